This is an optimization exercise on Yosys and OpenROAD, whose aim is small area, not a production implementation. Where RTL was checked, it was by simulation tests only, not by an equivalence proof against the original. Runs are listed by start time; runs that overlapped did not see each other's results, and the first one shown may already differ from the original design. The series may have gaps, and a smaller design here may also do less where the tests do not look. For runs 1 and 2, only the layout was checked, not whether the RTL still works. No activity file was given, so power comes from the tool's default toggle rates.

===== flow/run.sh =====
#!/bin/bash
# synth_recipe.tcl (not shown) runs the flow's synth.tcl, then flattens the netlist and writes it again
# the make line also repeats each setting of config.mk as NAME=value (left out here)
make -C /OpenROAD-flow-scripts/flow DESIGN_CONFIG=/design/flow/config.mk WORK_HOME=/design/flow/orfs CLKGATE_MAP_FILE= SYNTH_SCRIPT=/design/flow/synth_recipe.tcl finish

===== flow/config.mk =====
export PLATFORM = sky130hd
export DESIGN_NAME = riscv_cpu
export DESIGN_NICKNAME = riscv_cpu
export VERILOG_FILES = /design/flow/design.v
export SDC_FILE = /design/flow/constraint.sdc
export NUM_CORES = 4
export LEC_CHECK = 0
export CAP_MARGIN = 20
export CORE_MARGIN = 2
export CORE_UTILIZATION = 40
export SLEW_MARGIN = 20

===== flow/constraint.sdc =====
create_clock -name core_clock -period 8.0 [get_ports {clk}]
set_input_delay 1.6000 -clock core_clock [delete_from_list [all_inputs] [get_ports {clk}]]
set_output_delay 1.6000 -clock core_clock [all_outputs]
set_load 0.01 [all_outputs]

===== flow/design.v =====
module alu (
    input  logic [31:0] operand_a_i,  
    input  logic [31:0] operand_b_i,  
    input  logic [3:0]  alu_op_i,     
    output logic [31:0] result_o,     
    output logic        zero_o        
);
    localparam ALU_OP_ADD  = 4'b0000;
    localparam ALU_OP_SUB  = 4'b0001;
    localparam ALU_OP_SLL  = 4'b0010;  
    localparam ALU_OP_SLT  = 4'b0011;  
    localparam ALU_OP_SLTU = 4'b0100;  
    localparam ALU_OP_XOR  = 4'b0101;
    localparam ALU_OP_SRL  = 4'b0110;  
    localparam ALU_OP_SRA  = 4'b0111;  
    localparam ALU_OP_OR   = 4'b1000;
    localparam ALU_OP_AND  = 4'b1001;
    logic [31:0] result_comb;  
    always @(*) begin
        case (alu_op_i)
            ALU_OP_ADD:  result_comb = operand_a_i + operand_b_i;
            ALU_OP_SUB:  result_comb = operand_a_i - operand_b_i;
            ALU_OP_SLL:  result_comb = operand_a_i << operand_b_i[4:0];  
            ALU_OP_SLT:  result_comb = ($signed(operand_a_i) < $signed(operand_b_i)) ? 32'd1 : 32'd0;
            ALU_OP_SLTU: result_comb = (operand_a_i < operand_b_i) ? 32'd1 : 32'd0;
            ALU_OP_XOR:  result_comb = operand_a_i ^ operand_b_i;
            ALU_OP_SRL:  result_comb = operand_a_i >> operand_b_i[4:0];  
            ALU_OP_SRA:  result_comb = $signed(operand_a_i) >>> operand_b_i[4:0];  
            ALU_OP_OR:   result_comb = operand_a_i | operand_b_i;
            ALU_OP_AND:  result_comb = operand_a_i & operand_b_i;
            default:     result_comb = 32'b0;  
        endcase
    end
    assign result_o = result_comb;
    assign zero_o = (result_comb == 32'b0);  
endmodule
module control_unit (
    input  logic [6:0] opcode_i,     
    input  logic [2:0] funct3_i,     
    input  logic       funct7_b5_i,  
    output logic       alu_src_a_sel_o,  
    output logic [1:0] alu_src_b_sel_o,  
    output logic [3:0] alu_op_o,         
    output logic       mem_read_o,       
    output logic       mem_write_o,      
    output logic       reg_we_o,         
    output logic [1:0] wb_mux_sel_o,     
    output logic       branch_o,         
    output logic       jump_o            
);
    localparam OPCODE_R_TYPE  = 7'b0110011;  
    localparam OPCODE_I_TYPE  = 7'b0010011;  
    localparam OPCODE_LOAD    = 7'b0000011;  
    localparam OPCODE_STORE   = 7'b0100011;  
    localparam OPCODE_BRANCH  = 7'b1100011;  
    localparam OPCODE_LUI     = 7'b0110111;  
    localparam OPCODE_AUIPC   = 7'b0010111;  
    localparam OPCODE_JAL     = 7'b1101111;  
    localparam OPCODE_JALR    = 7'b1100111;  
    localparam ALU_OP_ADD  = 4'b0000;
    localparam ALU_OP_SUB  = 4'b0001;
    localparam ALU_OP_SLL  = 4'b0010;
    localparam ALU_OP_SLT  = 4'b0011;
    localparam ALU_OP_SLTU = 4'b0100;
    localparam ALU_OP_XOR  = 4'b0101;
    localparam ALU_OP_SRL  = 4'b0110;
    localparam ALU_OP_SRA  = 4'b0111;
    localparam ALU_OP_OR   = 4'b1000;
    localparam ALU_OP_AND  = 4'b1001;
    localparam ALU_OP_PASS_B = 4'b1010;  
    localparam DEFAULT_ALU_SRC_A = 1'b1;  
    localparam DEFAULT_ALU_SRC_B = 2'b00;  
    localparam DEFAULT_ALU_OP  = 4'b0000;  
    localparam DEFAULT_MEM_READ = 1'b0;
    localparam DEFAULT_MEM_WRITE= 1'b0;
    localparam DEFAULT_REG_WE  = 1'b0;
    localparam DEFAULT_WB_MUX  = 2'b00;  
    localparam DEFAULT_BRANCH = 1'b0;
    localparam DEFAULT_JUMP   = 1'b0;
    always_comb begin
        alu_src_a_sel_o = DEFAULT_ALU_SRC_A;
        alu_src_b_sel_o = DEFAULT_ALU_SRC_B;
        alu_op_o        = DEFAULT_ALU_OP;
        mem_read_o      = DEFAULT_MEM_READ;
        mem_write_o     = DEFAULT_MEM_WRITE;
        reg_we_o        = DEFAULT_REG_WE;
        wb_mux_sel_o    = DEFAULT_WB_MUX;
        branch_o        = DEFAULT_BRANCH;
        jump_o          = DEFAULT_JUMP;
        case (opcode_i)
            OPCODE_R_TYPE: begin
                alu_src_a_sel_o = 1'b1;  
                alu_src_b_sel_o = 2'b00;  
                reg_we_o        = 1'b1;
                wb_mux_sel_o    = 2'b00;  
                case (funct3_i)
                    3'b000: alu_op_o = funct7_b5_i ? ALU_OP_SUB : ALU_OP_ADD;  
                    3'b001: alu_op_o = ALU_OP_SLL;
                    3'b010: alu_op_o = ALU_OP_SLT;
                    3'b011: alu_op_o = ALU_OP_SLTU;
                    3'b100: alu_op_o = ALU_OP_XOR;
                    3'b101: alu_op_o = funct7_b5_i ? ALU_OP_SRA : ALU_OP_SRL;  
                    3'b110: alu_op_o = ALU_OP_OR;
                    3'b111: alu_op_o = ALU_OP_AND;
                    default: alu_op_o = DEFAULT_ALU_OP;  
                endcase
            end
            OPCODE_I_TYPE: begin
                alu_src_a_sel_o = 1'b1;  
                alu_src_b_sel_o = 2'b01;  
                reg_we_o        = 1'b1;
                wb_mux_sel_o    = 2'b00;  
                case (funct3_i)
                    3'b000: alu_op_o = ALU_OP_ADD;   
                    3'b010: alu_op_o = ALU_OP_SLT;   
                    3'b011: alu_op_o = ALU_OP_SLTU;  
                    3'b100: alu_op_o = ALU_OP_XOR;   
                    3'b110: alu_op_o = ALU_OP_OR;    
                    3'b111: alu_op_o = ALU_OP_AND;   
                    3'b001: alu_op_o = ALU_OP_SLL;   
                    3'b101: alu_op_o = funct7_b5_i ? ALU_OP_SRA : ALU_OP_SRL;  
                    default: alu_op_o = DEFAULT_ALU_OP;  
                endcase
            end
            OPCODE_LOAD: begin
                alu_src_a_sel_o = 1'b1;  
                alu_src_b_sel_o = 2'b01;  
                alu_op_o        = 4'b0000;  
                mem_read_o      = 1'b1;
                reg_we_o        = 1'b1;
                wb_mux_sel_o    = 2'b01;  
            end
            OPCODE_STORE: begin
                alu_src_a_sel_o = 1'b1;  
                alu_src_b_sel_o = 2'b01;  
                alu_op_o        = 4'b0000;  
                mem_write_o     = 1'b1;
            end
            OPCODE_BRANCH: begin
                alu_src_a_sel_o = 1'b1;  
                alu_src_b_sel_o = 2'b00;  
                alu_op_o        = ALU_OP_SUB;
                branch_o        = 1'b1;  
            end
            OPCODE_LUI: begin
                alu_src_a_sel_o = 1'b0;  
                alu_src_b_sel_o = 2'b01;  
                alu_op_o        = ALU_OP_PASS_B;  
                reg_we_o        = 1'b1;
                wb_mux_sel_o    = 2'b00;  
            end
            OPCODE_AUIPC: begin
                alu_src_a_sel_o = 1'b0;  
                alu_src_b_sel_o = 2'b01;  
                alu_op_o        = ALU_OP_ADD;  
                reg_we_o        = 1'b1;
                wb_mux_sel_o    = 2'b00;  
            end
            OPCODE_JAL: begin
                reg_we_o        = 1'b1;
                wb_mux_sel_o    = 2'b10;  
                alu_op_o        = DEFAULT_ALU_OP;  
                jump_o          = 1'b1;  
            end
            OPCODE_JALR: begin
                alu_src_a_sel_o = 1'b1;  
                alu_src_b_sel_o = 2'b01;  
                alu_op_o        = ALU_OP_ADD;  
                reg_we_o        = 1'b1;
                wb_mux_sel_o    = 2'b10;  
                jump_o          = 1'b1;  
            end
            default: begin
            end
        endcase
    end
endmodule
module if_stage (
    input  logic        clk,           
    input  logic        rst,           
    input  logic        jump_i,        
    input  logic        branch_i,      
    input  logic        branch_condition_met_i,  
    input  logic [31:0] jal_target_addr_i,     
    input  logic [31:0] jalr_target_addr_i,    
    input  logic [31:0] branch_target_addr_i,  
    input  logic        is_jalr_i,     
    output logic [31:0] pc_o,          
    output logic [31:0] pc_plus4_o     
);
    logic [31:0] pc_reg;       
    logic [31:0] next_pc;      
    logic [31:0] pc_plus_4;    
    assign pc_plus_4 = pc_reg + 4;
    always_comb begin
        if (jump_i) begin
            next_pc = is_jalr_i ? jalr_target_addr_i : jal_target_addr_i;  
        end else if (branch_condition_met_i) begin  
            next_pc = branch_target_addr_i;  
        end else begin
            next_pc = pc_plus_4;  
        end
    end
    always_ff @(posedge clk or posedge rst) begin
        if (rst) begin
            pc_reg <= 32'b0;  
        end else begin
            pc_reg <= next_pc;  
        end
    end
    assign pc_o = pc_reg;        
    assign pc_plus4_o = pc_plus_4;  
endmodule
module id_stage (
    input  logic        clk,           
    input  logic        rst,           
    input  logic [31:0] pc_i,          
    input  logic [31:0] instr_i,       
    input  logic [31:0] pc_plus4_i,    
    input  logic        wb_reg_we_i,   
    input  logic [4:0]  wb_rd_addr_i,  
    input  logic [31:0] wb_rd_data_i,  
    output logic [31:0] rs1_data_o,    
    output logic [31:0] rs2_data_o,    
    output logic [31:0] imm_o,         
    output logic [4:0]  rd_addr_o,     
    output logic [6:0]  opcode_o,      
    output logic [2:0]  funct3_o,      
    output logic [6:0]  funct7_o,      
    output logic [31:0] pc_o,          
    output logic [31:0] pc_plus4_o     
);
    logic [4:0] rs1_addr;
    logic [4:0] rs2_addr;
    assign opcode_o = instr_i[6:0];
    assign rd_addr_o = instr_i[11:7];
    assign funct3_o = instr_i[14:12];
    assign rs1_addr = instr_i[19:15];
    assign rs2_addr = instr_i[24:20];
    assign funct7_o = instr_i[31:25];
    logic [31:0] rf [31:0];  
    assign rs1_data_o = (rs1_addr == 5'b0) ? 32'b0 : rf[rs1_addr];
    assign rs2_data_o = (rs2_addr == 5'b0) ? 32'b0 : rf[rs2_addr];
    always_ff @(posedge clk) begin
        if (wb_reg_we_i && (wb_rd_addr_i != 5'b0)) begin  
            rf[wb_rd_addr_i] <= wb_rd_data_i;
        end
    end
    logic [31:0] imm_i_type;
    logic [31:0] imm_s_type;
    logic [31:0] imm_b_type;
    logic [31:0] imm_u_type;
    logic [31:0] imm_j_type;
    assign imm_i_type = {{20{instr_i[31]}}, instr_i[31:20]};  
    assign imm_s_type = {{20{instr_i[31]}}, instr_i[31:25], instr_i[11:7]};  
    assign imm_b_type = {{20{instr_i[31]}}, instr_i[7], instr_i[30:25], instr_i[11:8], 1'b0};  
    assign imm_u_type = {instr_i[31:12], 12'b0};  
    assign imm_j_type = {{12{instr_i[31]}}, instr_i[19:12], instr_i[20], instr_i[30:21], 1'b0};  
    always_comb begin
        case (opcode_o)
            7'b0110011: imm_o = 32'b0;  
            7'b0010011: imm_o = imm_i_type;  
            7'b0000011: imm_o = imm_i_type;  
            7'b1100111: imm_o = imm_i_type;  
            7'b0100011: imm_o = imm_s_type;  
            7'b1100011: imm_o = imm_b_type;  
            7'b0110111: imm_o = imm_u_type;  
            7'b0010111: imm_o = imm_u_type;  
            7'b1101111: imm_o = imm_j_type;  
            default: imm_o = 32'b0;  
        endcase
    end
    assign pc_o = pc_i;                
    assign pc_plus4_o = pc_plus4_i;
endmodule
module ex_stage (
    input  logic        clk,           
    input  logic        rst,           
    input  logic [31:0] pc_i,          
    input  logic [31:0] rs1_data_i,    
    input  logic [31:0] rs2_data_i,    
    input  logic [31:0] imm_i,         
    input  logic [4:0]  rd_addr_i,     
    input  logic [31:0] pc_plus4_i,    
    input  logic        alu_src_a_sel_i,  
    input  logic [1:0]  alu_src_b_sel_i,  
    input  logic [3:0]  alu_op_i,      
    input  logic [2:0]  funct3_i,      
    input  logic        branch_i,      
    output logic [31:0] alu_result_o,  
    output logic        alu_zero_o,    
    output logic [31:0] rs2_data_o,    
    output logic [4:0]  rd_addr_o,     
    output logic [31:0] pc_plus4_o,    
    output logic [31:0] branch_target_addr_o,  
    output logic [31:0] jalr_target_addr_o,    
    output logic        branch_condition_met_o  
);
    logic [31:0] alu_operand_a;
    logic [31:0] alu_operand_b;
    logic [31:0] alu_result;
    logic        alu_zero;
    logic        alu_sign;  
    assign alu_operand_a = alu_src_a_sel_i ? rs1_data_i : pc_i;
    assign alu_operand_b = (alu_src_b_sel_i == 2'b01) ? imm_i : rs2_data_i;  
    alu alu_inst (
        .operand_a_i(alu_operand_a),
        .operand_b_i(alu_operand_b),
        .alu_op_i   (alu_op_i),
        .result_o   (alu_result),
        .zero_o     (alu_zero)
    );
    assign branch_target_addr_o = pc_i + imm_i;
    assign jalr_target_addr_o   = rs1_data_i + imm_i;  
    assign alu_sign = alu_result[31];  
    always_comb begin
        branch_condition_met_o = 1'b0;  
        if (branch_i) begin
            case (funct3_i)
                3'b000: branch_condition_met_o = alu_zero;          
                3'b001: branch_condition_met_o = ~alu_zero;         
                3'b100: branch_condition_met_o = alu_sign;          
                3'b101: branch_condition_met_o = ~alu_sign | alu_zero;  
                3'b110: branch_condition_met_o = ~(rs1_data_i >= rs2_data_i);  
                3'b111: branch_condition_met_o = (rs1_data_i >= rs2_data_i);   
                default: branch_condition_met_o = 1'b0;
            endcase
        end
    end
    assign alu_result_o = alu_result;
    assign alu_zero_o   = alu_zero;
    assign rs2_data_o   = rs2_data_i;  
    assign rd_addr_o    = rd_addr_i;   
    assign pc_plus4_o   = pc_plus4_i;  
endmodule
module mem_stage (
    input  logic        clk,           
    input  logic        rst,           
    input  logic [31:0] alu_result_i,  
    input  logic [31:0] rs2_data_i,    
    input  logic [4:0]  rd_addr_i,     
    input  logic [31:0] pc_plus4_i,    
    input  logic        mem_read_i,    
    input  logic        mem_write_i,   
    input  logic [1:0]  mem_op_size_i, 
    output logic [31:0] data_addr_o,   
    output logic [31:0] data_wdata_o,  
    output logic [3:0]  data_we_o,     
    input  logic [31:0] data_rdata_i,  
    output logic [31:0] mem_rdata_o,   
    output logic [31:0] alu_result_o,  
    output logic [4:0]  rd_addr_o,     
    output logic [31:0] pc_plus4_o     
);
    assign data_addr_o = alu_result_i;  
    assign data_wdata_o = rs2_data_i;   
    assign data_we_o = mem_write_i ? 4'b1111 : 4'b0000;  
    assign mem_rdata_o = data_rdata_i;  
    assign alu_result_o = alu_result_i;
    assign rd_addr_o = rd_addr_i;
    assign pc_plus4_o = pc_plus4_i;
endmodule
module wb_stage (
    input  logic        clk,           
    input  logic        rst,           
    input  logic [31:0] mem_rdata_i,   
    input  logic [31:0] alu_result_i,  
    input  logic [4:0]  rd_addr_i,     
    input  logic [31:0] pc_plus4_i,    
    input  logic        reg_we_i,      
    input  logic [1:0]  wb_mux_sel_i,  
    output logic        wb_reg_we_o,   
    output logic [4:0]  wb_rd_addr_o,  
    output logic [31:0] wb_rd_data_o   
);
    logic [31:0] write_data;
    always_comb begin
        case (wb_mux_sel_i)
            2'b00:  write_data = alu_result_i;  
            2'b01:  write_data = mem_rdata_i;   
            2'b10:  write_data = pc_plus4_i;    
            default: write_data = alu_result_i;  
        endcase
    end
    assign wb_reg_we_o  = reg_we_i;      
    assign wb_rd_addr_o = rd_addr_i;     
    assign wb_rd_data_o = write_data;    
endmodule
module riscv_cpu (
    input clk,           
    input rst,           
    output logic [31:0] instr_addr_o,  
    input  logic [31:0] instr_data_i,  
    output logic [31:0] data_addr_o,   
    output logic [31:0] data_wdata_o,  
    output logic [3:0]  data_we_o,     
    input  logic [31:0] data_rdata_i   
);
    logic [31:0] if_pc;
    logic [31:0] if_pc_plus4;
    logic [31:0] id_rs1_data;
    logic [31:0] id_rs2_data;
    logic [31:0] id_imm;
    logic [4:0]  id_rd_addr;
    logic [6:0]  id_opcode;
    logic [2:0]  id_funct3;
    logic [6:0]  id_funct7;
    logic [31:0] id_pc;           
    logic [31:0] id_pc_plus4;     
    logic        ctrl_alu_src_a_sel;
    logic [1:0]  ctrl_alu_src_b_sel;
    logic [3:0]  ctrl_alu_op;
    logic        ctrl_mem_read;
    logic        ctrl_mem_write;
    logic        ctrl_reg_we;
    logic [1:0]  ctrl_wb_mux_sel;
    logic        ctrl_branch;  
    logic        ctrl_jump;    
    logic [31:0] ex_alu_result;
    logic        ex_alu_zero;
    logic [31:0] ex_rs2_data;
    logic [4:0]  ex_rd_addr;
    logic [31:0] ex_pc_plus4;
    logic [31:0] ex_branch_target_addr;  
    logic [31:0] ex_jalr_target_addr;    
    logic        ex_branch_condition_met;  
    logic        id_ex_alu_src_a_sel_reg;
    logic [1:0]  id_ex_alu_src_b_sel_reg;
    logic [3:0]  id_ex_alu_op_reg;
    logic        id_ex_mem_read_reg;
    logic        id_ex_mem_write_reg;
    logic        id_ex_reg_we_reg;
    logic [1:0]  id_ex_wb_mux_sel_reg;
    logic        id_ex_branch_reg;  
    logic [31:0] id_ex_pc_reg;
    logic [31:0] id_ex_pc_plus4_reg;
    logic [31:0] id_ex_rs1_data_reg;
    logic [31:0] id_ex_rs2_data_reg;
    logic [31:0] id_ex_imm_reg;
    logic [4:0]  id_ex_rd_addr_reg;
    logic [2:0]  id_ex_funct3_reg;  
    logic        ex_mem_mem_read_reg;
    logic        ex_mem_mem_write_reg;
    logic        ex_mem_reg_we_reg;
    logic [1:0]  ex_mem_wb_mux_sel_reg;
    logic [31:0] ex_mem_alu_result_reg;
    logic [31:0] ex_mem_rs2_data_reg;  
    logic [4:0]  ex_mem_rd_addr_reg;
    logic [31:0] ex_mem_pc_plus4_reg;  
    logic [31:0] mem_rdata;
    logic [31:0] mem_alu_result;
    logic [4:0]  mem_rd_addr;
    logic [31:0] mem_pc_plus4;
    logic        mem_wb_reg_we_reg;
    logic [1:0]  mem_wb_wb_mux_sel_reg;
    logic [31:0] mem_wb_mem_rdata_reg;
    logic [31:0] mem_wb_alu_result_reg;
    logic [4:0]  mem_wb_rd_addr_reg;
    logic [31:0] mem_wb_pc_plus4_reg;
    logic        wb_reg_we;
    logic [4:0]  wb_rd_addr;
    logic [31:0] wb_rd_data;
    logic [31:0] jal_target_addr;  
    logic        is_jalr;          
    if_stage if_stage_inst (
        .clk                    (clk),
        .rst                    (rst),
        .jump_i                 (ctrl_jump),                  
        .branch_i               (ctrl_branch),                
        .branch_condition_met_i (ex_branch_condition_met),  
        .jal_target_addr_i      (jal_target_addr),          
        .jalr_target_addr_i     (ex_jalr_target_addr),      
        .branch_target_addr_i   (ex_branch_target_addr),    
        .is_jalr_i              (is_jalr),                  
        .pc_o                   (if_pc),
        .pc_plus4_o             (if_pc_plus4)
    );
    id_stage id_stage_inst (
        .clk            (clk),
        .rst            (rst),
        .pc_i           (if_pc),         
        .instr_i        (instr_data_i),  
        .pc_plus4_i     (if_pc_plus4),   
        .wb_reg_we_i    (wb_reg_we),     
        .wb_rd_addr_i   (wb_rd_addr),    
        .wb_rd_data_i   (wb_rd_data),    
        .rs1_data_o     (id_rs1_data),
        .rs2_data_o     (id_rs2_data),
        .imm_o          (id_imm),
        .rd_addr_o      (id_rd_addr),
        .opcode_o       (id_opcode),
        .funct3_o       (id_funct3),
        .funct7_o       (id_funct7),
        .pc_o           (id_pc),         
        .pc_plus4_o     (id_pc_plus4)
    );
    control_unit control_unit_inst (
        .opcode_i       (id_opcode),
        .funct3_i       (id_funct3),      
        .funct7_b5_i    (id_funct7[5]),   
        .alu_src_a_sel_o(ctrl_alu_src_a_sel),
        .alu_src_b_sel_o(ctrl_alu_src_b_sel),
        .alu_op_o       (ctrl_alu_op),
        .mem_read_o     (ctrl_mem_read),
        .mem_write_o    (ctrl_mem_write),
        .reg_we_o       (ctrl_reg_we),
        .wb_mux_sel_o   (ctrl_wb_mux_sel),
        .branch_o       (ctrl_branch),  
        .jump_o         (ctrl_jump)     
    );
    assign jal_target_addr = id_pc + id_imm;  
    assign is_jalr = (id_opcode == 7'b1100111);  
    always_ff @(posedge clk or posedge rst) begin
        if (rst) begin
            id_ex_pc_reg            <= 32'b0;
            id_ex_pc_plus4_reg      <= 32'b0;
            id_ex_rs1_data_reg      <= 32'b0;
            id_ex_rs2_data_reg      <= 32'b0;
            id_ex_imm_reg           <= 32'b0;
            id_ex_rd_addr_reg       <= 5'b0;
            id_ex_funct3_reg        <= 3'b0;
            id_ex_alu_src_a_sel_reg <= 1'b1;  
            id_ex_alu_src_b_sel_reg <= 2'b00;  
            id_ex_alu_op_reg        <= 4'b0000;  
            id_ex_mem_read_reg      <= 1'b0;
            id_ex_mem_write_reg     <= 1'b0;
            id_ex_reg_we_reg        <= 1'b0;  
            id_ex_wb_mux_sel_reg    <= 2'b00;  
            id_ex_branch_reg        <= 1'b0;  
        end else begin  
            id_ex_pc_reg            <= id_pc;
            id_ex_pc_plus4_reg      <= id_pc_plus4;
            id_ex_rs1_data_reg      <= id_rs1_data;
            id_ex_rs2_data_reg      <= id_rs2_data;
            id_ex_imm_reg           <= id_imm;
            id_ex_rd_addr_reg       <= id_rd_addr;
            id_ex_funct3_reg        <= id_funct3;
            id_ex_alu_src_a_sel_reg <= ctrl_alu_src_a_sel;
            id_ex_alu_src_b_sel_reg <= ctrl_alu_src_b_sel;
            id_ex_alu_op_reg        <= ctrl_alu_op;
            id_ex_mem_read_reg      <= ctrl_mem_read;
            id_ex_mem_write_reg     <= ctrl_mem_write;
            id_ex_reg_we_reg        <= ctrl_reg_we;
            id_ex_wb_mux_sel_reg    <= ctrl_wb_mux_sel;
            id_ex_branch_reg        <= ctrl_branch;  
        end
    end
    ex_stage ex_stage_inst (
        .clk            (clk),
        .rst            (rst),
        .pc_i           (id_ex_pc_reg),         
        .rs1_data_i     (id_ex_rs1_data_reg),   
        .rs2_data_i     (id_ex_rs2_data_reg),   
        .imm_i          (id_ex_imm_reg),        
        .rd_addr_i      (id_ex_rd_addr_reg),    
        .pc_plus4_i     (id_ex_pc_plus4_reg),   
        .alu_src_a_sel_i(id_ex_alu_src_a_sel_reg),  
        .alu_src_b_sel_i(id_ex_alu_src_b_sel_reg),  
        .alu_op_i       (id_ex_alu_op_reg),        
        .funct3_i       (id_ex_funct3_reg),        
        .branch_i       (id_ex_branch_reg),        
        .alu_result_o   (ex_alu_result),
        .alu_zero_o     (ex_alu_zero),
        .rs2_data_o     (ex_rs2_data),          
        .rd_addr_o      (ex_rd_addr),           
        .pc_plus4_o     (ex_pc_plus4),          
        .branch_target_addr_o (ex_branch_target_addr),
        .jalr_target_addr_o   (ex_jalr_target_addr),
        .branch_condition_met_o(ex_branch_condition_met)
    );
    always_ff @(posedge clk or posedge rst) begin
        if (rst) begin
            ex_mem_alu_result_reg <= 32'b0;
            ex_mem_rs2_data_reg   <= 32'b0;
            ex_mem_rd_addr_reg    <= 5'b0;
            ex_mem_pc_plus4_reg   <= 32'b0;
            ex_mem_mem_read_reg   <= 1'b0;
            ex_mem_mem_write_reg  <= 1'b0;
            ex_mem_reg_we_reg     <= 1'b0;
            ex_mem_wb_mux_sel_reg <= 2'b00;
        end else begin  
            ex_mem_alu_result_reg <= ex_alu_result;
            ex_mem_rs2_data_reg   <= ex_rs2_data;  
            ex_mem_rd_addr_reg    <= ex_rd_addr;   
            ex_mem_pc_plus4_reg   <= ex_pc_plus4;  
            ex_mem_mem_read_reg   <= id_ex_mem_read_reg;
            ex_mem_mem_write_reg  <= id_ex_mem_write_reg;
            ex_mem_reg_we_reg     <= id_ex_reg_we_reg;
            ex_mem_wb_mux_sel_reg <= id_ex_wb_mux_sel_reg;
        end
    end
    mem_stage mem_stage_inst (
        .clk            (clk),
        .rst            (rst),
        .alu_result_i   (ex_mem_alu_result_reg),  
        .rs2_data_i     (ex_mem_rs2_data_reg),    
        .rd_addr_i      (ex_mem_rd_addr_reg),     
        .pc_plus4_i     (ex_mem_pc_plus4_reg),    
        .mem_read_i     (ex_mem_mem_read_reg),    
        .mem_write_i    (ex_mem_mem_write_reg),   
        .data_addr_o    (data_addr_o),
        .data_wdata_o   (data_wdata_o),
        .data_we_o      (data_we_o),
        .data_rdata_i   (data_rdata_i),
        .mem_rdata_o    (mem_rdata),              
        .alu_result_o   (mem_alu_result),         
        .rd_addr_o      (mem_rd_addr),            
        .pc_plus4_o     (mem_pc_plus4)            
    );
    always_ff @(posedge clk or posedge rst) begin
        if (rst) begin
            mem_wb_mem_rdata_reg    <= 32'b0;
            mem_wb_alu_result_reg <= 32'b0;
            mem_wb_rd_addr_reg    <= 5'b0;
            mem_wb_pc_plus4_reg   <= 32'b0;
            mem_wb_reg_we_reg     <= 1'b0;
            mem_wb_wb_mux_sel_reg <= 2'b00;
        end else begin  
            mem_wb_mem_rdata_reg    <= mem_rdata;       
            mem_wb_alu_result_reg <= mem_alu_result;   
            mem_wb_rd_addr_reg    <= mem_rd_addr;      
            mem_wb_pc_plus4_reg   <= mem_pc_plus4;     
            mem_wb_reg_we_reg     <= ex_mem_reg_we_reg;
            mem_wb_wb_mux_sel_reg <= ex_mem_wb_mux_sel_reg;
        end
    end
    wb_stage wb_stage_inst (
        .clk            (clk),
        .rst            (rst),
        .mem_rdata_i    (mem_wb_mem_rdata_reg),     
        .alu_result_i   (mem_wb_alu_result_reg),  
        .rd_addr_i      (mem_wb_rd_addr_reg),     
        .pc_plus4_i     (mem_wb_pc_plus4_reg),    
        .reg_we_i       (mem_wb_reg_we_reg),      
        .wb_mux_sel_i   (mem_wb_wb_mux_sel_reg),  
        .wb_reg_we_o    (wb_reg_we),
        .wb_rd_addr_o   (wb_rd_addr),
        .wb_rd_data_o   (wb_rd_data)
    );
    assign instr_addr_o = if_pc;
endmodule

==> results of run 1 <==
[metrics by stage]
stage               cells  total power [mW]  hold slack [ps]  util, %  setup WS [ps]
detailed placement   7693             15.85            334.7    43.21          900.5
CTS                  7968             22.82            333.4    45.79           1104
finish               7975             22.86            336.3    45.82          662.7
floorplan            5144             13.02            331.2        -          763.3
global placement     7692             15.83            332.1    43.19          835.8
global route         7970             23.61            345.2    45.81          541.5
[final timing paths]
kind / from / to / slack (ps) / depth (start not counted)
worst max register to register: id_ex_alu_src_b_sel_reg[0] / if_stage_inst.pc_reg[30] / 660 / 24
max in group asynchronous: rst / ex_mem_alu_result_reg[30] / 5340 / 3
min in group asynchronous: rst / if_stage_inst.pc_reg[8] / 1250 / 2
worst min register to register: ex_mem_pc_plus4_reg[15] / mem_wb_pc_plus4_reg[15] / 340 / 0
worst min-delay path: ex_mem_pc_plus4_reg[15] / mem_wb_pc_plus4_reg[15] / 340 / 0
worst max-delay path: id_ex_alu_src_b_sel_reg[0] / if_stage_inst.pc_reg[30] / 660 / 24
[routing by layer]
layer | share of wire (%) | global-route usage (%) | up-vias
li1 | - | - | 20936
met1 | 38 | 39.03 | 26845
met2 | 46 | 45.84 | 3016
met3 | 9.5 | 6.378 | 633
met4 | 6.7 | 16.66 | 6
met5 | 0.012 | 0 | -
[cells by family after synthesis]
family                     count (synthesis)  synth area share [%]
AOI/OAI and AO/OA                        987                 8.962
xor gates and xnor gates                 113                 1.318
adders and majority gates                233                 3.931
buffers and inverters                    503                 2.650
DFF                                     1442                 54.87
muxes                                    859                 22.28
other                                      1              0.004993
and+or+nand+nor                          975                 5.990
[area by class of cell]
type | instances | area share [%]
sequential | 1442 | 48.05
clock inverter | 77 | 0.7775
timing repair buffer | 383 | 3.940
tap | 2495 | 3.640
multi-input combinational | 3199 | 37.94
clock buffer | 198 | 4.862
inverter | 176 | 0.7746
antenna | 5 | 0.01459
[cell usage in the layout, fill, tap and decap left out, types with 85 or more instances in the layout]
cell type                         count
sky130_fd_sc_hd__nand2_1            239
sky130_fd_sc_hd__mux4_2             646
sky130_fd_sc_hd__o21ai_0            134
sky130_fd_sc_hd__edfxtp_1          1024
sky130_fd_sc_hd__a21o_1              85
sky130_fd_sc_hd__buf_4              215
sky130_fd_sc_hd__a21oi_1            194
sky130_fd_sc_hd__ha_1               227
sky130_fd_sc_hd__mux2i_1            193
sky130_fd_sc_hd__inv_1              169
sky130_fd_sc_hd__dfrtp_1            416
sky130_fd_sc_hd__clkbuf_16          155
sky130_fd_sc_hd__nor2_1             329
sky130_fd_sc_hd__clkdlybuf4s50_1    155
[critical path, cell delays in order (launching register included)]
cell and delay (ps):
sky130_fd_sc_hd__dfrtp_2 910, sky130_fd_sc_hd__nand2_1 130, sky130_fd_sc_hd__o21a_1 280, sky130_fd_sc_hd__ha_1 540, sky130_fd_sc_hd__inv_1 190, sky130_fd_sc_hd__nor3_1 460
sky130_fd_sc_hd__a21bo_2 300, sky130_fd_sc_hd__a21oi_1 800, sky130_fd_sc_hd__a311oi_1 220, sky130_fd_sc_hd__buf_4 210, sky130_fd_sc_hd__a21oi_1 690, sky130_fd_sc_hd__a31oi_1 200
sky130_fd_sc_hd__a21oi_1 170, sky130_fd_sc_hd__o2bb2ai_1 80, sky130_fd_sc_hd__buf_4 160, sky130_fd_sc_hd__nor4_1 270, sky130_fd_sc_hd__buf_4 180, sky130_fd_sc_hd__and4_1 320
sky130_fd_sc_hd__a21oi_1 90, sky130_fd_sc_hd__nand3b_1 230, sky130_fd_sc_hd__buf_12 200, sky130_fd_sc_hd__buf_4 160, sky130_fd_sc_hd__buf_4 130, sky130_fd_sc_hd__nor3_1 140
sky130_fd_sc_hd__nor3_1 60
[power by group through the flow]
stage | Sequential [mW] | Combinational [mW] | Clock, mW
after CTS | 10.2 | 5.55 | 7.08
after floorplan | 9.90 | 3.12 | 0
after global placement | 10.3 | 5.49 | 0
after detailed placement | 10.3 | 5.52 | 0
after global routing | 10.2 | 6.01 | 7.37
final | 10.2 | 5.68 | 6.97
==> summary.md, run 1 <==
The number of antenna violations at the first check in global routing is 15, and the power per standard cell area is 266.5 nW/um^2. The synthesis-to-finish area growth is 14.19%. Summed over all cells, the static leakage comes to 31.04 nW.

In this run the deepest clock path goes through 3 buffers. The core region area came out at 187200 sq um. After synthesis, the cell types taking the most area are sky130_fd_sc_hd__edfxtp_1 (41%), sky130_fd_sc_hd__mux4_2 (19%), sky130_fd_sc_hd__dfrtp_1 (14%). The area of the multi-input gates was 32540 sq um; the number of flip-flops in the largest register was 1024. The number of nets in the layout is 5653, and the die width is 437.3 um. Mean instance size in the synthesized netlist: 14.69 sq um.

The logs give 85770 sq um for the area of all placed cells without fillers and 0 for the post-cts repair resize count. The run gives 0 as the number of buffers added for setup after CTS. The die footprint is 191300 sq um.

The remaining global-route overflow came out at 0. In the synthesized netlist the dominant register cell turns out to be sky130_fd_sc_hd__edfxtp_1. The tools report the cell-internal power as 15.25 mW.

The layout cell share with drive strength beyond 1 was 22.34%. Yosys printed 7 warnings. Per report_power, the clock group accounts for 30.5% of the total. Of the post-synthesis cell area, the dominant cell type holds 40.94%. Sequential elements use 54.87% of the synthesized area. The flow ran to the end and the layout has no timing, DRC or antenna violations. The via count of the first global-routing pass was 51005; the number of enable-type register cells in the synthesized netlist was 1024.

Entering global routing, the biggest net connects 158 pins. The highest net fanout along the worst path works out to 28. The later pin in the worst-skew pair is clocked with a latency of 810 ps. The post-detailed-route count of antenna-violating nets is 0.

Across all layers, the routed design uses 51436 vias. The initialized floorplan defines 159 standard-cell rows. Headroom to the max-slew limit came out at 24.42%.

For this design the total switching power over the nets is 7.607 mW. Synthesis produced 5113 cells. The worst setup path is captured at a flip-flop.

After synthesis, the netlist uses 92 different library cells. The layout has 16196 filler cells. Of the total power, registers draw 44.7%. The root buffer cell chosen for the clock tree is sky130_fd_sc_hd__clkbuf_16. Across every metal layer, demand over resource in global routing totals 29.68%. The fraction of registers with async set/reset came out at 28.99%. The number of pins exceeding their max-slew limit in the final report was 0; the net switching share of the total power was 33.28%. After detailed routing, the average wire length per cell comes to 35.85 um. The synthesized design contains 1442 register bits. Clock transition time at the flip-flop clock pins of the worst setup and hold paths: 70 ps. Summed over all instances, the cell type with the most area after synthesis is sky130_fd_sc_hd__edfxtp_1. The type of the worst setup path was reg -> reg. VDD sags by at most 193.7 uV.

The worst setup path is launched from a flip-flop. The total clock buffers created by CTS is 152, and the final setup violation count is 0. The post-route fraction of the period consumed by the critical path is 91.72%, and the highest achievable clock rate is 136.3 MHz. The leading cell type by number of instances after synthesis is sky130_fd_sc_hd__edfxtp_1. id_stage_inst.rf holds more flip-flops than any other register. The final weighted congestion of routability-driven global placement was 1.050; the CTS sink count was 1442. The final hold violation count came out at 0.

Sorting the synthesized cells by how often they occur yields sky130_fd_sc_hd__edfxtp_1 (1024), sky130_fd_sc_hd__mux4_2 (646), sky130_fd_sc_hd__dfrtp_1 (417). After synthesis the cells add up to 75110 sq um. Number of hold-repair buffers added at the cts stage: 0.

The initial core utilization was 40.12%. The path class of the tightest hold or removal check is reg -> reg. For the final routed database, the setup TNS stands at 0 ps.

Counting I/O delays and the setup requirement, the final critical path takes 7337 ps. The iteration-0 DRC count of the detailed router came out at 6667. For the area taken by flip-flops and latches, the log shows 41210 sq um. The port buffer count came out at 165.

The share of total power dissipated in combinational logic is 24.9%. At the worst endpoint, the required time is 8670 ps. Detailed placement ended at an HPWL of 193900 um. The transition time at the pin with the least slew margin is 1123 ps, and the detailed-routing iteration count for the pre-antenna-repair pass is 8. The number of H-tree levels was 4. The first global-routing pass estimated 399000 um of wire. Across the run, the number of max-cap violations was 0. After detailed routing, the number of remaining DRC violations is 0. The clock arrives with 42.83 ps of skew. TritonCTS built the clock tree. The final layout contains routed wiring with a total length of 285900 um. Setup repair after global routing left no endpoint under its margin. From bottom edge to top edge, the die measures 437.3 um. After detailed placement, the total cell area comes to 80880 sq um.

For the arrival time of the worst setup path, the log shows 8010 ps. For the number of I/O pins, the log shows 166. In the routed layout, each cell is associated on average with a via count of 6.450.
==> run 2, diff against run 1 <==
==> flow/design.v (replaced) <==
module riscv_cpu (
    input clk,
    input rst,
    output logic [31:0] instr_addr_o,
    input  logic [31:0] instr_data_i,
    output logic [31:0] data_addr_o,
    output logic [31:0] data_wdata_o,
    output logic [3:0]  data_we_o,
    input  logic [31:0] data_rdata_i
);
    wire [31:0] ins = instr_data_i;
    wire [6:0]  op  = ins[6:0];
    wire [4:0]  rd  = ins[11:7];
    wire [2:0]  f3  = ins[14:12];
    wire [4:0]  ra  = ins[19:15];
    wire [4:0]  rb  = ins[24:20];
    wire is_r    = (op == 7'b0110011);
    wire is_i    = (op == 7'b0010011);
    wire is_ld   = (op == 7'b0000011);
    wire is_st   = (op == 7'b0100011);
    wire is_br   = (op == 7'b1100011);
    wire is_lui  = (op == 7'b0110111);
    wire is_aui  = (op == 7'b0010111);
    wire is_jal  = (op == 7'b1101111);
    wire is_jalr = (op == 7'b1100111);
    logic [31:0] imm;
    always_comb begin
        imm = 32'b0;
        if (is_i | is_ld | is_jalr) imm = {{20{ins[31]}}, ins[31:20]};
        if (is_st)                  imm = {{20{ins[31]}}, ins[31:25], ins[11:7]};
        if (is_br)                  imm = {{20{ins[31]}}, ins[7], ins[30:25], ins[11:8], 1'b0};
        if (is_lui | is_aui)        imm = {ins[31:12], 12'b0};
        if (is_jal)                 imm = {{12{ins[31]}}, ins[19:12], ins[20], ins[30:21], 1'b0};
    end
    logic [31:0] rf [1:31];
    logic        w_we;
    logic [4:0]  w_rd;
    logic [31:0] w_data;
    genvar gi;
    generate
        for (gi = 1; gi < 32; gi = gi + 1) begin : g_rf
            always_ff @(posedge clk)
                if (w_we && w_rd == gi) rf[gi] <= w_data;
        end
    endgenerate
    logic [31:0] rs1, rs2;
    always_comb begin
        rs1 = 32'b0;
        rs2 = 32'b0;
        for (int i = 1; i < 32; i++) begin
            rs1 = rs1 | ({32{ra == i}} & rf[i]);
            rs2 = rs2 | ({32{rb == i}} & rf[i]);
        end
    end
    logic [31:0] pc;
    wire [31:0] opb   = op[5] ? rs2 : imm;           
    wire        sub   = (f3 != 3'b000) | op[6] | (op[5] & ins[30]);
    wire [32:0] sum2  = {1'b0, rs1} + {1'b0, opb ^ {32{sub}}} + {32'b0, sub};
    wire [31:0] diff  = sum2[31:0];
    wire        ltu   = ~sum2[32];
    wire        lts   = (rs1[31] != opb[31]) ? rs1[31] : diff[31];
    wire        eq    = (rs1 == rs2);
    wire [31:0] jt    = rs1 + imm;           
    wire [31:0] pcimm = pc + imm;            
    wire [31:0] pc4   = pc + 32'd4;
    wire        shl   = ~f3[2];
    logic [31:0] shin, shout, shrev;
    always_comb begin
        for (int i = 0; i < 32; i++) shin[i] = shl ? rs1[31 - i] : rs1[i];
    end
    wire        fill  = ins[30] & rs1[31] & ~shl;
    assign shout = $signed({fill, shin}) >>> opb[4:0];
    always_comb begin
        for (int i = 0; i < 32; i++) shrev[i] = shout[31 - i];
    end
    logic [31:0] alu;
    always_comb begin
        case (f3)
            3'b000: alu = diff;
            3'b001: alu = shrev;
            3'b010: alu = {31'b0, lts};
            3'b011: alu = {31'b0, ltu};
            3'b100: alu = rs1 ^ opb;
            3'b101: alu = shout;
            3'b110: alu = rs1 | opb;
            default: alu = rs1 & opb;
        endcase
    end
    logic [31:0] res;
    always_comb begin
        if (is_st)                  res = rs2;
        else if (is_br | is_aui)    res = pcimm;
        else if (is_jal | is_jalr)  res = pc4;
        else if (is_lui)            res = 32'b0;
        else                        res = alu;
    end
    logic taken;
    always_comb begin
        case (f3)
            3'b000: taken = eq;
            3'b001: taken = ~eq;
            3'b100: taken = diff[31];
            3'b101: taken = ~diff[31];
            3'b110: taken = ltu;
            3'b111: taken = ~ltu;
            default: taken = 1'b0;
        endcase
        taken = taken & is_br;
    end
    wire wr = (is_r | is_i | is_ld | is_lui | is_aui | is_jal | is_jalr) & (rd != 5'd0);
    logic [31:0] e_jt, e_res, m_addr, m_res;
    logic        e_taken, e_we, e_ld, e_st, m_we, m_ld, m_st;
    logic [4:0]  e_rd, m_rd;
    always_ff @(posedge clk or posedge rst) begin
        if (rst) begin
            pc      <= 32'b0;
            e_jt    <= 32'b0;
            e_taken <= 1'b0;
            e_we    <= 1'b0;
            e_st    <= 1'b0;
            m_we    <= 1'b0;
            m_st    <= 1'b0;
            w_we    <= 1'b0;
        end else begin
            pc      <= is_jal ? pcimm : is_jalr ? e_jt : e_taken ? e_res : pc4;
            e_jt    <= jt;
            e_taken <= taken;
            e_we    <= wr;
            e_st    <= is_st;
            m_we    <= e_we;
            m_st    <= e_st;
            w_we    <= m_we;
        end
    end
    always_ff @(posedge clk) begin
        e_res  <= res;
        e_rd   <= rd;
        e_ld   <= is_ld;
        m_addr <= e_jt;
        m_res  <= e_res;
        m_rd   <= e_rd;
        m_ld   <= e_ld;
        w_data <= m_ld ? data_rdata_i : m_res;
        w_rd   <= m_rd;
    end
    assign instr_addr_o = pc;
    assign data_addr_o  = m_addr;
    assign data_wdata_o = m_res;
    assign data_we_o    = {4{m_st}};
endmodule
==> run 2 against run 1 <==
Compared with the run above: die area fell by 16%; combinational power fell by 21%; final area is 11% lower; final cell count increased by 3.5%; sequential power shrank 23%; critical path depth rose by 3; hold slack got worse by 9.1 ps; largest cell class unchanged; largest power group unchanged.
==> summary.md, run 2 <==
Via count of the first global-routing pass: 56929 (+12%). The share of the synthesized netlist area taken by xor and xnor gates came out at 2.305% (+0.99 points). The logs give 63080 sq um (-16%) for the cell area after synthesis and 226.2 uV (+17%) for the worst IR drop on VDD. The initial core utilization was 40.34% (+0.21 points); the post-route minimum period was 7366 ps (+29.02 ps).

The total buffers and inverters traversed by the critical path is 8 (+1). Area of all placed cells without fillers: 76650 sq um (-11%). The final hold violation count was 0 (unchanged); the port buffer count was 165 (unchanged). After synthesis, the cell types taking the most area are sky130_fd_sc_hd__edfxtp_1 (47%), sky130_fd_sc_hd__and3_1 (5.8%), sky130_fd_sc_hd__a22oi_1 (4.8%). Type of the worst setup path: in -> reg. In this design, the largest share of critical-path delay is due to simple AND/OR/NAND/NOR gates. The number of H-tree levels was 4 (unchanged). The placed wire-length estimate came out at 280100 um (+44%). The mean instance size in the synthesized netlist was 11.43 sq um (-22%); the DRC violations left was 0 (unchanged). The run gives 71780 sq um (-11%) as the placed instance area. Final setup violation count: 0 (unchanged). From synthesis to final layout, the design area changed by 21.51%.

The logs give 156400 sq um (-16%) for the core region area and 30.01 nW (-3.3%) for the static leakage. For the number of hold-repair buffers added at the cts stage, the log shows 0 (unchanged). The total number of placement rows was 145 (-8.8%). The tools report the number of antenna violations at the first check in global routing as 40 (+25). The area taken by flip-flops and latches was 34450 sq um (-16%). For the remaining max-slew budget at the tightest pin, the log shows 16.41% (-8.0 points).

The top cell types in the final layout, fill and taps aside, are sky130_fd_sc_hd__edfxtp_1 (992), sky130_fd_sc_hd__and3_1 (584), sky130_fd_sc_hd__buf_4 (575). The average routed wire per standard cell is 49.45 um (+38%). The arrival time of the worst setup path is 8080 ps (+70 ps), and the pin count of the biggest net entering global routing is 71 (-55%). The tools report the area of the multi-input gates as 27250 sq um (-16%). The most repeated library cell on the critical path is sky130_fd_sc_hd__buf_4. The fraction of registers with async set/reset was 5.800% (-23 points); the remaining global-route overflow was 0 (unchanged). The post-route fraction of the period consumed by the critical path was 92.08% (+0.36 points).

The die outline height was 401.1 um (-8.3%). The tools report the CTS sink count as 1207 (-16%). The tools report the buffer depth of the longest clock path as 3 (unchanged). The number of instances in the synthesized netlist came out at 5519 (+7.9%). The tools report the least setup slack across all paths after layout as 633.7 ps (-29.03 ps). The run gives 135.8 MHz (-0.39%) as the highest achievable clock rate.

By area, the combinational part of the netlist is dominated by compound AO/OA/AOI/OAI gates. The flow ran to the end and the layout has no timing, DRC or antenna violations. The source-to-sink clock delay at the later pin of the worst-skew pair is 820 ps (about the same), and the number of flip-flops in the largest register is 992 (-3.1%). The clock skew after layout was 37.78 ps (-5.056 ps). STA classifies the critical path startpoint as an input pin. The number of pins exceeding their max-slew limit in the final report is 0 (unchanged).

The number of warnings reported in the yosys synthesis log was 2 (-5); the mux cell area share after synthesis was 3.281% (-19 points). The tools report the total track usage as 49.21% (+20 points). The library cell used most frequently in the layout, excluding fill and tap cells, is sky130_fd_sc_hd__edfxtp_1. For this run, the leading register cell type out of synthesis is sky130_fd_sc_hd__edfxtp_1. The kind of path behind the tightest hold check is reg -> reg.

The transition time at the pin with the least slew margin is 1251 ps (+127.5 ps). Setup repair after global routing left no endpoint under its margin. The number of distinct library cells after synthesis is 94 (+2.2%). The detailed-route vias per instance was 7.476 (+16%); the total clock buffers created by CTS was 136 (-11%). The worst path required time is 8710 ps (+40 ps).

The arithmetic-cell share of the synthesized area counting full adders, half adders and majority gates is 3.229% (-0.70 points), and the complex-gate fraction of the synthesized area is 17.23% (+8.3 points). The die footprint came out at 160900 sq um (-16%). The slowest stage of the critical path is the sky130_fd_sc_hd__nor2_4 cell. The layout cell share with drive strength beyond 1 was 18.15% (-4.2 points); the number of enable-type register cells in the synthesized netlist was 992 (-3.1%).

The final weighted congestion of routability-driven global placement is 1.074 (+2.3%). The number of storage elements in the synthesis netlist came out at 1207 (-16%). The sequential-to-total area share from yosys stat was 54.60% (-0.26 points); the total via count in the routed design was 61687 (+20%). TritonCTS built the clock tree. The number of nets in the layout is 6273 (+11%). The top-area cell type share of the netlist area came out at 47.22% (+6.3 points). The commonest cells after synthesis are sky130_fd_sc_hd__edfxtp_1 (992), sky130_fd_sc_hd__and3_1 (585), sky130_fd_sc_hd__a22oi_1 (403).

Clock tree synthesis selected as its root buffer the cell sky130_fd_sc_hd__clkbuf_16. The worst slack after detailed placement came out at 169.3 ps (-731.3 ps). The post-cts repair resize count came out at 0 (unchanged). The tools report the wire length reported by the detailed router as 408000 um (+43%).

sky130_fd_sc_hd__edfxtp_1 takes more of the synthesized area than any other cell. The highest net fanout along the worst path works out to 15 (-46%). STA classifies the critical path endpoint as a flip-flop. For the detailed-routing iteration count for the pre-antenna-repair pass, the log shows 7 (-1). The number of max-capacitance violations reported was 0 (unchanged); the post-detailed-route count of antenna-violating nets was 0 (unchanged). The run gives 11907 (+79%) as the iteration-0 DRC count of the detailed router. The register with the most flip-flops in the final layout is rf. The tools report the number of fillers in the final layout as 14062 (-13%). The power per standard cell area came out at 249.5 nW/um^2 (-6.4%).

The tools report the wire length of the first global-routing pass as 533000 um (+34%). The number of I/O pins is 166 (unchanged), and the clock transition time at the flip-flop clock pins of the worst setup and hold paths is 60 ps (about the same). The peak per-stage delay on the critical path works out to 850 ps (-60 ps). The leading cell type by number of instances after synthesis is sky130_fd_sc_hd__edfxtp_1. The share of synthesized cell area in and, or, nand and nor gates was 16.06% (+10 points); the die width was 401.1 um (-8.3%).

The number of buffers added for setup after CTS was 0 (unchanged).
-- run 2: cell types whose count changed after synthesis, moves of 94 or more --
cell / delta
sky130_fd_sc_hd__a22oi_1: +343
sky130_fd_sc_hd__mux2i_1: -94
sky130_fd_sc_hd__nand3_1: +177
sky130_fd_sc_hd__dfxtp_1: +145
sky130_fd_sc_hd__dfrtp_1: -347
sky130_fd_sc_hd__clkbuf_1: +106
sky130_fd_sc_hd__and3_1: +570
sky130_fd_sc_hd__a2111oi_0: +147
sky130_fd_sc_hd__mux4_2: -627
-- run 2: final timing paths --
check / start / end / slack [ps] / cells past startpoint
min in group asynchronous: rst / pc[21] / 1340 / 3
worst max register to register: rf[1][22] / e_res[0] / 2150 / 21
worst max-delay path: instr_data_i[20] / e_res[23] / 630 / 27
worst min register to register: e_rd[3] / m_rd[3] / 330 / 0
worst min-delay path: e_rd[3] / m_rd[3] / 330 / 0
max in group asynchronous: rst / e_jt[5] / 6120 / 3
-- run 2: area by class of cell --
class | instances | share of cell area, %
well taps | 2058 | 3.359
inverters | 111 | 0.5485
flip-flops and latches | 1207 | 44.95
clock buffers | 168 | 4.731
multi-input cells | 3789 | 35.55
diodes | 34 | 0.1110
clock inverters | 83 | 1.466
repair buffers | 801 | 9.286
-- run 2: cell families (layout without fill, tap and decap cells) --
family	Yosys count	count (layout)
compound gates	1465	1465
buf+inv	523	1163
flops	1207	1207
fa+ha+maj	161	161
simple gates	1821	1821
other cells	0	34
mux	176	176
xor+xnor	166	166
-- run 2: power breakdown --
group          internal [mW]  leakage [nW]  switching (mW)
Clock                   3.84          2.29            2.93
Sequential              7.33          11.1           0.546
Combinational           1.56          16.7            2.92
-- run 2: stage by stage --
stage	power (mW)	util (%)	std cells	hold WS (ps)	TNS [ps]
after floorplan	9.600	-	5519	309.6	0
after global placement	12.23	45.84	7961	310.6	-81.40
after detailed placement	12.23	45.90	7965	312.1	0
after CTS	18.88	48.94	8216	327.4	0
after global routing	19.42	48.97	8222	328.6	0
final	19.12	49.01	8251	327.2	0
-- run 2: per-layer routing --
metal,GRT usage (%),routed length (um),vias up
met4,43.54,44340,28
met5,0,206,-
li1,-,-,23080
met3,17.82,55570,2061
met1,57.01,137400,30280
met2,71.62,170400,6238
==> run 3, diff against run 2 <==
--- a/flow/design.v
+++ b/flow/design.v
@@ -36,22 +36,33 @@
     logic        w_we;
     logic [4:0]  w_rd;
     logic [31:0] w_data;
-    genvar gi;
+    wire [31:1] wsel, rsel1, rsel2;
+    rf_dec5 u_wdec  (.a(w_rd), .en(w_we), .s(wsel));
+    rf_dec5 u_rdec1 (.a(ra),   .en(1'b1), .s(rsel1));
+    rf_dec5 u_rdec2 (.a(rb),   .en(1'b1), .s(rsel2));
+    genvar gi, gb;
     generate
         for (gi = 1; gi < 32; gi = gi + 1) begin : g_rf
-            always_ff @(posedge clk)
-                if (w_we && w_rd == gi) rf[gi] <= w_data;
+            wire we  = wsel[gi];
+            wire wen = ~wsel[gi];
+            for (gb = 0; gb < 32; gb = gb + 1) begin : g_bit
+                wire nxt;
+                rf_hold u_h (.d(w_data[gb]), .we(we), .q(rf[gi][gb]), .wen(wen), .y(nxt));
+                always_ff @(posedge clk) rf[gi][gb] <= nxt;
+            end
         end
     endgenerate
     logic [31:0] rs1, rs2;
-    always_comb begin
-        rs1 = 32'b0;
-        rs2 = 32'b0;
-        for (int i = 1; i < 32; i++) begin
-            rs1 = rs1 | ({32{ra == i}} & rf[i]);
-            rs2 = rs2 | ({32{rb == i}} & rf[i]);
+    generate
+        for (gb = 0; gb < 32; gb = gb + 1) begin : g_rd
+            wire [31:1] col;
+            for (gi = 1; gi < 32; gi = gi + 1) begin : g_col
+                assign col[gi] = rf[gi][gb];
+            end
+            rf_rdbit u_r1 (.s(rsel1), .d(col), .y(rs1[gb]));
+            rf_rdbit u_r2 (.s(rsel2), .d(col), .y(rs2[gb]));
         end
-    end
+    endgenerate
     logic [31:0] pc;
     wire [31:0] opb   = op[5] ? rs2 : imm;           
     wire        sub   = (f3 != 3'b000) | op[6] | (op[5] & ins[30]);
@@ -148,3 +159,28 @@
     assign data_wdata_o = m_res;
     assign data_we_o    = {4{m_st}};
 endmodule
+module rf_hold (input d, input we, input q, input wen, output y);
+    assign y = (d & we) | (q & wen);
+endmodule
+module rf_dec5 (input [4:0] a, input en, output [31:1] s);
+    genvar k;
+    generate
+        for (k = 1; k < 32; k = k + 1) begin : g
+            assign s[k] = en & (a == k);
+        end
+    endgenerate
+endmodule
+module rf_ao3 (input a1, input b1, input a2, input b2, input a3, input b3, output y);
+    assign y = ~((a1 & b1) | (a2 & b2) | (a3 & b3));
+endmodule
+module rf_rdbit (input [31:1] s, input [31:1] d, output y);
+    wire [9:0] t;
+    genvar k;
+    generate
+        for (k = 0; k < 10; k = k + 1) begin : g
+            rf_ao3 u (.a1(s[3*k+1]), .b1(d[3*k+1]), .a2(s[3*k+2]), .b2(d[3*k+2]),
+                      .a3(s[3*k+3]), .b3(d[3*k+3]), .y(t[k]));
+        end
+    endgenerate
+    assign y = ~(&t) | (s[31] & d[31]);
+endmodule
--- a/flow/config.mk
+++ b/flow/config.mk
@@ -9,3 +9,4 @@
 export CORE_MARGIN = 2
 export CORE_UTILIZATION = 40
 export SLEW_MARGIN = 20
+export SYNTH_HIERARCHICAL = 1
==> run 3 against run 2 <==
Compared with the run above: still clean on timing, DRC and antenna; maximum frequency is 0.96% lower; clock skew is 4.5 ps higher; final area is 11% lower; non-clock buffer count is 140 lower; die area is 12% lower; hold slack worse by 3.6 ps; sequential share of layout area is 8.9 points lower; critical endpoint is now e_res[30]; largest power group unchanged.
==> summary.md, run 3 <==
The run finished with no timing, DRC or antenna violations. The run gives 56653 (-8.2%) as the total via count in the routed design. The number of storage elements in the synthesis netlist came out at 1207 (unchanged). The tools report the root cell of the clock tree as sky130_fd_sc_hd__clkbuf_16. The cell area after synthesis is 55510 sq um (-12%). The die outline height was 376.5 um (-6.1%). The post-cts repair resize count is 0 (unchanged), and the mean instance size in the synthesized netlist is 10.71 sq um (-6.3%). The via count of the first global-routing pass was 52807 (-7.2%). The tools report the nature of the critical path endpoint as a flip-flop. The area of all placed cells without fillers came out at 67980 sq um (-11%). For the number of max-capacitance violations reported, the log shows 0 (unchanged).

Compared with the post-synthesis result, the final layout area differs by 22.46%. The number of pins exceeding their max-slew limit in the final report came out at 0 (unchanged). STA classifies the critical path startpoint as an input pin. The share of synthesized cell area in and, or, nand and nor gates is 7.515% (-8.5 points), and the iteration-0 DRC count of the detailed router is 11758 (-1.3%). The library cells used most frequently in the layout, excluding fill and tap cells, are sky130_fd_sc_hd__dfxtp_1 (1133), sky130_fd_sc_hd__a22o_1 (999), sky130_fd_sc_hd__a222oi_1 (643). The number of hold-repair buffers added at the cts stage came out at 0 (unchanged). The fraction of registers with async set/reset works out to 5.800% (unchanged). The worst path required time came out at 8620 ps (-90 ps). The number of H-tree levels came out at 4 (unchanged).

The number of instances in the synthesized netlist is 5184 (-6.1%), and the final hold slack is 323.5 ps (-3.632 ps). The number of I/O pins is 166 (unchanged). Post-detailed-route count of antenna-violating nets: 0 (unchanged). The largest family of logic cells by synthesized area is compound AO/OA/AOI/OAI gates.

The complex-gate fraction of the synthesized area came out at 36.43% (+19 points). The wire length reported by the detailed router is 290900 um (-29%). The source-to-sink clock delay at the later pin of the worst-skew pair is 800 ps (-20 ps). The logs give 9 (+7) for the number of warnings reported in the yosys synthesis log and 407400 um (-24%) for the wire length of the first global-routing pass. The tools report the CTS sink count as 1207 (unchanged).

For the buffer depth of the longest clock path, the log shows 3 (unchanged). Static leakage: 27.42 nW (-8.6%). The top-area cell type share of the netlist area is 41.01% (-6.2 points), and the sum of negative setup slack is 0 ps (unchanged). After synthesis, the cell types taking the most area are sky130_fd_sc_hd__dfxtp_1 (41%), sky130_fd_sc_hd__a22o_1 (16%), sky130_fd_sc_hd__a222oi_1 (12%). The most area-hungry cell type in the Yosys netlist was sky130_fd_sc_hd__dfxtp_1.

The total clock buffers created by CTS is 132 (-2.9%), and the mux cell area share after synthesis is 3.512% (+0.23 points). The tools report the DRC violations left as 0 (unchanged). The number of flip-flops in the largest register was 992 (unchanged); the remaining global-route overflow was 0 (unchanged). For the number of buffers added for setup after CTS, the log shows 0 (unchanged).

The run gives 40.32% (about the same) as the initial core utilization. The clock transition time at the flip-flop clock pins of the worst setup and hold paths came out at 70 ps (about the same). Setup repair after global routing left no endpoint under its margin. The number of enable-type register cells in the synthesized netlist was 0 (-100%).

The pin count of the biggest net entering global routing came out at 52 (-27%). The logs give 8060 ps (-20 ps) for the arrival time of the worst setup path and 49.38% (+0.37 points) for the utilization after layout. For the total number of placement rows, the log shows 136 (-6.2%). Type of the worst setup path: in -> reg. The hold path depth was 0 (unchanged). The cell count after placement was 7531 (-5.4%); the area taken by flip-flops and latches was 24520 sq um (-29%). Power per standard cell area: 217.1 nW/um^2 (-13%). The tools report the final hold violation count as 0 (unchanged). TritonCTS built the clock tree. The tools report the number of standard cells in the layout, taps in and fillers out as 7777 (-5.7%). The port buffer count was 165 (unchanged); the post-route minimum period was 7438 ps (+71.39 ps). The average routed wire per standard cell was 37.41 um (-24%). The number of nets in the layout came out at 6099 (-2.8%). The worst IR drop on VDD was 193.3 uV (-15%); the detailed-routing iteration count for the pre-antenna-repair pass was 13 (+6).

Clock skew after layout: 42.23 ps (+4.459 ps). The min-delay analysis places its worst path in the category reg -> reg. Leading cell type by number of instances after synthesis: sky130_fd_sc_hd__dfxtp_1. The detailed-route vias per instance was 7.285 (-2.6%). For the placed wire-length estimate, the log shows 199000 um (-29%). The die width came out at 376.5 um (-6.1%).

The tools report the worst slack after detailed placement as -107.6 ps (-276.9 ps). The least setup slack across all paths after layout is 562.3 ps (-71.39 ps). The tools report the die footprint as 141800 sq um (-12%).

The run gives 99 (+5.3%) as the number of distinct library cells after synthesis. The top flip-flop cell by instance count after synthesis was sky130_fd_sc_hd__dfxtp_1. The tools report the placed instance area as 63570 sq um (-11%). Remaining max-slew budget at the tightest pin: 21.41% (+5.0 points).

The highest net fanout along the worst path was 24 (+9); the arithmetic-cell share of the synthesized area counting full adders, half adders and majority gates was 3.670% (+0.44 points). The register ranked first by flip-flop count is rf. The layout cell share with drive strength beyond 1 is 15.39% (-2.8 points). Area of the multi-input gates: 30540 sq um (+12%).

Total track usage: 39.52% (-9.7 points). The tools report the number of antenna violations at the first check in global routing as 18 (-55%). The run gives 134.5 MHz (-0.96%) as the highest achievable clock rate. The number of fillers in the final layout was 12455 (-11%).

By count the netlist is led by sky130_fd_sc_hd__dfxtp_1 (1137), sky130_fd_sc_hd__a22o_1 (999), sky130_fd_sc_hd__a222oi_1 (643). The sequential-to-total area share from yosys stat is 44.16% (-10 points). Share of the synthesized netlist area taken by xor and xnor gates: 2.761% (+0.46 points). The most frequent standard cell in the layout excluding fill and tap cells is sky130_fd_sc_hd__dfxtp_1. The transition time at the pin with the least slew margin was 1171 ps (-79.89 ps); the final setup violation count was 0 (unchanged). The depth of the most critical reg-to-reg path came out at 18 (-14%). For the final weighted congestion of routability-driven global placement, the log shows 1.086 (+1.1%).

The overall power of the completed layout came out at 14.76 mW (-23%). Core region area: 137700 sq um (-12%). The post-route fraction of the period consumed by the critical path is 92.97% (+0.89 points).
==> run 3: layout make-up <==
| class | count | share of cell area, % |
|---|---|---|
| multi-input cells | 3729 | 44.93 |
| flip-flops and latches | 1207 | 36.07 |
| repair buffers | 661 | 8.473 |
| clock buffers | 190 | 5.612 |
| well taps | 1794 | 3.302 |
| clock inverters | 44 | 0.7970 |
| inverters | 141 | 0.7804 |
| diodes | 11 | 0.04049 |
==> run 3: worst paths after layout <==
path	start	to	slack [ps]
worst max register to register	rf[19][1]	e_res[30]	2600
worst min-delay path	m_rd[0]	w_rd[0]	320
worst max-delay path	instr_data_i[23]	e_res[30]	560
max in group asynchronous	rst	pc[2]	5710
min in group asynchronous	rst	e_jt[31]	1170
worst min register to register	m_rd[0]	w_rd[0]	320
==> run 3: Yosys stat by module, one instance, submodules excluded <==
module / copies in the design / cells / cell area [sq um]
rf_ao3: 640 / 1 / 10.01
rf_dec5: 3 / 46 / 230.2
rf_hold: 992 / 1 / 8.758
rf_rdbit: 64 / 4 / 27.53
riscv_cpu: 1 / 3158 / 37960
==> run 3: power breakdown <==
part           switching, mW  internal (mW)  total, mW
logic                   1.19          0.737       1.92
registers              0.330           6.30       6.63
clock network           2.69           3.51       6.20
total                   4.21           10.6       14.8
==> run 3: cells by family (layout without fill, tap and decap cells) <==
family | count (synthesis) | count (layout)
AOI/OAI and AO/OA | 2355 | 2355
xor gates and xnor gates | 175 | 175
adders and majority gates | 161 | 161
buffers and inverters | 263 | 1036
DFF | 1207 | 1207
muxes | 181 | 181
other | 1 | 27
and+or+nand+nor | 841 | 841
==> run 3: critical path: stages <==
cell                              delay, ps
sky130_fd_sc_hd__clkdlybuf4s50_1        720
sky130_fd_sc_hd__nand4_1                410
sky130_fd_sc_hd__nor2_4                 880
sky130_fd_sc_hd__a222oi_1               230
sky130_fd_sc_hd__nand4_1                230
sky130_fd_sc_hd__a2111o_1               390
sky130_fd_sc_hd__a32oi_4                 90
sky130_fd_sc_hd__nand2_1                 90
sky130_fd_sc_hd__o21ai_0                170
sky130_fd_sc_hd__fa_1                   420
sky130_fd_sc_hd__a211o_1                320
sky130_fd_sc_hd__a211oi_2               300
sky130_fd_sc_hd__o211ai_2               190
sky130_fd_sc_hd__a41oi_2                270
sky130_fd_sc_hd__o21a_1                 180
sky130_fd_sc_hd__o221a_2                220
sky130_fd_sc_hd__o311ai_2               130
sky130_fd_sc_hd__a221oi_2               320
sky130_fd_sc_hd__buf_4                  170
sky130_fd_sc_hd__xnor2_1                120
sky130_fd_sc_hd__a221oi_1               120
sky130_fd_sc_hd__a2111oi_0              470
==> run 3: routing by layer <==
layer / track usage (%) / vias to the layer above / wire length [um]
met4: 23.01 / 18 / 21700
li1: - / 23439 / -
met1: 52.41 / 27727 / 113100
met5: 0.4460 / - / 125
met2: 57.82 / 4557 / 119500
met3: 10.13 / 912 / 36500
==> run 4, diff against run 3 <==
--- a/flow/design.v
+++ b/flow/design.v
@@ -122,10 +122,19 @@
     logic [31:0] e_jt, e_res, m_addr, m_res;
     logic        e_taken, e_we, e_ld, e_st, m_we, m_ld, m_st;
     logic [4:0]  e_rd, m_rd;
+    logic e_first;
+    wire  sel_jal  = is_jal;
+    wire  sel_jalr = is_jalr & ~e_first;
+    wire  sel_br   = ~is_jal & ~is_jalr & e_taken;
+    wire  sel_inc  = ~is_jal & ~is_jalr & ~e_taken;
+    wire [31:0] next_pc = ({32{sel_jal}}  & pcimm) |
+                          ({32{sel_jalr}} & e_jt)  |
+                          ({32{sel_br}}   & e_res) |
+                          ({32{sel_inc}}  & pc4);
     always_ff @(posedge clk or posedge rst) begin
         if (rst) begin
             pc      <= 32'b0;
-            e_jt    <= 32'b0;
+            e_first <= 1'b1;
             e_taken <= 1'b0;
             e_we    <= 1'b0;
             e_st    <= 1'b0;
@@ -133,8 +142,8 @@
             m_st    <= 1'b0;
             w_we    <= 1'b0;
         end else begin
-            pc      <= is_jal ? pcimm : is_jalr ? e_jt : e_taken ? e_res : pc4;
-            e_jt    <= jt;
+            pc      <= next_pc;
+            e_first <= 1'b0;
             e_taken <= taken;
             e_we    <= wr;
             e_st    <= is_st;
@@ -144,6 +153,7 @@
         end
     end
     always_ff @(posedge clk) begin
+        e_jt   <= jt;
         e_res  <= res;
         e_rd   <= rd;
         e_ld   <= is_ld;
==> flow/flow/run.sh (new file) <==
#!/bin/bash
# Layout flow: the standard ORFS flow (standard.sh, unchanged synthesis),
# with these layout settings passed to make:
#  - port buffers use buf_1 instead of the default choice
#  - CTS without dummy loads (clustering as in config.mk)
#  - power recovery after global routing (downsizes non-critical gates)
set -uo pipefail
bash standard.sh \
  "BUFFER_PORTS_ARGS=-buffer_cell sky130_fd_sc_hd__buf_1" \
  "CTS_ARGS=-sink_clustering_enable -repair_clock_nets -sink_clustering_size 20 -sink_clustering_max_diameter 100 -dont_use_dummy_load" \
  "RECOVER_POWER=100" \
  finish > flow_make.log 2>&1
status=$?
cp -f orfs/logs/sky130hd/riscv_cpu/base/*.log . 2>/dev/null || true
exit $status
==> flow/standard.sh (new file) <==
#!/bin/bash
# synth_recipe.tcl (not shown) runs the flow's synth.tcl, then flattens the netlist and writes it again
# the make line also repeats each setting of config.mk as NAME=value (left out here)
make -C /OpenROAD-flow-scripts/flow DESIGN_CONFIG=/design/flow/config.mk WORK_HOME=/design/flow/orfs CLKGATE_MAP_FILE= SYNTH_SCRIPT=/design/flow/synth_recipe.tcl "${@:-finish}"
--- a/flow/config.mk
+++ b/flow/config.mk
@@ -5,8 +5,10 @@
 export SDC_FILE = /design/flow/constraint.sdc
 export NUM_CORES = 4
 export LEC_CHECK = 0
-export CAP_MARGIN = 20
+export CAP_MARGIN = 10
 export CORE_MARGIN = 2
 export CORE_UTILIZATION = 40
-export SLEW_MARGIN = 20
+export CTS_CLUSTER_DIAMETER = 100
+export CTS_CLUSTER_SIZE = 20
+export SLEW_MARGIN = 10
 export SYNTH_HIERARCHICAL = 1
removed: flow/run.sh
==> run 4 against run 3 <==
Compared with the run above: combinational power shrank 9%; now fails the layout checks on max-capacitance violations, max-slew violations; final area shrank 6.8%; worst setup slack lost 380 ps; non-clock buffer count shrank 80.
==> summary.md, run 4 <==
The arrival time of the worst setup path is 8420 ps (+360 ps). The min-delay analysis places its worst path in the category reg -> reg. The peak per-stage delay on the critical path is 820 ps (-60 ps), and the cell area after synthesis is 55540 sq um (about the same). The top-area cell type share of the netlist area is 42.14% (+1.1 points).

Mean instance size in the synthesized netlist: 10.54 sq um (-1.5%). Static leakage: 24.72 nW (-9.9%). The clock transition time at the flip-flop clock pins of the worst setup and hold paths is 80 ps (about the same).

For the number of instances in the synthesized netlist, the log shows 5268 (+1.6%). The run gives 136 (unchanged) as the total number of placement rows. Yosys instantiated no cell more often than sky130_fd_sc_hd__dfxtp_1. Final hold violation count: 0 (unchanged). The sequential power share was 54.6% (+9.7 points); the remaining max-slew budget at the tightest pin was -151.2% (-170 points). The global routing met2 resource utilization came out at 57.47% (-0.36 points). The root cell of the clock tree was sky130_fd_sc_hd__clkbuf_16. The run gives 0 (unchanged) as the post-cts repair resize count. The die width works out to 376.6 um (about the same). The tools report the final weighted congestion of routability-driven global placement as 1.058 (-2.5%).

Standard cell with the maximum stage delay on the critical path: sky130_fd_sc_hd__clkbuf_1. For the initial core utilization, the log shows 40.34% (about the same). The tools report the worst IR drop on VDD as 189.7 uV (-1.9%). The highest achievable clock rate is 127.9 MHz (-4.9%), and the number of distinct library cells after synthesis is 86 (-13%). The tools report the element type at the critical path start as an input pin. The cell-internal power was 8.459 mW (-20%); the wire length of the first global-routing pass was 412100 um (+1.1%). The number of antenna violations at the first check in global routing was 18 (unchanged); the number of nets in the layout was 6034 (-1.1%).

The most frequent standard cell in the layout excluding fill and tap cells is sky130_fd_sc_hd__dfxtp_1. The total clock buffers created by CTS was 73 (-45%); the sum of negative setup slack was 0 ps (unchanged). The number of warnings reported in the yosys synthesis log is 9 (unchanged), and the post-route fraction of the period consumed by the critical path is 97.71% (+4.7 points). The logs give 297500 um (+2.2%) for the wire length reported by the detailed router and 1208 (+0.083%) for the CTS sink count. The run gives 0 (unchanged) as the post-detailed-route count of antenna-violating nets. sky130_fd_sc_hd__dfxtp_1 takes more of the synthesized area than any other cell. Sorting the synthesized cells by how often they occur yields sky130_fd_sc_hd__dfxtp_1 (1169), sky130_fd_sc_hd__a22o_1 (1007), sky130_fd_sc_hd__a222oi_1 (641). The number of hold-repair buffers added at the cts stage is 0 (unchanged), and the number of pins exceeding their max-slew limit in the final report is 1839 (+1839). For the via count of the first global-routing pass, the log shows 52661 (-0.28%). More flip-flops sit in one register than any other, and that register is rf. Sorting the synthesized cells by area gives the leading types as sky130_fd_sc_hd__dfxtp_1 (42%), sky130_fd_sc_hd__a22o_1 (16%), sky130_fd_sc_hd__a222oi_1 (12%).

The tools report the final setup violation count as 0 (unchanged). The run finished, with violations left. Core region area: 137700 sq um (unchanged).

Total track usage: 40.04% (+0.52 points). The number of enable-type register cells in the synthesized netlist was 0 (unchanged); the layout cell share with drive strength beyond 1 was 10.59% (-4.8 points). For this run, the leading register cell type out of synthesis is sky130_fd_sc_hd__dfxtp_1. The detailed-route vias per instance works out to 7.513 (+3.1%). A clean result was blocked by max-capacitance violations, max-slew violations. The run gives 57136 (+0.85%) as the total via count in the routed design. The number of fillers in the final layout was 12971 (+4.1%); the net switching share of the total power was 29.72% (+1.2 points).

The logs give 30.9% (-11 points) for the clock share of power and 11.87% (+1.7 points) for the met3 demand-to-capacity share in global routing. The number of storage elements in the synthesis netlist is 1208 (+0.083%). The port buffer count works out to 165 (unchanged). The utilization after layout is 46.02% (-3.4 points).

Number of flip-flops in the largest register: 992 (unchanged). The buffer depth of the longest clock path is 3 (unchanged), and the average routed wire per standard cell is 39.12 um (+4.6%). Fraction of registers with async set/reset: 3.228% (-2.6 points). The tools report the source-to-sink clock delay at the later pin of the worst-skew pair as 730 ps (-70 ps). Walking the worst path, the cells encountered are clkbuf_1 > nand4b_1 > nor2_4 > buf_4 > a222oi_1 > nand4_1 > buf_4 > a2111o_1 > mux2i_1 > o311a_1 > a211oi_1 > a21oi_1 > a21oi_1 > a21oi_1 > a2111oi_0 > buf_4 > o22ai_1 > o21ai_0 > clkbuf_4. Placed wire-length estimate: 207400 um (+4.2%). The worst path required time came out at 8610 ps (about the same). The tools report the sequential-to-total area share from yosys stat as 43.90% (-0.26 points).

For the die footprint, the log shows 141800 sq um (about the same). The number of H-tree levels is 3 (-1), and the clock skew after layout is 89.91 ps (+47.68 ps). The number of max-capacitance violations reported was 60 (+60). The switching component of the power came out at 3.578 mW (-15%). In the layout the commonest cells are sky130_fd_sc_hd__dfxtp_1 (1169), sky130_fd_sc_hd__a22o_1 (1007), sky130_fd_sc_hd__a222oi_1 (641). Die outline height: 376.6 um (about the same). The tools report the number of buffers added for setup after CTS as 0 (unchanged). The number of I/O pins is 166 (unchanged), and the transition time at the pin with the least slew margin is 3754 ps (+2583 ps). The logs give 12631 (+7.4%) for the iteration-0 DRC count of the detailed router and 47 (-9.6%) for the pin count of the biggest net entering global routing.

DRC violations left: 0 (unchanged). The detailed-routing iteration count for the pre-antenna-repair pass was 13 (unchanged); the remaining global-route overflow was 0 (unchanged). TritonCTS built the clock tree. The type of the worst setup path is in -> reg. The worst setup path is captured at a flip-flop. The tools report the cell count after placement as 7526 (-0.066%).

For the met1 track demand over resource in global routing, the log shows 51.90% (-0.51 points). The synthesis-to-finish area growth came out at 14.08%. The layer flagged by global routing as most heavily used is met2. The combinational cell fraction of total power was 14.5% (+1.5 points); the power per standard cell area was 190.0 nW/um^2 (-13%). The post-route minimum period works out to 7817 ps (+379.2 ps). The highest net fanout along the worst path is 17 (-29%).

Setup repair after global routing left no endpoint under its margin. The number of standard cells in the layout, taps in and fillers out came out at 7605 (-2.2%).
[run 4: per-module statistics from Yosys, one instance, submodules excluded]
module / flops+latches / cells inside / copies in the design
rf_ao3: 0 / 1 / 640
rf_rdbit: 0 / 4 / 64
rf_hold: 0 / 1 / 992
riscv_cpu: 1208 / 3242 / 1
rf_dec5: 0 / 46 / 3
[run 4: cells by family after synthesis]
family / after synthesis / share of synthesized area (%)
AO/OA/AOI/OAI: 2420 / 37.22
XOR/XNOR: 174 / 2.744
adder cells (fa/ha/maj): 161 / 3.668
buffers and inverters: 265 / 1.886
flip-flops: 1208 / 43.90
multiplexers: 138 / 2.719
other: 2 / 0.01352
AND/OR/NAND/NOR: 900 / 7.854
[run 4: metrics by stage]
stage                     setup slack (ps)  hold slack, ps  instance area, sq um  total power, mW
after global placement               75.31           310.6                 61860            8.364
final                                183.1           317.3                 63360            12.04
after CTS                            851.2           319.8                 63690            11.98
after detailed placement             180.1           314.7                 61860            8.368
after global routing                 259.8           331.0                 63350            12.31
after floorplan                      806.9           309.6                 55590            7.520
[run 4: layer usage]
layer | share of wire (%) | vias to the layer above
met5 | 0.031 | -
met4 | 8.2 | 16
met3 | 14 | 895
met2 | 41 | 4816
met1 | 37 | 27963
li1 | - | 23446
[run 4: power by group through the flow]
stage | Clock [mW] | Sequential [mW] | Combinational (mW)
floorplan | 0 | 6.71 | 0.806
global placement | 0 | 6.69 | 1.68
detailed placement | 0 | 6.69 | 1.68
CTS | 3.74 | 6.55 | 1.69
global route | 3.91 | 6.59 | 1.81
finish | 3.72 | 6.57 | 1.75
[run 4: critical path, delay by kind of cell]
family | cells | cell delay, ps
buffers and inverters | 5 | 1960
muxes | 1 | 300
and+or+nand+nor | 3 | 1450
AOI/OAI and AO/OA | 10 | 3080
[run 4: final cells by class]
class / count / area [sq um] / share of cell area (%)
antenna: 6 / 15.01 / 0.02370
clock buffer: 73 / 1827 / 2.883
inverter: 133 / 499.2 / 0.7880
multi-input combinational: 3810 / 30760 / 48.56
sequential: 1208 / 24380 / 38.48
tap: 1794 / 2245 / 3.543
timing repair buffer: 581 / 3627 / 5.725
[run 4: worst paths after layout]
| check | cells after the start | to | slack (ps) | start |
|---|---|---|---|---|
| max | 19 | e_res[3] | 180 | instr_data_i[19] |
| min | 0 | m_addr[7] | 320 | e_jt[7] |
| max reg2reg | 5 | rf[1][19] | 1740 | w_rd[3] |
| min reg2reg | 0 | m_addr[7] | 320 | e_jt[7] |
| max in group asynchronous | 3 | pc[2] | 4170 | rst |
| min in group asynchronous | 3 | pc[16] | 2040 | rst |
==> run 5, diff against run 4 <==
==> flow/flow/run.sh (replaced) <==
#!/bin/bash
# Layout flow: the standard ORFS flow (standard.sh, unchanged synthesis),
# with these layout settings passed to make:
#  - port buffers use buf_1 instead of the default choice
#  - CTS without dummy loads (clustering as in config.mk)
set -uo pipefail
bash standard.sh \
  "BUFFER_PORTS_ARGS=-buffer_cell sky130_fd_sc_hd__buf_1" \
  "CTS_ARGS=-sink_clustering_enable -repair_clock_nets -sink_clustering_size 20 -sink_clustering_max_diameter 100 -dont_use_dummy_load" \
  finish > flow_make.log 2>&1
status=$?
cp -f orfs/logs/sky130hd/riscv_cpu/base/*.log . 2>/dev/null || true
exit $status
==> run 5 against run 4 <==
Compared with the run above: maximum frequency rose by 0.83%; routed wire length barely moved; core utilization rose by 0.26 points; synthesized area did not move; now clean on timing, DRC and antenna; hold slack got worse by 2.0 ps; clock skew barely moved; critical path depth did not move.
==> summary.md, run 5 <==
The total track usage came out at 40.04% (unchanged). The cell-internal power is 8.464 mW (about the same). Overall power of the completed layout: 12.05 mW (+0.13%). The worst IR drop on VDD is 192.5 uV (+1.5%), and the wire length of the first global-routing pass is 412100 um (unchanged). The register ranked first by flip-flop count is rf.

The run gives 297300 um (about the same) as the wire length reported by the detailed router. The pin count of the biggest net entering global routing was 47 (unchanged). Sorting the synthesized cells by area gives the leading types as sky130_fd_sc_hd__dfxtp_1 (42%), sky130_fd_sc_hd__a22o_1 (16%), sky130_fd_sc_hd__a222oi_1 (12%).

For the source-to-sink clock delay at the later pin of the worst-skew pair, the log shows 700 ps (-30 ps). Leaving out fill and tap cells, the most frequent cell in the layout is sky130_fd_sc_hd__dfxtp_1. The run finished with no timing, DRC or antenna violations. Final weighted congestion of routability-driven global placement: 1.058 (unchanged).

The run gives 0 (unchanged) as the final hold violation count. The placed wire-length estimate was 207400 um (unchanged); the number of antenna violations at the first check in global routing was 19 (+1). The highest achievable clock rate is 129.0 MHz (+0.83%). The switching component of the power came out at 3.588 mW (+0.29%).

For the clock share of power, the log shows 30.9% (about the same). The total number of placement rows is 136 (unchanged), and the number of storage elements in the synthesis netlist is 1208 (unchanged). The number of nets in the layout is 6034 (unchanged), and the power per standard cell area is 189.2 nW/um^2 (-0.42%). The remaining global-route overflow is 0 (unchanged), and the post-detailed-route count of antenna-violating nets is 0 (unchanged). The peak per-stage delay on the critical path works out to 800 ps (-20 ps). The mean instance size in the synthesized netlist came out at 10.54 sq um (unchanged). Setup repair after global routing left no endpoint under its margin. The element type at the critical path start was an input pin. The library cells used most frequently in the layout, excluding fill and tap cells, are sky130_fd_sc_hd__dfxtp_1 (1168), sky130_fd_sc_hd__a22o_1 (1007), sky130_fd_sc_hd__a222oi_1 (641). The initial core utilization is 40.34% (unchanged), and the layout cell share with drive strength beyond 1 is 12.14% (+1.6 points).

The number of pins exceeding their max-slew limit in the final report is 0 (-100%). The final setup violation count is 0 (unchanged), and the arrival time of the worst setup path is 8370 ps (-50 ps). In the synthesized netlist, the cells that appear most often are sky130_fd_sc_hd__dfxtp_1 (1169), sky130_fd_sc_hd__a22o_1 (1007), sky130_fd_sc_hd__a222oi_1 (641). The die width is 376.6 um (unchanged), and the core region area is 137700 sq um (unchanged).

The die outline height is 376.6 um (unchanged), and the detailed-route vias per instance is 7.518 (about the same). The clock transition time at the flip-flop clock pins of the worst setup and hold paths came out at 80 ps (about the same). Number of I/O pins: 166 (unchanged).

The top-area cell type share of the netlist area works out to 42.14% (unchanged). Top layer used by detailed routing: met5. The iteration-0 DRC count of the detailed router was 12766 (+1.1%).

The total via count in the routed design came out at 57190 (+0.095%). The buffer depth of the longest clock path came out at 3 (unchanged). The sum of negative setup slack came out at 0 ps (unchanged). The setup path with the least slack is of type in -> reg. Top flip-flop cell by instance count after synthesis: sky130_fd_sc_hd__dfxtp_1. The logs give 3 (unchanged) for the number of H-tree levels and 12.04% (+160 points) for the remaining max-slew budget at the tightest pin. The highest net fanout along the worst path came out at 17 (unchanged). The combinational cell fraction of total power is 14.6% (about the same), and the synthesis-to-finish area growth is 14.72%. Die footprint: 141800 sq um (unchanged).

For the static leakage, the log shows 24.96 nW (+0.96%). The number of instances in the synthesized netlist was 5268 (unchanged). The run gives 0 (unchanged) as the number of buffers added for setup after CTS.

The tools report the detailed-routing iteration count for the pre-antenna-repair pass as 14 (+1). The worst path required time came out at 8620 ps (about the same). The port buffer count is 165 (unchanged). The number of warnings reported in the yosys synthesis log is 9 (unchanged). For the number of fillers in the final layout, the log shows 12889 (-0.63%). For the post-cts repair resize count, the log shows 0 (unchanged). Total clock buffers created by CTS: 73 (unchanged). The number of hold-repair buffers added at the cts stage was 0 (unchanged); the average routed wire per standard cell was 39.08 um (about the same). The post-route fraction of the period consumed by the critical path was 96.91% (-0.80 points). The standard cell with the maximum stage delay on the critical path is sky130_fd_sc_hd__buf_1.

The run gives 86 (unchanged) as the number of distinct library cells after synthesis. Traced cell by cell, the critical path runs through buf_1 > nand4b_1 > nor2_4 > buf_4 > a222oi_1 > nand4_1 > buf_4 > a2111o_1 > mux2i_1 > o311a_1 > a211oi_1 > a21oi_1 > a21oi_1 > a21oi_1 > a2111oi_0 > buf_4 > o22ai_1 > o21ai_0 > buf_4. The sequential-to-total area share from yosys stat is 43.90% (unchanged). The net switching share of the total power came out at 29.77% (+0.047 points).

The total buffers and inverters traversed by the critical path was 5 (unchanged). The fraction of registers with async set/reset came out at 3.228% (unchanged). sky130_fd_sc_hd__dfxtp_1 takes more of the synthesized area than any other cell. The root cell of the clock tree is sky130_fd_sc_hd__clkbuf_16.

The detailed-route wire length on metal 1 came out at 112100 um (+0.55%). Yosys instantiated no cell more often than sky130_fd_sc_hd__dfxtp_1. For the number of max-capacitance violations reported, the log shows 0 (-100%). The sequential power share came out at 54.5% (about the same).

The tightest min-delay check is of the reg -> reg type. By instance count, the cell type seen most on the critical path is sky130_fd_sc_hd__buf_4. Wire length on met2: 120600 um (about the same).

The number of flip-flops in the largest register is 992 (unchanged), and the amount of wire on met3 after detailed routing is 40240 um (-1.6%). The run gives 1208 (unchanged) as the CTS sink count. The post-route minimum period is 7753 ps (-64.38 ps), and the DRC violations left is 0 (unchanged). TritonCTS built the clock tree. Grouping stages by cell kind, the critical path spends the most delay in compound AO/OA/AOI/OAI gates. The run gives 52661 (unchanged) as the via count of the first global-routing pass. The transition time at the pin with the least slew margin was 1316 ps (-2438 ps).

For the clock skew after layout, the log shows 89.90 ps (-0.01280 ps). The number of enable-type register cells in the synthesized netlist was 0 (unchanged). The worst setup path is captured at a flip-flop. The run gives 55540 sq um (unchanged) as the cell area after synthesis.
[run 5: metal layers]
layer,global-route usage (%),vias to the layer above
met1,51.90,27978
met3,11.87,927
met4,26.25,14
li1,-,23459
met2,57.47,4812
met5,0,-
[run 5: cell type report]
type	instances	area (sq um)	share of cell area [%]
multi-input cells	3810	30860	48.44
clock buffers	73	1827	2.867
diodes	8	20.02	0.03142
well taps	1794	2245	3.523
inverters	133	499.2	0.7836
repair buffers	581	3875	6.082
flip-flops and latches	1208	24380	38.27
[run 5: worst paths after layout]
check                                  from         to  slack [ps]  cells past startpoint
setup reg to reg                  rf[28][1]   e_res[3]        2410                     17
max in group asynchronous               rst      pc[2]        6390                      3
setup / recovery           instr_data_i[19]   e_res[3]         250                     19
min in group asynchronous               rst     pc[16]        1070                      3
hold / removal                      e_jt[7]  m_addr[7]         320                      0
hold reg to reg                     e_jt[7]  m_addr[7]         320                      0
[run 5: kinds of logic after synthesis]
| family | Yosys count | share of synthesized area (%) |
|---|---|---|
| compound gates | 2420 | 37.22 |
| xor+xnor | 174 | 2.744 |
| fa+ha+maj | 161 | 3.668 |
| buf+inv | 265 | 1.886 |
| flops | 1208 | 43.90 |
| mux | 138 | 2.719 |
| other cells | 2 | 0.01352 |
| simple gates | 900 | 7.854 |
[run 5: metrics by stage]
stage | setup slack (ps) | instance area, sq um | hold slack [ps] | std cells | util [%]
4_1_cts | 851.2 | 63690 | 319.8 | 7599 | 46.27
2_1_floorplan | 806.9 | 55590 | 309.6 | 5283 | -
3_3_place_gp | 75.31 | 61860 | 310.6 | 7526 | 44.94
5_1_grt | 482.7 | 63700 | 331.0 | 7602 | 46.27
3_5_place_dp | 180.1 | 61860 | 314.7 | 7526 | 44.94
6_report | 247.5 | 63710 | 315.2 | 7607 | 46.28
[run 5: Yosys stat by module (local to each module, per instance)]
module	copies in the design	cells inside	cell area, sq um	flops+latches
rf_ao3	640	1	10.01	0
rf_dec5	3	46	230.2	0
rf_hold	992	1	8.758	0
rf_rdbit	64	4	27.53	0
riscv_cpu	1	3242	37990	1208
[run 5: power groups by stage]
| stage | clock network (mW) | registers, mW | logic (mW) |
|---|---|---|---|
| floorplan | 0 | 6.71 | 0.806 |
| global placement | 0 | 6.69 | 1.68 |
| detailed placement | 0 | 6.69 | 1.68 |
| CTS | 3.74 | 6.55 | 1.69 |
| global route | 3.91 | 6.59 | 1.82 |
| finish | 3.73 | 6.57 | 1.76 |
==> run 6, diff against run 5 <==
==> flow/flow/run.sh (replaced) <==
#!/bin/bash
# Layout flow: the standard ORFS flow (standard.sh, unchanged synthesis),
# with these layout settings passed to make:
#  - port buffers use buf_2 instead of the default choice
#  - CTS without dummy loads (clustering as in config.mk)
set -uo pipefail
bash standard.sh \
  "BUFFER_PORTS_ARGS=-buffer_cell sky130_fd_sc_hd__buf_2" \
  "CTS_ARGS=-sink_clustering_enable -repair_clock_nets -sink_clustering_size 20 -sink_clustering_max_diameter 100 -dont_use_dummy_load" \
  finish > flow_make.log 2>&1
status=$?
cp -f orfs/logs/sky130hd/riscv_cpu/base/*.log . 2>/dev/null || true
exit $status
--- a/flow/config.mk
+++ b/flow/config.mk
@@ -7,7 +7,7 @@
 export LEC_CHECK = 0
 export CAP_MARGIN = 10
 export CORE_MARGIN = 2
-export CORE_UTILIZATION = 40
+export CORE_UTILIZATION = 45
 export CTS_CLUSTER_DIAMETER = 100
 export CTS_CLUSTER_SIZE = 20
 export SLEW_MARGIN = 10
==> run 6 against run 5 <==
Compared with the run above: still clean on timing, DRC and antenna; hold slack improved by 13 ps; clock skew is 9.7 ps lower; combinational power hardly changed; worst setup slack gained 360 ps; critical path depth is 3 higher; register-to-register slack gained 40 ps; count of clock-buffer cells in the layout unchanged; critical endpoint is now e_res[0]; largest cell class unchanged.
==> summary.md, run 6 <==
The highest net fanout along the worst path is 32 (+15). Walking the worst path, the cells encountered are buf_2 > nand4_1 > nor2_4 > a222oi_1 > nand4_1 > a2111o_1 > nand2_1 > o21ai_0 > xor2_1 > ha_1 > nand4_1 > nor3_1 > nand4_1 > a211oi_1 > buf_4 > o21ai_0 > a31oi_1 > buf_4 > xnor2_1 > nor4b_1 > a2111oi_0 > o21ai_0. The logs give 122200 sq um (-11%) for the core region area and 63050 sq um (-1.0%) for the area of all placed cells without fillers. The number of instances in the synthesized netlist came out at 5268 (unchanged). The hold path depth is 0 (unchanged). The tools report the utilization after layout as 51.60% (+5.3 points). The logs give 14.39% (+2.4 points) for the remaining max-slew budget at the tightest pin and 196400 um (-5.3%) for the placed wire-length estimate.

The DRC violations left is 0 (unchanged), and the placed instance area is 61210 sq um (-1.1%). Hold path startpoint: e_rd[4]. TritonCTS built the clock tree. The tools report the number of standard cells in the layout, taps in and fillers out as 7361 (-3.2%). The tools report the sequential-to-total area share from yosys stat as 43.90% (unchanged). Setup repair after global routing left no endpoint under its margin.

The final hold violation count was 0 (unchanged); the number of nets in the layout was 5958 (-1.3%). Initial core utilization: 45.45% (+5.1 points). Register ranked first by flip-flop count: rf. The clock transition time at the flip-flop clock pins of the worst setup and hold paths came out at 90 ps (about the same). In this design, the critical path's most frequently occurring cell is sky130_fd_sc_hd__nand4_1. The mean instance size in the synthesized netlist came out at 10.54 sq um (unchanged).

The endpoint identified for the worst register-to-register timing path is e_res[0]. For the wire length reported by the detailed router, the log shows 284100 um (-4.5%). The die footprint came out at 126200 sq um (-11%). The number of warnings reported in the yosys synthesis log was 9 (unchanged); the remaining global-route overflow was 0 (unchanged).

The kind of path behind the tightest hold check was reg -> reg. The total via count in the routed design was 56727 (-0.81%). STA classifies the critical path startpoint as an input pin. In this run the critical register-to-register path is launched from rf[10][10]. The number of pins exceeding their max-slew limit in the final report is 0 (unchanged). Transition time at the pin with the least slew margin: 1283 ps (-33.52 ps). Number of antenna violations at the first check in global routing: 26 (+7). The final setup violation count was 0 (unchanged); the layout cell share with drive strength beyond 1 was 13.81% (+1.7 points). Clock skew after layout: 80.17 ps (-9.727 ps). The run gives 135.2 MHz (+4.8%) as the highest achievable clock rate. The setup slack of the worst register-to-register path is 2450 ps (+40 ps), and the synthesis-to-finish area growth is 13.54%.

The die width is 355.3 um (-5.7%). By startpoint and endpoint, the worst setup path is classified as in -> reg. The tools report the post-detailed-route count of antenna-violating nets as 0 (unchanged). The run finished with no timing, DRC or antenna violations. The fraction of registers with async set/reset is 3.228% (unchanged), and the source-to-sink clock delay at the later pin of the worst-skew pair is 730 ps (+30 ps). The iteration-0 DRC count of the detailed router came out at 12507 (-2.0%).

For the arrival time of the worst setup path, the log shows 7920 ps (-450 ps). The run gives 3 (unchanged) as the buffer depth of the longest clock path. The number of enable-type register cells in the synthesized netlist was 0 (unchanged); the pin count of the biggest net entering global routing was 51 (+8.5%). The die outline height works out to 355.3 um (-5.7%). The tools report the total clock buffers created by CTS as 73 (unchanged). Static leakage: 25.13 nW (+0.68%). Tracing the worst setup path back leads to its startpoint at instr_data_i[22].

The most area-hungry cell type in the Yosys netlist is sky130_fd_sc_hd__dfxtp_1. The power per standard cell area is 190.7 nW/um^2 (+0.79%), and the final weighted congestion of routability-driven global placement is 1.085 (+2.6%). The run gives 42.84% (+2.8 points) as the total track usage. The number of storage elements in the synthesis netlist is 1208 (unchanged). The library cells used most frequently in the layout, excluding fill and tap cells, are sky130_fd_sc_hd__dfxtp_1 (1168), sky130_fd_sc_hd__a22o_1 (1007), sky130_fd_sc_hd__a222oi_1 (641). The depth of the most critical reg-to-reg path is 19 (+2), and the post-cts repair resize count is 0 (unchanged). The total number of placement rows was 128 (-5.9%); the number of max-capacitance violations reported was 0 (unchanged).

For the number of I/O pins, the log shows 166 (unchanged). The CTS sink count is 1208 (unchanged). Post-route fraction of the period consumed by the critical path: 92.46% (-4.4 points). The average routed wire per standard cell is 38.59 um (-1.3%). The run gives 0 (unchanged) as the number of hold-repair buffers added at the cts stage. The post-route minimum period works out to 7397 ps (-355.7 ps).

The worst hold path endpoint is m_rd[4]. The cell area after synthesis was 55540 sq um (unchanged); the number of flip-flops in the largest register was 992 (unchanged). The worst path required time is 8520 ps (-100 ps).

The logs give 185.5 uV (-3.6%) for the worst IR drop on VDD and 11118 (-14%) for the number of fillers in the final layout. The peak per-stage delay on the critical path came out at 1040 ps (+240 ps). In the post-synthesis netlist, the biggest area contributors are sky130_fd_sc_hd__dfxtp_1 (42%), sky130_fd_sc_hd__a22o_1 (16%), sky130_fd_sc_hd__a222oi_1 (12%).

The tree is rooted in a sky130_fd_sc_hd__clkbuf_16. The number of distinct library cells after synthesis was 86 (unchanged). Leading cell type by number of instances after synthesis: sky130_fd_sc_hd__dfxtp_1. The run gives 394900 um (-4.2%) as the wire length of the first global-routing pass. The cell count after placement was 7281 (-3.3%).

The overall power of the completed layout is 12.02 mW (-0.25%). The slowest stage of the critical path is the sky130_fd_sc_hd__nor2_4 cell. The tools report the detailed-routing iteration count for the pre-antenna-repair pass as 14 (unchanged). For the number of buffers added for setup after CTS, the log shows 0 (unchanged). Detailed-route vias per instance: 7.706 (+2.5%). Top flip-flop cell by instance count after synthesis: sky130_fd_sc_hd__dfxtp_1. The tools report the via count of the first global-routing pass as 51912 (-1.4%).

The top-area cell type share of the netlist area came out at 42.14% (unchanged). By count the netlist is led by sky130_fd_sc_hd__dfxtp_1 (1169), sky130_fd_sc_hd__a22o_1 (1007), sky130_fd_sc_hd__a222oi_1 (641). The library cell used most frequently in the layout, excluding fill and tap cells, is sky130_fd_sc_hd__dfxtp_1. STA classifies the critical path endpoint as a flip-flop.

The port buffer count works out to 165 (unchanged). The run gives 0 ps (unchanged) as the sum of negative setup slack. Number of H-tree levels: 3 (unchanged).
run 6: final cells by class:
| class | count | area, sq um | share of cell area [%] |
|---|---|---|---|
| inverter | 133 | 499.2 | 0.7918 |
| antenna | 7 | 17.52 | 0.02778 |
| clock buffer | 73 | 1827 | 2.897 |
| timing repair buffer | 505 | 3418 | 5.421 |
| multi-input combinational | 3810 | 30880 | 48.97 |
| tap | 1625 | 2033 | 3.225 |
| sequential | 1208 | 24380 | 38.67 |
run 6: critical path: cells and delay by family:
family	cells	cell delay (ps)
compound gates	8	2250
xor+xnor	2	360
fa+ha+maj	1	440
buf+inv	3	660
simple gates	8	2540
run 6: Yosys stat by module, one instance, submodules excluded:
module	flip-flops and latches	copies in the design
rf_ao3	0	640
rf_hold	0	992
rf_dec5	0	3
riscv_cpu	1208	1
rf_rdbit	0	64
run 6: power by group:
part | leakage (nW) | internal (mW) | switching, mW
Sequential | 9.95 | 6.27 | 0.288
Combinational | 14.3 | 0.575 | 1.16
Clock | 0.900 | 1.63 | 2.10
run 6: metal layers:
metal  track usage, %  vias to the layer above  wire length [um]
li1                 -                    23288                 -
met5                0                        -               126
met2            61.84                     4759            116000
met3            12.64                      967             38280
met4            28.02                       20             23310
met1            55.45                    27693            106300
run 6: how the worst max path moves through the flow:
stage | to
floorplan | e_res[29]
detailed placement | e_res[0]
global route | e_res[0]
global placement | e_res[0]
CTS | e_res[0]
finish | e_res[0]
run 6: cell families (layout without fill, tap and decap cells):
group           Yosys count  in the layout  share of synthesized area [%]
simple gates            900            900                          7.854
mux                     138            138                          2.719
compound gates         2420           2420                          37.22
fa+ha+maj               161            161                          3.668
flops                  1208           1208                          43.90
buf+inv                 265            711                          1.886
xor+xnor                174            174                          2.744
other cells               2             24                        0.01352
run 6: stage by stage:
step | hold slack (ps) | worst slack, ps
after floorplan | 309.6 | 806.9
after global placement | 311.0 | 387.7
after detailed placement | 313.6 | 347.9
after CTS | 331.8 | 1034
after global routing | 335.7 | 479.9
final | 328.0 | 603.1

separate check: timing with driven ports:
In the flow no input, the clock included, has a driving cell. The finished layouts below were timed again as built, in two steps.
Step 1 assumes that a clkbuf_16 drives the clock port and a buf_2 every other input.
Step 2 adds t to the input delays and takes it off the output delays; t is the mean of the earliest and latest rising clock arrival at the registers after step 1. Input paths then give back, and output paths get back, about the clock's delay inside the block.
Slacks: ideal / step 1 / step 2; pairs: ideal / step 1.
run | t (ns) | setup WS [ns] | worst setup path after step 2 | slew at the worst register clock pin (ns) | pins driven straight from the clock port
run 1 | 0.869 | 0.663 / 0.663 / 0.663 | register to register | 0.07 / 0.07 | 1
run 2 | 0.897 | 0.634 / 0.561 / -0.337 | input to register | 0.07 / 0.07 | 1
run 3 | 0.863 | 0.562 / 0.596 / -0.267 | input to register | 0.07 / 0.07 | 1
run 4 | 0.757 | 0.183 / 0.235 / -0.523 | input to register | 0.09 / 0.09 | 1
run 5 | 0.760 | 0.247 / 0.298 / -0.462 | input to register | 0.09 / 0.09 | 1
run 6 | 0.763 | 0.603 / 0.654 / -0.109 | input to register | 0.09 / 0.09 | 1
For run 2, which loses most, drivers alone change the setup slack by -0.073 ns; drivers and shift together by -0.971 ns.
